This is an optimization exercise on Yosys and OpenROAD, whose aim is small area and a short achievable clock period, not a production implementation. Function was checked by simulation only, so behaviour that the tests miss may differ from the original. Runs are listed by start time; runs that overlapped did not see each other's results, and the first one shown may already differ from the original design. The series may have gaps, and a smaller design here may also do less where the tests do not look. Power figures rest on the tool's default switching activity, not on a simulated workload.

**flow/run.sh**
```bash
#!/bin/bash
# synth_recipe.tcl (not shown) runs the flow's synth.tcl, then flattens the netlist and writes it again
# the make line also repeats each setting of config.mk as NAME=value (left out here)
make -C /OpenROAD-flow-scripts/flow DESIGN_CONFIG=/design/flow/config.mk WORK_HOME=/design/flow/orfs CLKGATE_MAP_FILE= SYNTH_SCRIPT=/design/flow/synth_recipe.tcl finish
```
**flow/config.mk**
```make
export PLATFORM = sky130hd
export DESIGN_NAME = Top_Level
export DESIGN_NICKNAME = Top_Level
export VERILOG_FILES = /design/flow/design.v
export SDC_FILE = /design/flow/constraint.sdc
export NUM_CORES = 4
export LEC_CHECK = 0
export CAP_MARGIN = 20
export CORE_MARGIN = 2
export CORE_UTILIZATION = 40
export SLEW_MARGIN = 20
```
**flow/constraint.sdc**
```tcl
create_clock -name core_clock -period 7.0 [get_ports {clk}]
set_input_delay 1.4000 -clock core_clock [delete_from_list [all_inputs] [get_ports {clk}]]
set_output_delay 1.4000 -clock core_clock [all_outputs]
set_load 0.01 [all_outputs]
```
**flow/design.v**
```verilog
`timescale 1ns / 1ps
module Adder(
  input [31:0] a, 
  input[31:0] b,
  output [31:0] out
);
  assign out = a + b;
endmodule 
`timescale 1ns / 1ps
module mux(
  input [31:0] in1,
  input [31:0] in2,
  input sel,
  output [31:0] out
);
	reg [31:0] ouput;
  always @(in1 or in2 or sel)
  begin
    if (sel)
      ouput <= in2;
    else
      ouput <= in1;
  end
  assign out = ouput;
endmodule 
`timescale 1ns / 1ps
module mux2(
  input [31:0] in1,
  input [31:0] in2, 
  input [31:0]  in3, 
  input [1:0] sel,
  output [31:0] out
);
  wire [31:0] tempResult;
  mux m1 (.in1(in1), .in2(in2), .sel(sel[0]), .out(tempResult));
  mux m2 (.in1(tempResult), .in2(in3), .sel(sel[1]), .out(out));
endmodule 
`timescale 1ns / 1ps
module PC(
  input clk, 
  input reset, 
  input [31:0] PC_In,
  output [31:0] PC_Out
);
	reg [31:0]pc_out;
  always @(posedge reset or posedge clk)
  begin
    if(reset)
      pc_out<= 31'd0;
    else
      pc_out <= PC_In;
  end
  assign PC_Out = pc_out;
endmodule 
`timescale 1ns / 1ps
module IDRegister(
  input [31:0] PC_in,
  input [31:0] ins_in,
  input clk,
  input reset,
  output [31:0] PC_out, 
  output [31:0] ins_out 
);
	reg [31:0] pc,ins;
  always @(posedge reset or posedge clk)
  begin
    if(reset)
      begin
        ins <= 32'b0;
        pc <= 32'b0;
      end
    else
      begin
        pc <= PC_in;
        ins <= ins_in;
      end
  end
  assign PC_out = pc;
  assign ins_out = ins;
endmodule 
`timescale 1ns / 1ps
module Decoder(
  input [31:0] Instruction,
  output [6:0] opcode,
  output [4:0] rd,
  output [2:0] funct3,
  output [4:0] rs1,
  output [4:0] rs2,
  output [6:0] funct7,
  output [11:0] imm
);
  assign opcode = Instruction[6:0];
  assign rd = Instruction[11:7];
  assign funct3 = Instruction[14:12];
  assign rs1 = Instruction[19:15];
  assign rs2 = Instruction[24:20];
  assign funct7 = Instruction[31:25];
  assign imm = Instruction[31:20];
endmodule 
`timescale 1ns / 1ps
module Control_Unit(
  input[6:0] Opcode,
  output Branch, 
  output MemRead, 
  output MemtoReg, 
  output MemWrite, 
  output ALUSrc, 
  output RegWrite, 
  output [1:0] ALUOp 
);
	reg branch, memRead, memtoReg, memWrite, aLUSrc, regWrite;
	reg [1:0] aLUOp;
  always @(Opcode)
  begin
    if(Opcode == 7'b0110011)
    begin
      aLUSrc <= 0;
      memtoReg <= 0;
      regWrite <= 1;
      memRead <= 0;
      memWrite <= 0;
      branch <= 0;
      aLUOp <= 2'b10;
    end
    else if(Opcode == 7'b0000011)
    begin
      aLUSrc <= 1;
      memtoReg <= 1;
      regWrite <= 1;
      memRead <= 1;
      memWrite <= 0;
      branch <= 0;
      aLUOp <= 2'b00;
    end
    else if(Opcode == 7'b0100011)
    begin
      aLUSrc <= 1;
      memtoReg <= 1;
      regWrite <=0;
      memRead <= 0;
      memWrite <= 1;
      branch <= 0;
      aLUOp <= 2'b00;
    end
    else if(Opcode == 7'b1100011)
    begin
      aLUSrc <= 0;
      memtoReg <= 0;
      regWrite <=0;
      memRead <= 0;
      memWrite <= 0;
      branch <= 1;
      aLUOp <= 2'b01;
    end
    else
    begin
      aLUSrc <= 0;
      memtoReg <= 0;
      regWrite <=0;
      memRead <= 0;
      memWrite <= 0;
      branch <= 0;
      aLUOp <= 2'b00;
    end
  end
  assign Branch = branch; 
  assign MemRead=memRead;
  assign MemtoReg= memtoReg;
  assign MemWrite= memWrite;
  assign ALUSrc= aLUSrc;
  assign RegWrite= regWrite;
  assign ALUOp = aLUOp;
endmodule 
`timescale 1ns / 1ps
module RegisterFile(
  input[4:0] rs1, 
  input[4:0] rs2, 
  input[4:0] rd, 
  input[31:0] writeData, 
  input regWrite, 
  input clk, 
  input reset,
  output[31:0] ReadData1,
  output [31:0] ReadData2 
);
  reg [31:0] registerArr [31:0];
  always @(posedge reset or posedge clk)
  begin
    if(reset)
      begin
        registerArr[0] <= 32'd0;
        registerArr[1] <= 32'd0;
        registerArr[2] <= 32'd0;
        registerArr[3] <= 32'd0;
        registerArr[4] <= 32'd0;
        registerArr[5] <= 32'd0;
        registerArr[6] <= 32'd0;
        registerArr[7] <= 32'd0;
        registerArr[8] <= 32'd0;
        registerArr[9] <= 32'd0;
        registerArr[10] <= 32'd15;
        registerArr[11] <= 32'd0;
        registerArr[12] <= 32'd0;
        registerArr[13] <= 32'd0;
        registerArr[14] <= 32'd0;
        registerArr[15] <= 32'd0;
        registerArr[16] <= 32'd0;
        registerArr[17] <= 32'd0;
        registerArr[18] <= 32'd0;
        registerArr[19] <= 32'd0;
        registerArr[20] <= 32'd0;
        registerArr[21] <= 32'd4;
        registerArr[22] <= 32'd0;
        registerArr[23] <= 32'd0;
        registerArr[24] <= 32'd0;
        registerArr[25] <= 32'd0;
        registerArr[26] <= 32'd0;
        registerArr[27] <= 32'd0;
        registerArr[28] <= 32'd0;
        registerArr[29] <= 32'd0;
        registerArr[30] <= 32'd0;
        registerArr[31] <= 32'd0;
      end
    else
    begin
      if(regWrite)
      begin
        registerArr[rd] <= writeData;
      end
    end
  end
  assign ReadData1 = registerArr[rs1];
  assign ReadData2 = registerArr[rs2];
endmodule 
`timescale 1ns / 1ps
module Sign_Entender(
		input[11:0]immediate,
		output[31:0] signExtend
    );
	  assign signExtend = {{20{immediate[11]}}, immediate};
endmodule 
`timescale 1ns / 1ps
module EXRegister(
  input [31:0] PC_in,
  input[31:0] data1_in,
  input[31:0] data2_in,
  input[31:0] immData_in, 
  input[4:0] rs1_in, 
  input[4:0] rs2_in, 
  input[4:0] rd_in,
  input[3:0] Funct_in,
	 input Branch_in, input MemRead_in, 
	 input MemtoReg_in, input MemWrite_in, 
	 input ALUSrc_in, input RegWrite_in, 
	 input[1:0] ALUOp_in, 
	 input clk, input reset,
   output[31:0] PC,
   output[31:0] data1,
   output[31:0] data2,
   output[31:0] immData, 
   output[4:0] rs1, 
   output[4:0] rs2, 
   output[4:0] rd,
   output[3:0] Funct,
          output Branch, output MemRead, 
			 output MemtoReg, output MemWrite, 
			 output ALUSrc, output RegWrite,
          output [1:0] ALUOp 
);
	reg [31:0] PC_out,data1_out,data2_out,immData_out;
         reg [4:0] rs1_out,  rs2_out, rd_out;
         reg [3:0] Funct_out;
         reg Branch_out, MemRead_out, MemtoReg_out, MemWrite_out, ALUSrc_out, RegWrite_out;
         reg [1:0] ALUOp_out ;
  always @(posedge reset or posedge clk)
  begin
    if(reset)
      begin
        PC_out <= 64'b0;
        data1_out <= 64'b0;
        data2_out <= 64'b0;
        immData_out <= 64'b0;
        rs1_out <= 5'b0;
        rs2_out <= 5'b0;
        rd_out <= 5'b0;
        Funct_out <= 4'b0;
        Branch_out <= 1'b0;
        MemRead_out <= 1'b0;
        MemtoReg_out <= 1'b0;
        MemWrite_out <= 1'b0;
        ALUSrc_out <= 1'b0;
        RegWrite_out <= 1'b0;
        ALUOp_out <= 2'b0;
      end
    else
      begin
        PC_out <= PC_in;
        data1_out <= data1_in;
        data2_out <= data2_in;
        immData_out <= immData_in;
        rs1_out <= rs1_in;
        rs2_out <= rs2_in;
        rd_out <= rd_in;
        Funct_out <= Funct_in;
        Branch_out <= Branch_in;
        MemRead_out <= MemRead_in;
        MemtoReg_out <= MemtoReg_in;
        MemWrite_out <= MemWrite_in;
        ALUSrc_out <= ALUSrc_in;
        RegWrite_out <= RegWrite_in;
        ALUOp_out <= ALUOp_in;
      end
  end
   assign PC=PC_out;
   assign data1=data1_out;
   assign data2= data2_out;
   assign immData= immData_out; 
   assign rs1= rs1_out; 
   assign rs2= rs2_out; 
   assign rd=rd_out;
   assign Funct= Funct_out;
   assign Branch= Branch_out; 
	assign MemRead= MemRead_out;
	assign MemtoReg=MemtoReg_out; 
	assign MemWrite= MemWrite_out; 
	assign ALUSrc= ALUSrc_out; 
	assign RegWrite= RegWrite_out;
   assign ALUOp= ALUOp_out; 
endmodule 
`timescale 1ns / 1ps
module ALU_Control(
  input[1:0] ALUOp, 
  input [3:0] Funct,
  output [3:0] Op
);
	reg [3:0] Operation;
  always @(ALUOp or Funct)
  begin
    Operation = 4'b1111;
    if(ALUOp == 2'b00)
      Operation = 4'b0010;
    else if(ALUOp == 2'b01)
      Operation = 4'b0110;
    else if(ALUOp == 2'b10)
    begin
      if(Funct == 4'b0000)
        Operation = 4'b0010;
      else if(Funct == 4'b1000)
        Operation = 4'b0110;
      else if(Funct == 4'b0111)
        Operation = 4'b0000;
      else if(Funct == 4'b0110)
        Operation = 4'b0001;
    end
  end
  assign Op= Operation;
endmodule 
module ForwardingUnit(
  input [4:0] rdMem,
  input regWriteMem, 
  input [4:0] rdWb, 
  input regWriteWb, 
  input [4:0] rs1, 
  input [4:0] rs2,
  output [1:0] For_A, 
  output [1:0] For_B
);
		reg [1:0] ForwardA;
		reg [1:0] ForwardB;
	  always @(rdMem or rdWb or regWriteMem or regWriteWb or rs1 or rs2)
	  begin
		 if (regWriteMem && (rdMem !== 5'b0) && (rdMem === rs2))
			ForwardB = 2'b10;
		 else if (regWriteWb && (rdWb !== 5'b0) && (rdWb === rs2))
			ForwardB <= 2'b01;
		 else
			ForwardB <= 2'b00;
		 if (regWriteMem && (rdMem !== 5'b0) && (rdMem === rs1))
			ForwardA <= 2'b10;
		 else if (regWriteWb && (rdWb !== 5'b0) && (rdWb === rs1))
			ForwardA <= 2'b01;
		 else
			ForwardA <= 2'b00;
	  end
	  assign For_A = ForwardA;
	  assign For_B = ForwardB;
endmodule 
module ALU_32_bit(
  input [31:0] a, 
  input [31:0] b, 
  input [3:0] ALUOp,
  output [31:0] Result, 
  output zero
);
	 reg [31:0] result;
    always @* begin
        case (ALUOp)
            4'b0110: result = a - b;
            4'b0010: result = a + b;
            4'b0110: result = a - b;
            4'b0000: result = a & b;
            4'b0001: result = a | b;
            4'b0111: result = (a < b) ? 32'b1 : 32'b0;
				4'b1111: 
				begin
					result = ALUOp ^ ALUOp;
            end
            default: result = 32'b0;  
        endcase
    end
    assign zero = (result == 32'b0);  
    assign Result = result;  
endmodule
module MEMRegister(
  input [31:0] PC_in,
            input [31:0] aluResult_in,
            input [31:0] data2_in,
             input [4:0] rd_in,
             input Branch_in, input MemRead_in,input MemtoReg_in,input MemWrite_in,input RegWrite_in,input zero_in,
             input clk,input reset,
  output[31:0] PC,
  output[31:0] aluResult,
  output[31:0] data2,
  output[4:0] rd,
  output Branch, output MemRead, output MemtoReg,output MemWrite,output RegWrite,output zero
);
		   reg [31:0] PC_out;
         reg [31:0] aluResult_out;
         reg [31:0] data2_out;
         reg [4:0] rd_out;
         reg Branch_out, MemRead_out, MemtoReg_out, MemWrite_out,RegWrite_out,zero_out;
  always @(posedge reset or posedge clk)
  begin
    if(reset)
      begin
        PC_out <= 64'b0;
        aluResult_out <= 64'b0;
        data2_out <= 64'b0;
        rd_out <= 5'b0;
        Branch_out <= 1'b0;
        MemRead_out <= 1'b0;
        MemtoReg_out <= 1'b0;
        MemWrite_out <= 1'b0;
        RegWrite_out <= 1'b0;
        zero_out <= 1'b0;
      end
    else
      begin
        PC_out <= PC_in;
        aluResult_out <= aluResult_in;
        data2_out <= data2_in;
        rd_out <= rd_in;
        Branch_out <= Branch_in;
        MemRead_out <= MemRead_in;
        MemtoReg_out <= MemtoReg_in;
        MemWrite_out <= MemWrite_in;
        RegWrite_out <= RegWrite_in;
        zero_out <= zero_in;
      end
  end
		assign PC=PC_out;
		assign aluResult= aluResult_out;
		assign data2 = data2_out;
		assign rd= rd_out;
		assign Branch= Branch_out;
		assign MemRead=MemRead_out;
		assign MemtoReg=MemtoReg_out;
		assign  MemWrite=  MemWrite_out;
		assign RegWrite= RegWrite_out;
		assign zero= zero_out;
endmodule 
`timescale 1ns / 1ps
 module Branch_AND(
	input branch,
	input zero,
	output pc_select
	);
	assign pc_select = branch & zero;
	endmodule
module WBRegister(
			input[31:0] aluResult_in,
			input[31:0] memData_in,
			input[4:0] rd_in,
			input MemtoReg_in,
			input RegWrite_in,
			input clk,input reset,
			output [31:0] aluResult,
			output[31:0] memData,
			output[4:0] rd,
			output MemtoReg,output RegWrite
);
			reg [31:0] aluResult_out,memData_out;
         reg [4:0] rd_out;
         reg MemtoReg_out, RegWrite_out;
  always @(posedge reset or posedge clk)
  begin
    if(reset)
      begin
        aluResult_out <= 64'b0;
        memData_out <= 64'b0;
        rd_out <= 5'b0;
        MemtoReg_out <= 1'b0;
        RegWrite_out <= 1'b0;
      end
    else
      begin
        aluResult_out <= aluResult_in;
        memData_out <= memData_in;
        rd_out <= rd_in;
        MemtoReg_out <= MemtoReg_in;
        RegWrite_out <= RegWrite_in;
      end
  end
	assign aluResult=aluResult_out;
	assign memData=memData_out;
	assign rd=rd_out;
	assign MemtoReg=MemtoReg_out;
	assign RegWrite = RegWrite_out;
endmodule 
`timescale 1ns / 1ps
module Top_Level(
	input clk,
	input reset,
	output[31:0] PC,
	input [31:0] Instruction,
	output [31:0] WriteData,
	output [4:0] WriteReg,
	output RegWrite,
	output [31:0] DataAddr,
	output [31:0] DataOut,
	output MemWrite,
	output MemRead,
	input [31:0] DataIn
    );
 wire [31:0] ALU_Results;
 wire [31:0] pc_mux_out;
PC pc(.clk(clk), .reset(reset),
  .PC_In(pc_mux_out),
  .PC_Out(PC)
	);
	wire [31:0] adder_out;
Adder adder(
  .a(PC), 
  .b(1),
  .out(adder_out)
  );
		wire [31:0] BranchPC_In;
		wire [31:0] pcMEM;
		wire pc_sel;
mux pc_select(
  .in1(adder_out),
  .in2(pcMEM),
  .sel(pc_sel),
  .out(pc_mux_out)
);
	wire [31:0]PC_IF, Instruction_IF;
IDRegister if_id(
  .PC_in(PC),
  .ins_in(Instruction),
  .clk(clk),
  .reset(reset),
  .PC_out(PC_IF), 
  .ins_out(Instruction_IF) 
);
	wire [6:0] opcode,funct7; wire [4:0]rd,rs1,rs2; wire [2:0] funct3;
	wire [11:0] imm;
Decoder decoder(
  .Instruction(Instruction_IF),
  .opcode(opcode),
  .rd(rd),.rs1(rs1),.rs2(rs2),
  .funct3(funct3),
  .funct7 (funct7),
  .imm(imm)
);
	wire branch,memRead,memToReg,memWrite,regWrite,aluSrc;
	wire [1:0] aluOp;
Control_Unit control(
  .Opcode(opcode),
  .Branch(branch), 
  .MemRead(memRead), 
  .MemtoReg(memToReg), 
  .MemWrite(memWrite), 
  .ALUSrc(aluSrc), 
  .RegWrite(regWrite), 
  .ALUOp (aluOp)
);
	wire[31:0] ReadData1,ReadData2;
RegisterFile regFile(
  .rs1(rs1), 
  .rs2(rs2), 
  .rd(rdWB), 
  .writeData(WriteData), 
  .regWrite(RegWriteWB), 
  .clk(clk), .reset(reset),
  .ReadData1(ReadData1),
  .ReadData2(ReadData2) 
);
	wire [31:0] imm_extended;
Sign_Entender signExtend(
		.immediate(imm),
		.signExtend(imm_extended)
    );
		wire [31:0] PC_out,data1_out,data2_out,immData_out;
		wire [4:0] rs1_out,  rs2_out, rd_out;
		wire [3:0] Funct_out;
		wire Branch_out, MemRead_out, MemtoReg_out, MemWrite_out, ALUSrc_out, RegWrite_out;
		wire [1:0] ALUOp_out ;
EXRegister	ID_EX(
  .PC_in(PC_IF),
  .data1_in(ReadData1),
  .data2_in(ReadData2),
  .immData_in(imm_extended), 
  .rs1_in(rs1), 
  .rs2_in(rs2), 
  .rd_in(rd),
  .Funct_in({Instruction_IF[31],funct3}),
  .Branch_in(branch), .MemRead_in(memRead), 
  .MemtoReg_in(memToReg), .MemWrite_in(memWrite), 
	.ALUSrc_in(aluSrc),.RegWrite_in(regWrite), 
	 .ALUOp_in(aluOp), 
	 .clk(clk),. reset(reset),
   .PC(PC_out),
   .data1(data1_out),
   .data2(data2_out),
   .immData(immData_out), 
   .rs1(rs1_out), 
   .rs2(rs2_out), 
   .rd(rd_out),
   .Funct(Funct_out),
	.Branch(Branch_out),.MemRead(MemRead_out), 
	.MemtoReg(MemtoReg_out),.MemWrite(MemWrite_out), 
	.ALUSrc(ALUSrc_out),.RegWrite(RegWrite_out),
	.ALUOp(ALUOp_out) 
);
  wire [3:0] Op;
ALU_Control aluCt(
	.ALUOp(ALUOp_out), 
	.Funct(Funct_out), 
	.Op(Op)
);
Adder adder1(
		.a(PC_out), 
		.b(immData_out), 
		.out(BranchPC_In)
  );
  wire [31:0] aluResultMEM,updatedData1 ;
  wire [1:0] ForwardA;
  mux2 data1ForwardingMux (
	  .in1(data1_out), 
	  .in2(WriteData), 
	  .in3(aluResultMEM), 
	  .sel(ForwardA), 
	  .out(updatedData1)
  );
  wire [1:0] ForwardB;
  wire [31:0] updatedData2;
  mux2 data2ForwardingMux (
	  .in1(data2_out), 
	  .in2(WriteData),
	  .in3(aluResultMEM),
	  .sel(ForwardB), 
	  .out(updatedData2)
  );
  wire [4:0] rdMEM,rdWB;
  wire RegWriteMEM,RegWriteWB;
  ForwardingUnit fwd(
	  .rdMem(rdMEM), 
	  .regWriteMem(RegWriteMEM), 
	  .rdWb(rdWB),
	  .regWriteWb(RegWriteWB), 
	  .rs1(rs1_out), .rs2(rs2_out), 
	  .For_A(ForwardA), 
	  .For_B(ForwardB)
  );
  wire [31:0]ReadData3;
  mux aluSrcMux(
	  .in1(updatedData2), 
	  .in2(immData_out), 
	  .out(ReadData3), 
	  .sel(ALUSrc_out)
  );
  wire zero;
 ALU_32_bit main_alu(
  .a(updatedData1), 
  .b(ReadData3), 
  .ALUOp(Op),
  .Result(ALU_Results), 
  .zero(zero)
);
  wire[31:0] data2MEM;
  wire BranchMEM,MemReadMEM, MemtoRegMEM,MemWriteMEM, zeroMEM;
  MEMRegister memReg(
		.clk(clk), 
	  .reset(reset), 
	  .PC_in(BranchPC_In),
	  .aluResult_in(ALU_Results), 
	  .data2_in(updatedData2),
		.rd_in(rd_out), 
		.Branch_in(Branch_out), 
		.MemRead_in(MemRead_out), 
		.MemtoReg_in(MemtoReg_out), 
		.MemWrite_in(MemWrite_out), 
		.RegWrite_in(RegWrite_out), 
		.zero_in(zero),
		 .aluResult(aluResultMEM), 
		 .data2(data2MEM), 
		 .rd(rdMEM),
		 .Branch(BranchMEM), 
		 .MemRead(MemReadMEM),
		 .MemtoReg(MemtoRegMEM), 
		 .MemWrite(MemWriteMEM),
		 .RegWrite(RegWriteMEM),
		 .PC(pcMEM), 
		 .zero(zeroMEM)
	 );
  wire [31:0] MemRead_Data;
  assign DataAddr = aluResultMEM;
  assign DataOut = data2MEM;
  assign MemWrite = MemWriteMEM;
  assign MemRead = MemReadMEM;
  assign MemRead_Data = MemReadMEM ? DataIn : 32'b0;
 Branch_AND b_and(
	.branch(BranchMEM),
	.zero(zeroMEM),
	.pc_select(pc_sel)
	);
	wire [31:0] aluResultWB,MemRead_DataWB;
	wire MemtoRegWB;
  WBRegister wbReg(
  .clk(clk), 
  .reset(reset),
  .aluResult_in(aluResultMEM), 
  .memData_in(MemRead_Data), 
  .rd_in(rdMEM), 
  .MemtoReg_in(MemtoRegMEM), 
  .RegWrite_in(RegWriteMEM),
  .aluResult(aluResultWB), 
  .memData(MemRead_DataWB), 
  .rd(rdWB),
  .MemtoReg(MemtoRegWB), 
  .RegWrite(RegWriteWB));
  assign WriteReg = rdWB;
  assign RegWrite = RegWriteWB;
  mux memRegMux(
	  .in1(aluResultWB), 
	  .in2(MemRead_DataWB), 
	  .out(WriteData), 
	  .sel(MemtoRegWB)
  );
endmodule 
```
==> notes.md, run 1 <==
WL/cell 35.02 µm; worst IR drop on VDD 0.2772 mV; Placer Congestion 0.9924; drt total wl 327900 µm; fmax 152.1 MHz; total negative slack 0 ns; Post-CTS Resized 0; Mapped Nets 7246; final setup margin 0.4238 ns; Detailed Place HPWL 187900 µm; min Tclk post-route 6.576 ns; crit end category register; DRT iter0 DRCs 12710; RSZ-0062 raised after global routing false; Syn Area/Cell 9.565 µm²; CP top delay family simple AND/OR/NAND/NOR gates; GRT Overall Usage 37.13%; Die ar. 171900 µm²; Skew-Pair Late Insertion Delay 0.83 ns; asr flop ratio synth 100.0%; FP Rows 150; HP Class register to register; sequential share of the synthesized area 52.90%; Die H 414.6 µm; CTS Buf Count 155; share of the synthesized area in the top cell type 52.70%; # clock sinks 1425; Congestion Overflow GR 0; Startpoint Class register; initial core utilization 40.32%; PwrDens 243.9 nW/µm²; Mapped Area 67420 µm²; area leader, netlist dfrtp_1; Buf/Inv on CP 2; crit share post-route 93.95%; Primary FF master, synth dfrtp_1; met3 GRT Util 16.74%; DRC viols 0; share of cells above drive strength 1 8.927%; most used routing layer in global routing met2; Setup CP Type register to register; crit-path max FO 48; Std-Cell Core Area 167200 µm²; slew margin rel. 9.987%; worst-path cell chain or4_1, o21ai_0, nor4_2, buf_12, nand2_1, o21ai_0, buf_4, mux2_2, ha_1, a211o_1, a31oi_2, o21ai_2, o22ai_2, o21ai_0, nor2b_1, a311o_1, nor4_1, or4bb_1, or4_1, or4_1, nor4_2; Ys Warns 12; met2 Usage GRT 52.01%; Hold Buf Count CTS 0; pin count of the biggest net entering global routing 171; H-Tree Depth 4; Slew @ Worst Pin 1.347 ns; CP max stage delay 0.56 ns; initial antenna violation count 26; status complete, no violations; vias in the first global route 59410; vias per inst 6.835; synth top area cells dfrtp_1, a21oi_1, o21ai_0; port buffer count 201; Clock power frac 45.0%; flops & latches, synth 1425; clock buffer depth 3; Root Driver clkbuf_16; slowest stage cell, crit path or4bb_1; Post-layout nets 7212; Synth cell types 93; post-CTS setup buffer count 0; TritonCTS clock tree done; via count 64010; CP arrival 7.29 ns; Place WS 0.5491 ns; Mapped Cells 7049; Seq pwr share 46.1%; maxcap violations 0; Fin. Hold Viols 0; clock-pin slew on the worst setup and hold paths 0.06 ns; Int Pwr 14.01 mW; Switching Power 5.032 mW; Worst EP required 7.71 ns; Die Wd 414.6 µm; Max Slew Vio Count 0; Commonest cells post-synth dfrtp_1, nor2_1, a21oi_1, nand2_1, o21ai_0; DR pass1 iterations 11; combinational share of power 8.8%; global-route met1 utilization 46.80%; global-route wire length before repair 457100 µm; count leader, synth dfrtp_1; Net Sw Frac 26.42%; clk_skew 0.03067 ns; # setup viols final 0; EDFF count, synth 0; P&R area growth vs syn 15.84%; # IOs 202; DRT antenna net count 0; Pleak 33.98 nW
-- final timing paths --
kind	startpoint	slack, ns	cells past startpoint	to
max in group asynchronous	reset	4.34	4	wbReg.MemtoReg_out$_DFF_PP0_
max reg2reg	memReg.rd_out[2]$_DFF_PP0_	0.42	21	memReg.zero_out$_DFF_PP0_
min in group asynchronous	reset	0.94	2	if_id.ins[15]$_DFF_PP0_
min	if_id.pc[11]$_DFF_PP0_	0.34	0	ID_EX.PC_out[11]$_DFF_PP0_
max	memReg.rd_out[2]$_DFF_PP0_	0.42	21	memReg.zero_out$_DFF_PP0_
min reg2reg	if_id.pc[11]$_DFF_PP0_	0.34	0	ID_EX.PC_out[11]$_DFF_PP0_
-- worst reg2reg max path, delay by kind of cell (launching register included) --
kind | cells | cell delay [ns]
buf+inv | 2 | 0.34
fa+ha+maj | 1 | 0.44
compound gates | 8 | 1.95
mux | 1 | 0.27
flops | 1 | 0.43
simple gates | 9 | 3.03
-- stage by stage --
| step | power (mW) | hold slack, ns | util [%] | area, µm² | instances |
|---|---|---|---|---|---|
| 2_1_floorplan | 9.759 | 0.3312 | - | 67430 | 7049 |
| 3_3_place_gp | 10.53 | 0.3316 | 43.44 | 72640 | 9053 |
| 3_5_place_dp | 10.55 | 0.3347 | 43.49 | 72730 | 9057 |
| 4_1_cts | 19.02 | 0.3435 | 46.61 | 77940 | 9335 |
| 5_1_grt | 19.52 | 0.3455 | 46.67 | 78050 | 9342 |
| 6_report | 19.05 | 0.3406 | 46.70 | 78100 | 9364 |
-- placed cells by master (no fill, tap or decap), types with 35 or more instances in the layout --
cell type,netlist,final
and2_1,39,38
nand2_1,709,699
a22oi_1,320,320
nand3_1,107,107
nor2_1,771,697
clkbuf_1,562,44
a22o_1,321,321
clkbuf_16,0,158
xnor2_1,46,46
inv_1,142,141
nand4_1,144,144
a221oi_1,332,332
nor3_1,39,35
ha_1,128,128
o21ai_0,695,695
buf_4,3,193
clkdlybuf4s50_1,0,201
o32a_1,64,64
nor2_4,0,74
a21oi_1,743,743
dfrtp_1,1420,1418
-- power groups by stage --
| stage | registers [mW] | logic [mW] | clock network (mW) |
|---|---|---|---|
| after floorplan | 8.85 | 0.904 | 0 |
| after global placement | 8.92 | 1.61 | 0 |
| after detailed placement | 8.92 | 1.63 | 0 |
| after CTS | 8.78 | 1.63 | 8.61 |
| after global routing | 8.81 | 1.78 | 8.93 |
| final | 8.79 | 1.68 | 8.58 |
-- flip-flops by register name (all words and copies together) (netlist names), 12 cells and up --
register,flops
ID_EX.immData_out,12
wbReg.aluResult_out,32
regFile.registerArr,1024
memReg.data2_out,32
ID_EX.data2_out,32
if_id.ins,32
ID_EX.data1_out,32
wbReg.memData_out,32
pc.pc_out,32
ID_EX.PC_out,32
memReg.aluResult_out,32
if_id.pc,32
memReg.PC_out,32
-- final cells by class --
class | count | area (µm²)
inverter | 144 | 544.3
sequential | 1425 | 35670
antenna | 24 | 60.06
tap | 2204 | 2758
clock buffer | 225 | 4436
multi-input combinational | 4873 | 29950
timing repair buffer | 416 | 3909
fill | 15620 | 89120
clock inverter | 53 | 775.7
-- logic make-up (layout without fill, tap and decap cells) --
family / Yosys count / count (layout) / share of synthesized area (%)
buf+inv: 751 / 838 / 4.357
other cells: 0 / 24 / 0
mux: 49 / 49 / 0.7367
fa+ha+maj: 131 / 131 / 2.464
compound gates: 2676 / 2676 / 26.15
flops: 1425 / 1425 / 52.90
xor+xnor: 80 / 80 / 1.039
simple gates: 1937 / 1937 / 12.36
-- layer usage --
metal	share of wire, %	vias up	wire, µm
met1	36	30820	119200
met2	40	5690	132300
met3	15	1801	50400
li1	-	25670	-
met5	0.14	-	448
met4	7.8	28	25600
==> inputs of run 2 (changes only) <==
==> flow/design.v (replaced) <==
module RegisterFile(
  input clk,
  input reset,
  input we,
  input [4:0] wa,
  input [31:0] wd,
  input [4:0] ra1,
  input [4:0] ra2,
  output [31:0] rd1,
  output [31:0] rd2
);
  wire [31:0] wsel;
  wire [1023:0] q;
  reg [31:0] v;
  genvar i;
  generate
    for (i = 0; i < 32; i = i + 1) begin : r
      reg [31:0] data;
      assign wsel[i] = we && (wa == i);
      always @(posedge clk)
        if (wsel[i]) data <= wd;
      assign q[i*32 +: 32] = data;
    end
  endgenerate
  always @(posedge clk or posedge reset)
    if (reset) v <= 32'b0;
    else v <= v | wsel;
  wire [31:0] s1 = (32'b1 << ra1) & v;
  wire [31:0] s2 = (32'b1 << ra2) & v;
  reg [31:0] o1, o2;
  integer k;
  always @* begin
    o1 = 32'b0;
    o2 = 32'b0;
    for (k = 0; k < 32; k = k + 1) begin
      o1 = o1 | ({32{s1[k]}} & q[k*32 +: 32]);
      o2 = o2 | ({32{s2[k]}} & q[k*32 +: 32]);
    end
    if (ra1 == 5'd10 && !v[10]) o1 = o1 | 32'd15;
    if (ra1 == 5'd21 && !v[21]) o1 = o1 | 32'd4;
    if (ra2 == 5'd10 && !v[10]) o2 = o2 | 32'd15;
    if (ra2 == 5'd21 && !v[21]) o2 = o2 | 32'd4;
  end
  assign rd1 = o1;
  assign rd2 = o2;
endmodule
module Top_Level(
	input clk,
	input reset,
	output [31:0] PC,
	input [31:0] Instruction,
	output [31:0] WriteData,
	output [4:0] WriteReg,
	output RegWrite,
	output [31:0] DataAddr,
	output [31:0] DataOut,
	output MemWrite,
	output MemRead,
	input [31:0] DataIn
);
  reg [31:0] pc;
  reg take_m;
  reg [31:0] m2_m;
  always @(posedge clk or posedge reset)
    if (reset) pc <= 32'b0;
    else pc <= take_m ? m2_m : pc + 32'd1;
  assign PC = pc;
  wire [6:0] opc = Instruction[6:0];
  wire isR_f   = opc == 7'b0110011;
  wire isLW_f  = opc == 7'b0000011;
  wire isSW_f  = opc == 7'b0100011;
  wire isBEQ_f = opc == 7'b1100011;
  reg [31:0] pc_d;
  reg [31:7] ins_d;
  reg isR_d, isLW_d, isSW_d, isBEQ_d;
  always @(posedge clk) begin
    pc_d <= pc;
    ins_d <= Instruction[31:7];
  end
  always @(posedge clk or posedge reset)
    if (reset) {isR_d, isLW_d, isSW_d, isBEQ_d} <= 4'b0;
    else {isR_d, isLW_d, isSW_d, isBEQ_d} <= {isR_f, isLW_f, isSW_f, isBEQ_f};
  wire [4:0] rd  = ins_d[11:7];
  wire [4:0] rs1 = ins_d[19:15];
  wire [4:0] rs2 = ins_d[24:20];
  wire [3:0] funct = {ins_d[31], ins_d[14:12]};
  wire [11:0] imm = ins_d[31:20];
  wire regWrite_d = isR_d | isLW_d;
  wire aluSrc_d = isLW_d | isSW_d;
  wire opSub_d = isR_d & (funct == 4'b1000);
  wire opAnd_d = isR_d & (funct == 4'b0111);
  wire opOr_d  = isR_d & (funct == 4'b0110);
  wire opArith_d = ~isR_d | (funct == 4'b0000) | (funct == 4'b1000);
  reg [4:0] rd_e, rd_m;
  reg fw_e, fw_m;             
  reg regWrite_m, memRead_m;
  reg [31:0] res_m;
  wire [31:0] rf1, rf2;
  reg [31:0] wb_data;
  reg [4:0] wb_rd;
  reg wb_we;
  RegisterFile regFile(
    .clk(clk), .reset(reset),
    .we(wb_we), .wa(wb_rd), .wd(wb_data),
    .ra1(rs1), .ra2(rs2), .rd1(rf1), .rd2(rf2));
  wire fwdM1 = fw_e & (rd_e == rs1);
  wire fwdM2 = fw_e & (rd_e == rs2);
  wire fwdW1 = fw_m & (rd_m == rs1);
  wire fwdW2 = fw_m & (rd_m == rs2);
  wire [31:0] wbval = memRead_m ? DataIn : res_m;
  wire [31:0] d1_in = fwdW1 ? wbval : rf1;
  wire [31:0] d2_in = fwdW2 ? wbval : rf2;
  wire [31:0] target = pc_d + {{20{imm[11]}}, imm};
  wire [31:0] x_in = isBEQ_d ? target : {target[31:12], imm};
  reg [31:0] d1_e, d2_e, x_e;
  reg selM1_e, selM2_e, aluSrc_e, opArith_e, opSub_e, opAnd_e, opOr_e;
  reg regWrite_e, memRead_e, memWrite_e, isBEQ_e;
  always @(posedge clk) begin
    d1_e <= d1_in;
    d2_e <= d2_in;
    x_e <= x_in;
    rd_e <= rd;
    selM1_e <= fwdM1;
    selM2_e <= fwdM2;
    aluSrc_e <= aluSrc_d;
    opArith_e <= opArith_d;
    opSub_e <= opSub_d;
    opAnd_e <= opAnd_d;
    opOr_e <= opOr_d;
  end
  always @(posedge clk or posedge reset)
    if (reset) {regWrite_e, memRead_e, memWrite_e, isBEQ_e, fw_e} <= 5'b0;
    else {regWrite_e, memRead_e, memWrite_e, isBEQ_e, fw_e} <=
         {regWrite_d, isLW_d, isSW_d, isBEQ_d, regWrite_d & (rd != 5'd0)};
  wire [31:0] a = selM1_e ? res_m : d1_e;
  wire [31:0] f2 = selM2_e ? res_m : d2_e;
  wire [31:0] b = aluSrc_e ? {{20{x_e[11]}}, x_e[11:0]} : f2;
  wire [31:0] sum = a + (opSub_e ? ~b : b) + {31'b0, opSub_e};
  wire [31:0] res = opArith_e ? sum : opAnd_e ? (a & b) : opOr_e ? (a | b) : 32'b0;
  wire take = isBEQ_e & (a == f2);
  wire [31:0] m2_in = isBEQ_e ? x_e : f2;
  reg memWrite_m;
  always @(posedge clk) begin
    res_m <= res;
    m2_m <= m2_in;
    rd_m <= rd_e;
  end
  always @(posedge clk or posedge reset)
    if (reset) {regWrite_m, memRead_m, memWrite_m, take_m, fw_m} <= 5'b0;
    else {regWrite_m, memRead_m, memWrite_m, take_m, fw_m} <=
         {regWrite_e, memRead_e, memWrite_e, take, fw_e};
  assign DataAddr = res_m;
  assign DataOut = m2_m;
  assign MemWrite = memWrite_m;
  assign MemRead = memRead_m;
  always @(posedge clk) begin
    wb_data <= wbval;
    wb_rd <= rd_m;
  end
  always @(posedge clk or posedge reset)
    if (reset) wb_we <= 1'b0;
    else wb_we <= regWrite_m;
  assign WriteData = wb_data;
  assign WriteReg = wb_rd;
  assign RegWrite = wb_we;
endmodule
==> run 2 against run 1 <==
Clock power decreased by 9.4%. Sequential power increased by 2.5%. Synthesized cell count decreased by 39%. Critical endpoint is now res_m[15]$_DFF_P_. Combinational power decreased by 57%.
==> notes.md, run 2 <==
Fin. Hold Viols 0 (unchanged); area leader, netlist edfxtp_1; Die ar. 148900 µm² (-13%); r2r endpoint res_m[15]$_DFF_P_; Post-CTS Resized 0 (unchanged); max FFs per register 1024 (unchanged); Pleak 23.15 nW (-32%); Die Wd 385.9 µm (-6.9%); asr flop ratio synth 5.750% (-94 points); Placed Cells incl. Taps 6212 (-31%); sequential share of the synthesized area 65.41% (+13 points); drt total wl 269900 µm (-18%); port buffer count 201 (unchanged); DRC viols 0 (unchanged); Root Driver clkbuf_16; Post-Synth XOR/XNOR Area 2.523% (+1.5 points); # clock sinks 1374 (-3.6%); share of cells above drive strength 1 13.35% (+4.4 points); crit share post-route 64.94% (-29 points); worst IR drop on VDD 0.1570 mV (-43%); Detailed Place HPWL 151200 µm (-20%); Ys Warns 2 (-10); share of the synthesized area in the top cell type 52.72% (about the same); global-route wire length before repair 362400 µm (-21%); FP Rows 140 (-6.7%); Mapped Cells 4281 (-39%); crit-path max FO 32 (-33%); Die H 385.9 µm (-6.9%); crit end category register; most frequent cells in the layout edfxtp_1, a22oi_1, dfxtp_1; Post-DP Area 62930 µm² (-13%); Synth Area in Simple Gates 6.845% (-5.5 points); mux cell area share after synthesis 2.821% (+2.1 points); H-Tree Depth 4 (unchanged); Setup CP Type register to register; # setup viols final 0 (unchanged); combinational family with the most area after synthesis compound AO/OA/AOI/OAI gates; maxcap violations 0 (unchanged); post-layout util 46.61% (-0.096 points); final setup margin 2.454 ns (+2.030 ns); WL/cell 41.58 µm (+19%); vias in the first global route 44300 (-25%); most common cell after layout, fill and taps aside edfxtp_1; via count 47830 (-25%); initial core utilization 40.17% (-0.15 points); Biggest register regFile.r.data; clock-pin slew on the worst setup and hold paths 0.06 ns (about the same); clk_skew 0.04278 ns (+0.01211 ns); count leader, synth edfxtp_1; EDFF count, synth 1024 (+1024); DRT iter0 DRCs 11560 (-9.0%); Slew @ Worst Pin 1.197 ns (-0.1502 ns); CP arrival 5.20 ns (-2.09 ns); synth top area cells edfxtp_1, dfxtp_1, a22oi_1; clock buffer depth 3 (unchanged); Congestion Overflow GR 0 (unchanged); status complete, no violations; adder-cell share of the synthesized area 1.399% (-1.1 points); min Tclk post-route 4.546 ns (-2.030 ns); PwrDens 258.6 nW/µm² (+6.0%); Max Slew Vio Count 0 (unchanged); Skew-Pair Late Insertion Delay 0.81 ns (-0.02 ns); CTS Buf Count 141 (-9.0%); post-synthesis compound-gate area fraction 18.05% (-8.1 points); Place WS 2.640 ns (+2.091 ns); P&R area growth vs syn 16.04%; Worst EP required 7.65 ns (-0.06 ns); pin count of the biggest net entering global routing 66 (-61%); Commonest cells post-synth edfxtp_1, a22oi_1, dfxtp_1, a221oi_1, clkbuf_1; vias per inst 7.369 (+7.8%); post-route cell area 67680 µm² (-13%); HP Class register to register; flops & latches, synth 1374 (-3.6%); total negative slack 0 ns (unchanged); Placer Congestion 0.9935 (+0.11%); Synth cell types 78 (-16%); post-CTS setup buffer count 0 (unchanged); GRT Overall Usage 35.30% (-1.8 points); Setup crit end res_m[15]$_DFF_P_; Non-Filler Instances 6491 (-31%); Post-layout nets 4568 (-37%); Mapped Nets 4411 (-39%); FF-to-FF path depth 12 (-43%); fmax 220.0 MHz (+45%); TritonCTS clock tree done; Primary FF master, synth edfxtp_1; DRT antenna net count 0 (unchanged); Hold Buf Count CTS 0 (unchanged); Startpoint Class register; Mapped Area 58330 µm² (-13%); initial antenna violation count 21 (-19%); Syn Area/Cell 13.62 µm² (+42%); RSZ-0062 raised after global routing false; # IOs 202 (unchanged); Std-Cell Core Area 145200 µm² (-13%); worst r2r src selM2_e$_DFF_P_; CP startpoint selM2_e$_DFF_P_; DR pass1 iterations 12 (+1); slew margin rel. 20.22% (+10 points); R2R Setup Slk 2.45 ns (+2.03 ns)
run 2: cell types whose count changed after synthesis, sizes merged, moves of 271 or more:
cell,previous run,this run
dfrtp,1420,79
edfxtp,0,1024
nor2,771,100
a21oi,743,102
o21ai,697,82
nand2,709,112
clkbuf,567,203
dfxtp,0,271
run 2: logic make-up (layout without fill, tap and decap cells):
group	count (synthesis)	after routing
AOI/OAI and AO/OA	1355	1355
xor gates and xnor gates	168	168
and+or+nand+nor	748	748
buffers and inverters	418	691
muxes	154	154
adders and majority gates	64	64
DFF	1374	1374
other	0	20
run 2: final cells by class:
type,count,area [µm²]
multi-input cells,2489,18950
well taps,1917,2399
flip-flops and latches,1374,38170
repair buffers,347,3120
fillers,12650,77530
diodes,20,50.05
clock inverters,73,753.2
inverters,85,320.3
clock buffers,186,3928
run 2: per-stage QoR:
step                hold slack (ns)  total power [mW]
finish                       0.3509             17.50
global route                 0.3652             17.87
CTS                          0.3529             17.49
detailed placement           0.3371             9.889
global placement             0.3353             9.883
floorplan                    0.3227             9.510
run 2: per-layer routing:
metal	global-route usage [%]	vias to the layer above	part of all wire [%]
li1	-	17800	-
met1	41.28	23040	33
met2	51.59	5325	42
met3	16.92	1648	17
met4	22.92	24	8.5
met5	0.1300	-	0.098
run 2: worst max-delay path, cell delays in order (launching register included):
cell and delay (ns):
dfxtp_2 0.97, mux2_2 0.45, mux2i_1 0.27, xnor2_1 0.11
ha_1 0.40, and3_1 0.24, a221oi_1 0.55, nor2_1 0.15
a311oi_1 0.50, o211ai_1 0.23, a31oi_1 0.25, xor2_1 0.18
mux2i_1 0.10
run 2: how the worst min path moves through the flow:
| stage | start | endpoint | slack [ns] | depth (start not counted) |
|---|---|---|---|---|
| after detailed placement | regWrite_m$_DFF_PP0_ | wb_we$_DFF_PP0_ | 0.34 | 0 |
| final | memWrite_e$_DFF_PP0_ | memWrite_m$_DFF_PP0_ | 0.35 | 0 |
| after global routing | ins_d[9]$_DFF_P_ | rd_e[2]$_DFF_P_ | 0.37 | 0 |
| after floorplan | ins_d[11]$_DFF_P_ | rd_e[4]$_DFF_P_ | 0.32 | 0 |
| after CTS | memWrite_e$_DFF_PP0_ | memWrite_m$_DFF_PP0_ | 0.35 | 0 |
| after global placement | ins_d[11]$_DFF_P_ | rd_e[4]$_DFF_P_ | 0.34 | 0 |
run 2: report_power, final:
group | total [mW] | internal (mW) | switching [mW]
Sequential | 9.01 | 8.86 | 0.151
Clock | 7.77 | 4.45 | 3.32
Combinational | 0.727 | 0.306 | 0.421
==> inputs of run 3 (changes only) <==
--- a/flow/design.v
+++ b/flow/design.v
@@ -87,7 +87,7 @@
   wire [11:0] imm = ins_d[31:20];
   wire regWrite_d = isR_d | isLW_d;
   wire aluSrc_d = isLW_d | isSW_d;
-  wire opSub_d = isR_d & (funct == 4'b1000);
+  wire sub_d = isR_d & (funct == 4'b1000) | isBEQ_d;
   wire opAnd_d = isR_d & (funct == 4'b0111);
   wire opOr_d  = isR_d & (funct == 4'b0110);
   wire opArith_d = ~isR_d | (funct == 4'b0000) | (funct == 4'b1000);
@@ -108,23 +108,27 @@
   wire fwdW1 = fw_m & (rd_m == rs1);
   wire fwdW2 = fw_m & (rd_m == rs2);
   wire [31:0] wbval = memRead_m ? DataIn : res_m;
-  wire [31:0] d1_in = fwdW1 ? wbval : rf1;
-  wire [31:0] d2_in = fwdW2 ? wbval : rf2;
-  wire [31:0] target = pc_d + {{20{imm[11]}}, imm};
-  wire [31:0] x_in = isBEQ_d ? target : {target[31:12], imm};
-  reg [31:0] d1_e, d2_e, x_e;
-  reg selM1_e, selM2_e, aluSrc_e, opArith_e, opSub_e, opAnd_e, opOr_e;
+  wire [31:0] v1 = fwdW1 ? wbval : rf1;
+  wire [31:0] v2 = fwdW2 ? wbval : rf2;
+  wire [31:0] immx = {{20{imm[11]}}, imm};
+  wire [31:0] target = pc_d + immx;
+  wire [31:0] d1_in = fwdM1 ? 32'b0 : v1;
+  wire [31:0] bx_in = aluSrc_d ? immx : (fwdM2 ? 32'b0 : v2 ^ {32{sub_d}});
+  wire [31:0] sd_in = isBEQ_d ? target : v2;
+  reg [31:0] d1_e, bx_e, sd_e;
+  reg selM1_e, selMp_e, selMn_e, selSD_e, sub_e, opArith_e, opAnd_e, opOr_e;
   reg regWrite_e, memRead_e, memWrite_e, isBEQ_e;
   always @(posedge clk) begin
     d1_e <= d1_in;
-    d2_e <= d2_in;
-    x_e <= x_in;
+    bx_e <= bx_in;
+    sd_e <= sd_in;
     rd_e <= rd;
     selM1_e <= fwdM1;
-    selM2_e <= fwdM2;
-    aluSrc_e <= aluSrc_d;
+    selMp_e <= fwdM2 & ~aluSrc_d & ~sub_d;
+    selMn_e <= fwdM2 & ~aluSrc_d & sub_d;
+    selSD_e <= fwdM2 & ~isBEQ_d;
+    sub_e <= sub_d;
     opArith_e <= opArith_d;
-    opSub_e <= opSub_d;
     opAnd_e <= opAnd_d;
     opOr_e <= opOr_d;
   end
@@ -132,13 +136,14 @@
     if (reset) {regWrite_e, memRead_e, memWrite_e, isBEQ_e, fw_e} <= 5'b0;
     else {regWrite_e, memRead_e, memWrite_e, isBEQ_e, fw_e} <=
          {regWrite_d, isLW_d, isSW_d, isBEQ_d, regWrite_d & (rd != 5'd0)};
-  wire [31:0] a = selM1_e ? res_m : d1_e;
-  wire [31:0] f2 = selM2_e ? res_m : d2_e;
-  wire [31:0] b = aluSrc_e ? {{20{x_e[11]}}, x_e[11:0]} : f2;
-  wire [31:0] sum = a + (opSub_e ? ~b : b) + {31'b0, opSub_e};
-  wire [31:0] res = opArith_e ? sum : opAnd_e ? (a & b) : opOr_e ? (a | b) : 32'b0;
-  wire take = isBEQ_e & (a == f2);
-  wire [31:0] m2_in = isBEQ_e ? x_e : f2;
+  wire [31:0] a = ({32{selM1_e}} & res_m) | d1_e;
+  wire [31:0] bb = ({32{selMp_e}} & res_m) | ({32{selMn_e}} & ~res_m) | bx_e;
+  wire [32:0] sum1 = {a, 1'b1} + {bb, sub_e};
+  wire [31:0] sum = sum1[32:1];
+  wire [31:0] res = ({32{opArith_e}} & sum) | ({32{opAnd_e}} & (a & bb)) |
+                    ({32{opOr_e}} & (a | bb));
+  wire take = isBEQ_e & (&(a ^ bb));
+  wire [31:0] m2_in = selSD_e ? res_m : sd_e;
   reg memWrite_m;
   always @(posedge clk) begin
     res_m <= res;
--- a/flow/config.mk
+++ b/flow/config.mk
@@ -7,5 +7,7 @@
 export LEC_CHECK = 0
 export CAP_MARGIN = 20
 export CORE_MARGIN = 2
-export CORE_UTILIZATION = 40
+export CORE_UTILIZATION = 60
+export SETUP_SLACK_MARGIN = 4.0
 export SLEW_MARGIN = 20
+export TNS_END_PERCENT = 5
==> run 3 against run 2 <==
Still clean. Sequential power down 0.9%. Final cell count down 6.2%. Clock skew down 0.010 ns. Total power down 1.8%. Routed wire length up 3.4%. Fmax up 31%. Worst hold slack worse by 0.0053 ns. Clock power down 0.6%. Largest cell class unchanged.
==> notes.md, run 3 <==
final setup margin 3.542 ns (+1.088 ns); DRC viols 0 (unchanged); GRT Overall Usage 52.76% (+17 points); Worst EP required 7.66 ns (about the same); flops & latches, synth 1375 (+0.073%); RSZ-0062 raised after global routing true; slowest stage cell, crit path o22ai_2; Syn Area/Cell 13.34 µm² (-2.1%); share of cells above drive strength 1 16.87% (+3.5 points); drt total wl 279000 µm (+3.4%); most common cell after layout, fill and taps aside edfxtp_1; Primary FF master, synth edfxtp_1; Die Wd 317.0 µm (-18%); synth top area cells edfxtp_1, dfxtp_1, a22oi_1; Mapped Cells 4407 (+2.9%); Root Driver clkbuf_16; Biggest register regFile.r.data; Startpoint Class register; CP max stage delay 0.51 ns (-0.46 ns); WL/cell 45.84 µm (+10%); crit end category register; Die ar. 100500 µm² (-33%); H-Tree Depth 4 (unchanged); Placed Cells incl. Taps 5691 (-8.4%); Ys Warns 2 (unchanged); Post-layout nets 4825 (+5.6%); share of the synthesized area in the top cell type 52.32% (-0.40 points); via count 50840 (+6.3%); Place WS 2.663 ns (+0.02312 ns); sequential share of the synthesized area 64.95% (-0.46 points); Placer Congestion 0.9713 (-2.2%); slew margin rel. 16.94% (-3.3 points); Congestion Overflow GR 0 (unchanged); CP arrival 4.11 ns (-1.09 ns); PwrDens 247.7 nW/µm² (-4.2%); CTS Buf Count 139 (-1.4%); area leader, netlist edfxtp_1; total negative slack 0 ns (unchanged); status complete, no violations; vias in the first global route 45940 (+3.7%); worst-path cell chain buf_8, xnor2_1, nand4_1, or2_4, buf_4, nand3_1, or3_1, o22ai_2, nor3_1, a221o_1; count leader, synth edfxtp_1; pin count of the biggest net entering global routing 64 (-3.0%); Die H 317.0 µm (-18%); vias per inst 8.352 (+13%); Synth cell types 78 (unchanged); TritonCTS clock tree done; # setup viols final 0 (unchanged); Mapped Nets 4571 (+3.6%); Skew-Pair Late Insertion Delay 0.78 ns (-0.03 ns); initial antenna violation count 38 (+81%); DR pass1 iterations 17 (+5); DRT antenna net count 0 (unchanged); # IOs 202 (unchanged); clock-pin slew on the worst setup and hold paths 0.06 ns (about the same); Commonest cells post-synth edfxtp_1, a22oi_1, dfxtp_1, clkbuf_1, nand4_1; Pleak 24.85 nW (+7.3%); asr flop ratio synth 5.745% (about the same); Slew @ Worst Pin 1.246 ns (+0.04911 ns); crit share post-route 49.40% (-16 points); clock buffer depth 3 (unchanged); clk_skew 0.03261 ns (-0.01017 ns); HP Class register to register; Detailed Place HPWL 141300 µm (-6.5%); most frequent cells in the layout edfxtp_1, a22oi_1, dfxtp_1; Mapped Area 58770 µm² (+0.76%); DRT iter0 DRCs 13940 (+21%); crit-path max FO 20 (-38%); maxcap violations 0 (unchanged); worst IR drop on VDD 0.3056 mV (+95%); global-route wire length before repair 360200 µm (-0.61%); fmax 289.2 MHz (+31%); Non-Filler Instances 6087 (-6.2%); # clock sinks 1375 (+0.073%); P&R area growth vs syn 18.06%; initial core utilization 60.68% (+21 points); min Tclk post-route 3.458 ns (-1.088 ns); Setup CP Type register to register; final hold slack 0.3456 ns (-0.005305 ns); EDFF count, synth 1024 (unchanged); Fin. Hold Viols 0 (unchanged); max FFs per register 1024 (unchanged); FP Rows 114 (-19%); port buffer count 201 (unchanged); Std-Cell Core Area 96850 µm² (-33%); Max Slew Vio Count 0 (unchanged)
run 3: critical path, delay by kind of cell (launching register included):
kind            cells  cell delay, ns
simple gates        5            1.48
compound gates      2            0.79
buf+inv             2            0.59
flops               1            0.34
xor+xnor            1            0.12
run 3: kinds of logic after synthesis:
family | after synthesis | synth area share [%]
compound gates | 1429 | 18.59
mux | 98 | 1.812
xor+xnor | 93 | 1.386
fa+ha+maj | 98 | 2.112
buf+inv | 427 | 2.885
flops | 1375 | 64.95
simple gates | 887 | 8.263
run 3: final cells by class:
class                   count  area [µm²]
well taps                1276        1597
multi-input cells        2619       20240
fillers                  6529       27470
diodes                     34       85.08
clock buffers             189        3916
clock inverters            68       749.5
flip-flops and latches   1375       38270
inverters                  97       365.4
repair buffers            429        4158
run 3: path summary, 6_finish.rpt:
check | from | end | slack (ns) | cells after the start
setup / recovery | ins_d[23]$_DFF_P_ | bx_e[4]$_DFF_P_ | 3.54 | 10
hold / removal | memWrite_e$_DFF_PP0_ | memWrite_m$_DFF_PP0_ | 0.35 | 0
setup reg to reg | ins_d[23]$_DFF_P_ | bx_e[4]$_DFF_P_ | 3.54 | 10
hold reg to reg | memWrite_e$_DFF_PP0_ | memWrite_m$_DFF_PP0_ | 0.35 | 0
max in group asynchronous | reset | take_m$_DFF_PP0_ | 4.83 | 3
min in group asynchronous | reset | memWrite_m$_DFF_PP0_ | 1.11 | 2
run 3: metrics by stage:
stage,total power [mW],cell area (µm²),util [%]
6_report,17.19,69380,71.64
5_1_grt,17.44,69320,71.57
4_1_cts,17.04,68100,70.32
3_5_place_dp,9.536,62440,64.47
3_3_place_gp,9.531,62440,64.47
2_1_floorplan,9.268,58770,-
run 3: timing repair:
item,4_1_cts,5_1_grt
gates resized for setup,175,134
setup buffers,33,55
hold endpoints to repair,0,0
setup endpoints to repair,274,251
pin swaps,20,38
gates cloned,4,13
hold buffers,0,0
run 3: metal layers:
layer	share of wire, %	track usage, %	up-vias	wire, µm
li1	-	-	18450	-
met1	30	61.69	23760	84650
met2	38	70.90	6289	106300
met3	20	30.71	2282	55440
met4	11	38.89	61	31160
met5	0.55	6.487	-	1524
run 3: power by group:
part	internal [mW]	switching, mW	leakage, nW	total, mW
clock network	4.46	3.26	2.26	7.72
registers	8.81	0.117	12.7	8.93
logic	0.206	0.329	9.93	0.534
==> inputs of run 4 (changes only) <==
==> flow/design.v (replaced) <==
module Adder_ka(input gnh, input tnh, input gnl, input tnl, output g, output t);
  assign g = ~(gnh & (tnh | gnl));
  assign t = ~(tnh | tnl);
endmodule
module Adder_kb(input gh, input th, input gl, input tl, output gn, output tn);
  assign gn = ~(gh | (th & gl));
  assign tn = ~(th & tl);
endmodule
module Adder_kag(input gnh, input tnh, input gnl, output g);
  assign g = ~(gnh & (tnh | gnl));
endmodule
module Adder_kbg(input gh, input th, input gl, output gn);
  assign gn = ~(gh | (th & gl));
endmodule
module Adder_inv(input i, output o);
  assign o = ~i;
endmodule
module Adder_pg(input a, input b, output gn, output tn);
  assign gn = ~(a & b);
  assign tn = ~(a | b);
endmodule
module Adder_sel(input c, input y0, input y1, output r);
  assign r = c ? y1 : y0;
endmodule
module Adder(
  input [31:0] a,
  input [31:0] b,
  input cin,
  input [31:0] y0,
  input [31:0] y1,
  output [31:0] r
);
  wire cinn = ~cin;
  wire g0_1, t0_1;
  wire g0_2, t0_2;
  wire g0_3, t0_3;
  wire g0_4, t0_4;
  wire g0_5, t0_5;
  wire g0_6, t0_6;
  wire g0_7, t0_7;
  wire g0_8, t0_8;
  wire g0_9, t0_9;
  wire g0_10, t0_10;
  wire g0_11, t0_11;
  wire g0_12, t0_12;
  wire g0_13, t0_13;
  wire g0_14, t0_14;
  wire g0_15, t0_15;
  wire g0_16, t0_16;
  wire g0_17, t0_17;
  wire g0_18, t0_18;
  wire g0_19, t0_19;
  wire g0_20, t0_20;
  wire g0_21, t0_21;
  wire g0_22, t0_22;
  wire g0_23, t0_23;
  wire g0_24, t0_24;
  wire g0_25, t0_25;
  wire g0_26, t0_26;
  wire g0_27, t0_27;
  wire g0_28, t0_28;
  wire g0_29, t0_29;
  wire g0_30, t0_30;
  wire g0_31, t0_31;
  wire g0_32, t0_32;
  wire g1_1;
  wire g1_2, t1_2;
  wire g1_3, t1_3;
  wire g1_4, t1_4;
  wire g1_5, t1_5;
  wire g1_6, t1_6;
  wire g1_7, t1_7;
  wire g1_8, t1_8;
  wire g1_9, t1_9;
  wire g1_10, t1_10;
  wire g1_11, t1_11;
  wire g1_12, t1_12;
  wire g1_13, t1_13;
  wire g1_14, t1_14;
  wire g1_15, t1_15;
  wire g1_16, t1_16;
  wire g1_17, t1_17;
  wire g1_18, t1_18;
  wire g1_19, t1_19;
  wire g1_20, t1_20;
  wire g1_21, t1_21;
  wire g1_22, t1_22;
  wire g1_23, t1_23;
  wire g1_24, t1_24;
  wire g1_25, t1_25;
  wire g1_26, t1_26;
  wire g1_27, t1_27;
  wire g1_28, t1_28;
  wire g1_29, t1_29;
  wire g1_30, t1_30;
  wire g1_31, t1_31;
  wire g1_32, t1_32;
  wire cinn_i;
  wire g2_2;
  wire g2_3;
  wire g2_4, t2_4;
  wire g2_5, t2_5;
  wire g2_6, t2_6;
  wire g2_7, t2_7;
  wire g2_8, t2_8;
  wire g2_9, t2_9;
  wire g2_10, t2_10;
  wire g2_11, t2_11;
  wire g2_12, t2_12;
  wire g2_13, t2_13;
  wire g2_14, t2_14;
  wire g2_15, t2_15;
  wire g2_16, t2_16;
  wire g2_17, t2_17;
  wire g2_18, t2_18;
  wire g2_19, t2_19;
  wire g2_20, t2_20;
  wire g2_21, t2_21;
  wire g2_22, t2_22;
  wire g2_23, t2_23;
  wire g2_24, t2_24;
  wire g2_25, t2_25;
  wire g2_26, t2_26;
  wire g2_27, t2_27;
  wire g2_28, t2_28;
  wire g2_29, t2_29;
  wire g2_30, t2_30;
  wire g2_31, t2_31;
  wire g2_32, t2_32;
  wire g3_4;
  wire g1_1_i;
  wire g3_5;
  wire g3_6;
  wire g3_7;
  wire g3_8, t3_8;
  wire g3_9, t3_9;
  wire g3_10, t3_10;
  wire g3_11, t3_11;
  wire g3_12, t3_12;
  wire g3_13, t3_13;
  wire g3_14, t3_14;
  wire g3_15, t3_15;
  wire g3_16, t3_16;
  wire g3_17, t3_17;
  wire g3_18, t3_18;
  wire g3_19, t3_19;
  wire g3_20, t3_20;
  wire g3_21, t3_21;
  wire g3_22, t3_22;
  wire g3_23, t3_23;
  wire g3_24, t3_24;
  wire g3_25, t3_25;
  wire g3_26, t3_26;
  wire g3_27, t3_27;
  wire g3_28, t3_28;
  wire g3_29, t3_29;
  wire g3_30, t3_30;
  wire g3_31, t3_31;
  wire g3_32, t3_32;
  wire g4_8;
  wire g4_9;
  wire g2_2_i;
  wire g4_10;
  wire g2_3_i;
  wire g4_11;
  wire g4_12;
  wire g4_13;
  wire g4_14;
  wire g4_15;
  wire g4_16, t4_16;
  wire g4_17, t4_17;
  wire g4_18, t4_18;
  wire g4_19, t4_19;
  wire g4_20, t4_20;
  wire g4_21, t4_21;
  wire g4_22, t4_22;
  wire g4_23, t4_23;
  wire g4_24, t4_24;
  wire g4_25, t4_25;
  wire g4_26, t4_26;
  wire g4_27, t4_27;
  wire g4_28, t4_28;
  wire g4_29, t4_29;
  wire g4_30, t4_30;
  wire g4_31, t4_31;
  wire g4_32, t4_32;
  wire g5_16;
  wire g5_17;
  wire g5_18;
  wire g5_19;
  wire g3_4_i;
  wire g5_20;
  wire g3_5_i;
  wire g5_21;
  wire g3_6_i;
  wire g5_22;
  wire g3_7_i;
  wire g5_23;
  wire g5_24;
  wire g5_25;
  wire g5_26;
  wire g5_27;
  wire g5_28;
  wire g5_29;
  wire g5_30;
  wire g5_31;
  wire g5_32, t5_32;
  wire g6_32;
  Adder_pg u1(.a(a[0]), .b(b[0]), .gn(g0_1), .tn(t0_1));
  Adder_pg u2(.a(a[1]), .b(b[1]), .gn(g0_2), .tn(t0_2));
  Adder_pg u3(.a(a[2]), .b(b[2]), .gn(g0_3), .tn(t0_3));
  Adder_pg u4(.a(a[3]), .b(b[3]), .gn(g0_4), .tn(t0_4));
  Adder_pg u5(.a(a[4]), .b(b[4]), .gn(g0_5), .tn(t0_5));
  Adder_pg u6(.a(a[5]), .b(b[5]), .gn(g0_6), .tn(t0_6));
  Adder_pg u7(.a(a[6]), .b(b[6]), .gn(g0_7), .tn(t0_7));
  Adder_pg u8(.a(a[7]), .b(b[7]), .gn(g0_8), .tn(t0_8));
  Adder_pg u9(.a(a[8]), .b(b[8]), .gn(g0_9), .tn(t0_9));
  Adder_pg u10(.a(a[9]), .b(b[9]), .gn(g0_10), .tn(t0_10));
  Adder_pg u11(.a(a[10]), .b(b[10]), .gn(g0_11), .tn(t0_11));
  Adder_pg u12(.a(a[11]), .b(b[11]), .gn(g0_12), .tn(t0_12));
  Adder_pg u13(.a(a[12]), .b(b[12]), .gn(g0_13), .tn(t0_13));
  Adder_pg u14(.a(a[13]), .b(b[13]), .gn(g0_14), .tn(t0_14));
  Adder_pg u15(.a(a[14]), .b(b[14]), .gn(g0_15), .tn(t0_15));
  Adder_pg u16(.a(a[15]), .b(b[15]), .gn(g0_16), .tn(t0_16));
  Adder_pg u17(.a(a[16]), .b(b[16]), .gn(g0_17), .tn(t0_17));
  Adder_pg u18(.a(a[17]), .b(b[17]), .gn(g0_18), .tn(t0_18));
  Adder_pg u19(.a(a[18]), .b(b[18]), .gn(g0_19), .tn(t0_19));
  Adder_pg u20(.a(a[19]), .b(b[19]), .gn(g0_20), .tn(t0_20));
  Adder_pg u21(.a(a[20]), .b(b[20]), .gn(g0_21), .tn(t0_21));
  Adder_pg u22(.a(a[21]), .b(b[21]), .gn(g0_22), .tn(t0_22));
  Adder_pg u23(.a(a[22]), .b(b[22]), .gn(g0_23), .tn(t0_23));
  Adder_pg u24(.a(a[23]), .b(b[23]), .gn(g0_24), .tn(t0_24));
  Adder_pg u25(.a(a[24]), .b(b[24]), .gn(g0_25), .tn(t0_25));
  Adder_pg u26(.a(a[25]), .b(b[25]), .gn(g0_26), .tn(t0_26));
  Adder_pg u27(.a(a[26]), .b(b[26]), .gn(g0_27), .tn(t0_27));
  Adder_pg u28(.a(a[27]), .b(b[27]), .gn(g0_28), .tn(t0_28));
  Adder_pg u29(.a(a[28]), .b(b[28]), .gn(g0_29), .tn(t0_29));
  Adder_pg u30(.a(a[29]), .b(b[29]), .gn(g0_30), .tn(t0_30));
  Adder_pg u31(.a(a[30]), .b(b[30]), .gn(g0_31), .tn(t0_31));
  Adder_pg u32(.a(a[31]), .b(b[31]), .gn(g0_32), .tn(t0_32));
  Adder_kag u33(.gnh(g0_1), .tnh(t0_1), .gnl(cinn), .g(g1_1));
  Adder_ka u34(.gnh(g0_2), .tnh(t0_2), .gnl(g0_1), .tnl(t0_1), .g(g1_2), .t(t1_2));
  Adder_ka u35(.gnh(g0_3), .tnh(t0_3), .gnl(g0_2), .tnl(t0_2), .g(g1_3), .t(t1_3));
  Adder_ka u36(.gnh(g0_4), .tnh(t0_4), .gnl(g0_3), .tnl(t0_3), .g(g1_4), .t(t1_4));
  Adder_ka u37(.gnh(g0_5), .tnh(t0_5), .gnl(g0_4), .tnl(t0_4), .g(g1_5), .t(t1_5));
  Adder_ka u38(.gnh(g0_6), .tnh(t0_6), .gnl(g0_5), .tnl(t0_5), .g(g1_6), .t(t1_6));
  Adder_ka u39(.gnh(g0_7), .tnh(t0_7), .gnl(g0_6), .tnl(t0_6), .g(g1_7), .t(t1_7));
  Adder_ka u40(.gnh(g0_8), .tnh(t0_8), .gnl(g0_7), .tnl(t0_7), .g(g1_8), .t(t1_8));
  Adder_ka u41(.gnh(g0_9), .tnh(t0_9), .gnl(g0_8), .tnl(t0_8), .g(g1_9), .t(t1_9));
  Adder_ka u42(.gnh(g0_10), .tnh(t0_10), .gnl(g0_9), .tnl(t0_9), .g(g1_10), .t(t1_10));
  Adder_ka u43(.gnh(g0_11), .tnh(t0_11), .gnl(g0_10), .tnl(t0_10), .g(g1_11), .t(t1_11));
  Adder_ka u44(.gnh(g0_12), .tnh(t0_12), .gnl(g0_11), .tnl(t0_11), .g(g1_12), .t(t1_12));
  Adder_ka u45(.gnh(g0_13), .tnh(t0_13), .gnl(g0_12), .tnl(t0_12), .g(g1_13), .t(t1_13));
  Adder_ka u46(.gnh(g0_14), .tnh(t0_14), .gnl(g0_13), .tnl(t0_13), .g(g1_14), .t(t1_14));
  Adder_ka u47(.gnh(g0_15), .tnh(t0_15), .gnl(g0_14), .tnl(t0_14), .g(g1_15), .t(t1_15));
  Adder_ka u48(.gnh(g0_16), .tnh(t0_16), .gnl(g0_15), .tnl(t0_15), .g(g1_16), .t(t1_16));
  Adder_ka u49(.gnh(g0_17), .tnh(t0_17), .gnl(g0_16), .tnl(t0_16), .g(g1_17), .t(t1_17));
  Adder_ka u50(.gnh(g0_18), .tnh(t0_18), .gnl(g0_17), .tnl(t0_17), .g(g1_18), .t(t1_18));
  Adder_ka u51(.gnh(g0_19), .tnh(t0_19), .gnl(g0_18), .tnl(t0_18), .g(g1_19), .t(t1_19));
  Adder_ka u52(.gnh(g0_20), .tnh(t0_20), .gnl(g0_19), .tnl(t0_19), .g(g1_20), .t(t1_20));
  Adder_ka u53(.gnh(g0_21), .tnh(t0_21), .gnl(g0_20), .tnl(t0_20), .g(g1_21), .t(t1_21));
  Adder_ka u54(.gnh(g0_22), .tnh(t0_22), .gnl(g0_21), .tnl(t0_21), .g(g1_22), .t(t1_22));
  Adder_ka u55(.gnh(g0_23), .tnh(t0_23), .gnl(g0_22), .tnl(t0_22), .g(g1_23), .t(t1_23));
  Adder_ka u56(.gnh(g0_24), .tnh(t0_24), .gnl(g0_23), .tnl(t0_23), .g(g1_24), .t(t1_24));
  Adder_ka u57(.gnh(g0_25), .tnh(t0_25), .gnl(g0_24), .tnl(t0_24), .g(g1_25), .t(t1_25));
  Adder_ka u58(.gnh(g0_26), .tnh(t0_26), .gnl(g0_25), .tnl(t0_25), .g(g1_26), .t(t1_26));
  Adder_ka u59(.gnh(g0_27), .tnh(t0_27), .gnl(g0_26), .tnl(t0_26), .g(g1_27), .t(t1_27));
  Adder_ka u60(.gnh(g0_28), .tnh(t0_28), .gnl(g0_27), .tnl(t0_27), .g(g1_28), .t(t1_28));
  Adder_ka u61(.gnh(g0_29), .tnh(t0_29), .gnl(g0_28), .tnl(t0_28), .g(g1_29), .t(t1_29));
  Adder_ka u62(.gnh(g0_30), .tnh(t0_30), .gnl(g0_29), .tnl(t0_29), .g(g1_30), .t(t1_30));
  Adder_ka u63(.gnh(g0_31), .tnh(t0_31), .gnl(g0_30), .tnl(t0_30), .g(g1_31), .t(t1_31));
  Adder_ka u64(.gnh(g0_32), .tnh(t0_32), .gnl(g0_31), .tnl(t0_31), .g(g1_32), .t(t1_32));
  Adder_inv u65(.i(cinn), .o(cinn_i));
  Adder_kbg u66(.gh(g1_2), .th(t1_2), .gl(cinn_i), .gn(g2_2));
  Adder_kbg u67(.gh(g1_3), .th(t1_3), .gl(g1_1), .gn(g2_3));
  Adder_kb u68(.gh(g1_4), .th(t1_4), .gl(g1_2), .tl(t1_2), .gn(g2_4), .tn(t2_4));
  Adder_kb u69(.gh(g1_5), .th(t1_5), .gl(g1_3), .tl(t1_3), .gn(g2_5), .tn(t2_5));
  Adder_kb u70(.gh(g1_6), .th(t1_6), .gl(g1_4), .tl(t1_4), .gn(g2_6), .tn(t2_6));
  Adder_kb u71(.gh(g1_7), .th(t1_7), .gl(g1_5), .tl(t1_5), .gn(g2_7), .tn(t2_7));
  Adder_kb u72(.gh(g1_8), .th(t1_8), .gl(g1_6), .tl(t1_6), .gn(g2_8), .tn(t2_8));
  Adder_kb u73(.gh(g1_9), .th(t1_9), .gl(g1_7), .tl(t1_7), .gn(g2_9), .tn(t2_9));
  Adder_kb u74(.gh(g1_10), .th(t1_10), .gl(g1_8), .tl(t1_8), .gn(g2_10), .tn(t2_10));
  Adder_kb u75(.gh(g1_11), .th(t1_11), .gl(g1_9), .tl(t1_9), .gn(g2_11), .tn(t2_11));
  Adder_kb u76(.gh(g1_12), .th(t1_12), .gl(g1_10), .tl(t1_10), .gn(g2_12), .tn(t2_12));
  Adder_kb u77(.gh(g1_13), .th(t1_13), .gl(g1_11), .tl(t1_11), .gn(g2_13), .tn(t2_13));
  Adder_kb u78(.gh(g1_14), .th(t1_14), .gl(g1_12), .tl(t1_12), .gn(g2_14), .tn(t2_14));
  Adder_kb u79(.gh(g1_15), .th(t1_15), .gl(g1_13), .tl(t1_13), .gn(g2_15), .tn(t2_15));
  Adder_kb u80(.gh(g1_16), .th(t1_16), .gl(g1_14), .tl(t1_14), .gn(g2_16), .tn(t2_16));
  Adder_kb u81(.gh(g1_17), .th(t1_17), .gl(g1_15), .tl(t1_15), .gn(g2_17), .tn(t2_17));
  Adder_kb u82(.gh(g1_18), .th(t1_18), .gl(g1_16), .tl(t1_16), .gn(g2_18), .tn(t2_18));
  Adder_kb u83(.gh(g1_19), .th(t1_19), .gl(g1_17), .tl(t1_17), .gn(g2_19), .tn(t2_19));
  Adder_kb u84(.gh(g1_20), .th(t1_20), .gl(g1_18), .tl(t1_18), .gn(g2_20), .tn(t2_20));
  Adder_kb u85(.gh(g1_21), .th(t1_21), .gl(g1_19), .tl(t1_19), .gn(g2_21), .tn(t2_21));
  Adder_kb u86(.gh(g1_22), .th(t1_22), .gl(g1_20), .tl(t1_20), .gn(g2_22), .tn(t2_22));
  Adder_kb u87(.gh(g1_23), .th(t1_23), .gl(g1_21), .tl(t1_21), .gn(g2_23), .tn(t2_23));
  Adder_kb u88(.gh(g1_24), .th(t1_24), .gl(g1_22), .tl(t1_22), .gn(g2_24), .tn(t2_24));
  Adder_kb u89(.gh(g1_25), .th(t1_25), .gl(g1_23), .tl(t1_23), .gn(g2_25), .tn(t2_25));
  Adder_kb u90(.gh(g1_26), .th(t1_26), .gl(g1_24), .tl(t1_24), .gn(g2_26), .tn(t2_26));
  Adder_kb u91(.gh(g1_27), .th(t1_27), .gl(g1_25), .tl(t1_25), .gn(g2_27), .tn(t2_27));
  Adder_kb u92(.gh(g1_28), .th(t1_28), .gl(g1_26), .tl(t1_26), .gn(g2_28), .tn(t2_28));
  Adder_kb u93(.gh(g1_29), .th(t1_29), .gl(g1_27), .tl(t1_27), .gn(g2_29), .tn(t2_29));
  Adder_kb u94(.gh(g1_30), .th(t1_30), .gl(g1_28), .tl(t1_28), .gn(g2_30), .tn(t2_30));
  Adder_kb u95(.gh(g1_31), .th(t1_31), .gl(g1_29), .tl(t1_29), .gn(g2_31), .tn(t2_31));
  Adder_kb u96(.gh(g1_32), .th(t1_32), .gl(g1_30), .tl(t1_30), .gn(g2_32), .tn(t2_32));
  Adder_kag u97(.gnh(g2_4), .tnh(t2_4), .gnl(cinn), .g(g3_4));
  Adder_inv u98(.i(g1_1), .o(g1_1_i));
  Adder_kag u99(.gnh(g2_5), .tnh(t2_5), .gnl(g1_1_i), .g(g3_5));
  Adder_kag u100(.gnh(g2_6), .tnh(t2_6), .gnl(g2_2), .g(g3_6));
  Adder_kag u101(.gnh(g2_7), .tnh(t2_7), .gnl(g2_3), .g(g3_7));
  Adder_ka u102(.gnh(g2_8), .tnh(t2_8), .gnl(g2_4), .tnl(t2_4), .g(g3_8), .t(t3_8));
  Adder_ka u103(.gnh(g2_9), .tnh(t2_9), .gnl(g2_5), .tnl(t2_5), .g(g3_9), .t(t3_9));
  Adder_ka u104(.gnh(g2_10), .tnh(t2_10), .gnl(g2_6), .tnl(t2_6), .g(g3_10), .t(t3_10));
  Adder_ka u105(.gnh(g2_11), .tnh(t2_11), .gnl(g2_7), .tnl(t2_7), .g(g3_11), .t(t3_11));
  Adder_ka u106(.gnh(g2_12), .tnh(t2_12), .gnl(g2_8), .tnl(t2_8), .g(g3_12), .t(t3_12));
  Adder_ka u107(.gnh(g2_13), .tnh(t2_13), .gnl(g2_9), .tnl(t2_9), .g(g3_13), .t(t3_13));
  Adder_ka u108(.gnh(g2_14), .tnh(t2_14), .gnl(g2_10), .tnl(t2_10), .g(g3_14), .t(t3_14));
  Adder_ka u109(.gnh(g2_15), .tnh(t2_15), .gnl(g2_11), .tnl(t2_11), .g(g3_15), .t(t3_15));
  Adder_ka u110(.gnh(g2_16), .tnh(t2_16), .gnl(g2_12), .tnl(t2_12), .g(g3_16), .t(t3_16));
  Adder_ka u111(.gnh(g2_17), .tnh(t2_17), .gnl(g2_13), .tnl(t2_13), .g(g3_17), .t(t3_17));
  Adder_ka u112(.gnh(g2_18), .tnh(t2_18), .gnl(g2_14), .tnl(t2_14), .g(g3_18), .t(t3_18));
  Adder_ka u113(.gnh(g2_19), .tnh(t2_19), .gnl(g2_15), .tnl(t2_15), .g(g3_19), .t(t3_19));
  Adder_ka u114(.gnh(g2_20), .tnh(t2_20), .gnl(g2_16), .tnl(t2_16), .g(g3_20), .t(t3_20));
  Adder_ka u115(.gnh(g2_21), .tnh(t2_21), .gnl(g2_17), .tnl(t2_17), .g(g3_21), .t(t3_21));
  Adder_ka u116(.gnh(g2_22), .tnh(t2_22), .gnl(g2_18), .tnl(t2_18), .g(g3_22), .t(t3_22));
  Adder_ka u117(.gnh(g2_23), .tnh(t2_23), .gnl(g2_19), .tnl(t2_19), .g(g3_23), .t(t3_23));
  Adder_ka u118(.gnh(g2_24), .tnh(t2_24), .gnl(g2_20), .tnl(t2_20), .g(g3_24), .t(t3_24));
  Adder_ka u119(.gnh(g2_25), .tnh(t2_25), .gnl(g2_21), .tnl(t2_21), .g(g3_25), .t(t3_25));
  Adder_ka u120(.gnh(g2_26), .tnh(t2_26), .gnl(g2_22), .tnl(t2_22), .g(g3_26), .t(t3_26));
  Adder_ka u121(.gnh(g2_27), .tnh(t2_27), .gnl(g2_23), .tnl(t2_23), .g(g3_27), .t(t3_27));
  Adder_ka u122(.gnh(g2_28), .tnh(t2_28), .gnl(g2_24), .tnl(t2_24), .g(g3_28), .t(t3_28));
  Adder_ka u123(.gnh(g2_29), .tnh(t2_29), .gnl(g2_25), .tnl(t2_25), .g(g3_29), .t(t3_29));
  Adder_ka u124(.gnh(g2_30), .tnh(t2_30), .gnl(g2_26), .tnl(t2_26), .g(g3_30), .t(t3_30));
  Adder_ka u125(.gnh(g2_31), .tnh(t2_31), .gnl(g2_27), .tnl(t2_27), .g(g3_31), .t(t3_31));
  Adder_ka u126(.gnh(g2_32), .tnh(t2_32), .gnl(g2_28), .tnl(t2_28), .g(g3_32), .t(t3_32));
  Adder_kbg u127(.gh(g3_8), .th(t3_8), .gl(cinn_i), .gn(g4_8));
  Adder_kbg u128(.gh(g3_9), .th(t3_9), .gl(g1_1), .gn(g4_9));
  Adder_inv u129(.i(g2_2), .o(g2_2_i));
  Adder_kbg u130(.gh(g3_10), .th(t3_10), .gl(g2_2_i), .gn(g4_10));
  Adder_inv u131(.i(g2_3), .o(g2_3_i));
  Adder_kbg u132(.gh(g3_11), .th(t3_11), .gl(g2_3_i), .gn(g4_11));
  Adder_kbg u133(.gh(g3_12), .th(t3_12), .gl(g3_4), .gn(g4_12));
  Adder_kbg u134(.gh(g3_13), .th(t3_13), .gl(g3_5), .gn(g4_13));
  Adder_kbg u135(.gh(g3_14), .th(t3_14), .gl(g3_6), .gn(g4_14));
  Adder_kbg u136(.gh(g3_15), .th(t3_15), .gl(g3_7), .gn(g4_15));
  Adder_kb u137(.gh(g3_16), .th(t3_16), .gl(g3_8), .tl(t3_8), .gn(g4_16), .tn(t4_16));
  Adder_kb u138(.gh(g3_17), .th(t3_17), .gl(g3_9), .tl(t3_9), .gn(g4_17), .tn(t4_17));
  Adder_kb u139(.gh(g3_18), .th(t3_18), .gl(g3_10), .tl(t3_10), .gn(g4_18), .tn(t4_18));
  Adder_kb u140(.gh(g3_19), .th(t3_19), .gl(g3_11), .tl(t3_11), .gn(g4_19), .tn(t4_19));
  Adder_kb u141(.gh(g3_20), .th(t3_20), .gl(g3_12), .tl(t3_12), .gn(g4_20), .tn(t4_20));
  Adder_kb u142(.gh(g3_21), .th(t3_21), .gl(g3_13), .tl(t3_13), .gn(g4_21), .tn(t4_21));
  Adder_kb u143(.gh(g3_22), .th(t3_22), .gl(g3_14), .tl(t3_14), .gn(g4_22), .tn(t4_22));
  Adder_kb u144(.gh(g3_23), .th(t3_23), .gl(g3_15), .tl(t3_15), .gn(g4_23), .tn(t4_23));
  Adder_kb u145(.gh(g3_24), .th(t3_24), .gl(g3_16), .tl(t3_16), .gn(g4_24), .tn(t4_24));
  Adder_kb u146(.gh(g3_25), .th(t3_25), .gl(g3_17), .tl(t3_17), .gn(g4_25), .tn(t4_25));
  Adder_kb u147(.gh(g3_26), .th(t3_26), .gl(g3_18), .tl(t3_18), .gn(g4_26), .tn(t4_26));
  Adder_kb u148(.gh(g3_27), .th(t3_27), .gl(g3_19), .tl(t3_19), .gn(g4_27), .tn(t4_27));
  Adder_kb u149(.gh(g3_28), .th(t3_28), .gl(g3_20), .tl(t3_20), .gn(g4_28), .tn(t4_28));
  Adder_kb u150(.gh(g3_29), .th(t3_29), .gl(g3_21), .tl(t3_21), .gn(g4_29), .tn(t4_29));
  Adder_kb u151(.gh(g3_30), .th(t3_30), .gl(g3_22), .tl(t3_22), .gn(g4_30), .tn(t4_30));
  Adder_kb u152(.gh(g3_31), .th(t3_31), .gl(g3_23), .tl(t3_23), .gn(g4_31), .tn(t4_31));
  Adder_kb u153(.gh(g3_32), .th(t3_32), .gl(g3_24), .tl(t3_24), .gn(g4_32), .tn(t4_32));
  Adder_kag u154(.gnh(g4_16), .tnh(t4_16), .gnl(cinn), .g(g5_16));
  Adder_kag u155(.gnh(g4_17), .tnh(t4_17), .gnl(g1_1_i), .g(g5_17));
  Adder_kag u156(.gnh(g4_18), .tnh(t4_18), .gnl(g2_2), .g(g5_18));
  Adder_kag u157(.gnh(g4_19), .tnh(t4_19), .gnl(g2_3), .g(g5_19));
  Adder_inv u158(.i(g3_4), .o(g3_4_i));
  Adder_kag u159(.gnh(g4_20), .tnh(t4_20), .gnl(g3_4_i), .g(g5_20));
  Adder_inv u160(.i(g3_5), .o(g3_5_i));
  Adder_kag u161(.gnh(g4_21), .tnh(t4_21), .gnl(g3_5_i), .g(g5_21));
  Adder_inv u162(.i(g3_6), .o(g3_6_i));
  Adder_kag u163(.gnh(g4_22), .tnh(t4_22), .gnl(g3_6_i), .g(g5_22));
  Adder_inv u164(.i(g3_7), .o(g3_7_i));
  Adder_kag u165(.gnh(g4_23), .tnh(t4_23), .gnl(g3_7_i), .g(g5_23));
  Adder_kag u166(.gnh(g4_24), .tnh(t4_24), .gnl(g4_8), .g(g5_24));
  Adder_kag u167(.gnh(g4_25), .tnh(t4_25), .gnl(g4_9), .g(g5_25));
  Adder_kag u168(.gnh(g4_26), .tnh(t4_26), .gnl(g4_10), .g(g5_26));
  Adder_kag u169(.gnh(g4_27), .tnh(t4_27), .gnl(g4_11), .g(g5_27));
  Adder_kag u170(.gnh(g4_28), .tnh(t4_28), .gnl(g4_12), .g(g5_28));
  Adder_kag u171(.gnh(g4_29), .tnh(t4_29), .gnl(g4_13), .g(g5_29));
  Adder_kag u172(.gnh(g4_30), .tnh(t4_30), .gnl(g4_14), .g(g5_30));
  Adder_kag u173(.gnh(g4_31), .tnh(t4_31), .gnl(g4_15), .g(g5_31));
  Adder_ka u174(.gnh(g4_32), .tnh(t4_32), .gnl(g4_16), .tnl(t4_16), .g(g5_32), .t(t5_32));
  Adder_kbg u175(.gh(g5_32), .th(t5_32), .gl(cinn_i), .gn(g6_32));
  Adder_sel u176(.c(cin), .y0(y0[0]), .y1(y1[0]), .r(r[0]));
  Adder_sel u177(.c(g1_1), .y0(y0[1]), .y1(y1[1]), .r(r[1]));
  Adder_sel u178(.c(g2_2), .y0(y1[2]), .y1(y0[2]), .r(r[2]));
  Adder_sel u179(.c(g2_3), .y0(y1[3]), .y1(y0[3]), .r(r[3]));
  Adder_sel u180(.c(g3_4), .y0(y0[4]), .y1(y1[4]), .r(r[4]));
  Adder_sel u181(.c(g3_5), .y0(y0[5]), .y1(y1[5]), .r(r[5]));
  Adder_sel u182(.c(g3_6), .y0(y0[6]), .y1(y1[6]), .r(r[6]));
  Adder_sel u183(.c(g3_7), .y0(y0[7]), .y1(y1[7]), .r(r[7]));
  Adder_sel u184(.c(g4_8), .y0(y1[8]), .y1(y0[8]), .r(r[8]));
  Adder_sel u185(.c(g4_9), .y0(y1[9]), .y1(y0[9]), .r(r[9]));
  Adder_sel u186(.c(g4_10), .y0(y1[10]), .y1(y0[10]), .r(r[10]));
  Adder_sel u187(.c(g4_11), .y0(y1[11]), .y1(y0[11]), .r(r[11]));
  Adder_sel u188(.c(g4_12), .y0(y1[12]), .y1(y0[12]), .r(r[12]));
  Adder_sel u189(.c(g4_13), .y0(y1[13]), .y1(y0[13]), .r(r[13]));
  Adder_sel u190(.c(g4_14), .y0(y1[14]), .y1(y0[14]), .r(r[14]));
  Adder_sel u191(.c(g4_15), .y0(y1[15]), .y1(y0[15]), .r(r[15]));
  Adder_sel u192(.c(g5_16), .y0(y0[16]), .y1(y1[16]), .r(r[16]));
  Adder_sel u193(.c(g5_17), .y0(y0[17]), .y1(y1[17]), .r(r[17]));
  Adder_sel u194(.c(g5_18), .y0(y0[18]), .y1(y1[18]), .r(r[18]));
  Adder_sel u195(.c(g5_19), .y0(y0[19]), .y1(y1[19]), .r(r[19]));
  Adder_sel u196(.c(g5_20), .y0(y0[20]), .y1(y1[20]), .r(r[20]));
  Adder_sel u197(.c(g5_21), .y0(y0[21]), .y1(y1[21]), .r(r[21]));
  Adder_sel u198(.c(g5_22), .y0(y0[22]), .y1(y1[22]), .r(r[22]));
  Adder_sel u199(.c(g5_23), .y0(y0[23]), .y1(y1[23]), .r(r[23]));
  Adder_sel u200(.c(g5_24), .y0(y0[24]), .y1(y1[24]), .r(r[24]));
  Adder_sel u201(.c(g5_25), .y0(y0[25]), .y1(y1[25]), .r(r[25]));
  Adder_sel u202(.c(g5_26), .y0(y0[26]), .y1(y1[26]), .r(r[26]));
  Adder_sel u203(.c(g5_27), .y0(y0[27]), .y1(y1[27]), .r(r[27]));
  Adder_sel u204(.c(g5_28), .y0(y0[28]), .y1(y1[28]), .r(r[28]));
  Adder_sel u205(.c(g5_29), .y0(y0[29]), .y1(y1[29]), .r(r[29]));
  Adder_sel u206(.c(g5_30), .y0(y0[30]), .y1(y1[30]), .r(r[30]));
  Adder_sel u207(.c(g5_31), .y0(y0[31]), .y1(y1[31]), .r(r[31]));
endmodule
module mux #(parameter W = 32) (
  input [W-1:0] in,
  output [W-1:0] out1,
  output [W-1:0] out2
);
  assign out1 = in;
  assign out2 = in;
endmodule
module ALU_32_bit(
  input [31:0] res_m,
  input [31:0] d1,
  input [31:0] bx,
  input selM1,
  input selMp,
  input selMn,
  input sub,
  input opArith,
  input opAnd,
  input opOr,
  output [31:0] res,
  output eq
);
  wire [31:0] a = ({32{selM1}} & res_m) | d1;
  wire [31:0] bb = ({32{selMp}} & res_m) | ({32{selMn}} & ~res_m) | bx;
  wire [31:0] x = a ^ bb;
  wire [31:0] lg = ({32{opAnd}} & (a & bb)) | ({32{opOr}} & (a | bb));
  wire [31:0] y0 = ({32{opArith}} & x) | lg;
  wire [31:0] y1 = ({32{opArith}} & ~x) | lg;
  Adder add(.a(a), .b(bb), .cin(sub), .y0(y0), .y1(y1), .r(res));
  assign eq = &x;
endmodule
module Top_Level(
	input clk,
	input reset,
	output [31:0] PC,
	input [31:0] Instruction,
	output [31:0] WriteData,
	output [4:0] WriteReg,
	output RegWrite,
	output [31:0] DataAddr,
	output [31:0] DataOut,
	output MemWrite,
	output MemRead,
	input [31:0] DataIn
);
  reg [31:0] pc;
  reg take_m;
  reg [31:0] m2_m;
  always @(posedge clk or posedge reset)
    if (reset) pc <= 32'b0;
    else pc <= take_m ? m2_m : pc + 32'd1;
  assign PC = pc;
  wire [6:0] opc = Instruction[6:0];
  wire isR_f   = opc == 7'b0110011;
  wire isLW_f  = opc == 7'b0000011;
  wire isSW_f  = opc == 7'b0100011;
  wire isBEQ_f = opc == 7'b1100011;
  reg [31:0] pc_d;
  reg [31:7] ins_d;
  reg [3:0] rs1lo_d, rs2lo_d;    
  reg [7:0] rs1hi_d, rs2hi_d;    
  reg isR_d, isLW_d, isSW_d, isBEQ_d;
  always @(posedge clk) begin
    pc_d <= pc;
    ins_d <= Instruction[31:7];
    rs1lo_d <= 4'b1 << Instruction[16:15];
    rs1hi_d <= 8'b1 << Instruction[19:17];
    rs2lo_d <= 4'b1 << Instruction[21:20];
    rs2hi_d <= 8'b1 << Instruction[24:22];
  end
  always @(posedge clk or posedge reset)
    if (reset) {isR_d, isLW_d, isSW_d, isBEQ_d} <= 4'b0;
    else {isR_d, isLW_d, isSW_d, isBEQ_d} <= {isR_f, isLW_f, isSW_f, isBEQ_f};
  wire [4:0] rd  = ins_d[11:7];
  wire [4:0] rs1 = ins_d[19:15];
  wire [4:0] rs2 = ins_d[24:20];
  wire [3:0] funct = {ins_d[31], ins_d[14:12]};
  wire [11:0] imm = ins_d[31:20];
  wire regWrite_d = isR_d | isLW_d;
  wire aluSrc_d = isLW_d | isSW_d;
  wire sub_d = isR_d & (funct == 4'b1000) | isBEQ_d;
  wire opAnd_d = isR_d & (funct == 4'b0111);
  wire opOr_d  = isR_d & (funct == 4'b0110);
  wire opArith_d = ~isR_d | (funct == 4'b0000) | (funct == 4'b1000);
  reg [4:0] rd_e, rd_m;
  reg fw_e, fw_m;             
  reg regWrite_m, memRead_m;
  reg [31:0] res_m;
  reg [31:0] wb_data;
  reg [4:0] wb_rd;
  reg wb_we;
  wire [31:0] wsel;
  wire [1023:0] rfq;
  reg [31:0] rfv;
  genvar i;
  generate
    for (i = 0; i < 32; i = i + 1) begin : r
      reg [31:0] data;
      assign wsel[i] = wb_we && (wb_rd == i);
      always @(posedge clk)
        if (wsel[i]) data <= wb_data;
      assign rfq[i*32 +: 32] = data;
    end
  endgenerate
  always @(posedge clk or posedge reset)
    if (reset) rfv <= 32'b0;
    else rfv <= rfv | wsel;
  wire [31:0] s1, s2;
  generate
    for (i = 0; i < 32; i = i + 1) begin : rs
      assign s1[i] = rs1lo_d[i % 4] & rs1hi_d[i / 4] & rfv[i];
      assign s2[i] = rs2lo_d[i % 4] & rs2hi_d[i / 4] & rfv[i];
    end
  endgenerate
  wire init1_10 = rs1lo_d[2] & rs1hi_d[2] & ~rfv[10];
  wire init1_21 = rs1lo_d[1] & rs1hi_d[5] & ~rfv[21];
  wire init2_10 = rs2lo_d[2] & rs2hi_d[2] & ~rfv[10];
  wire init2_21 = rs2lo_d[1] & rs2hi_d[5] & ~rfv[21];
  reg [31:0] rf1, rf2;
  integer k;
  always @* begin
    rf1 = {28'b0, init1_10, init1_10 | init1_21, init1_10, init1_10};
    rf2 = {28'b0, init2_10, init2_10 | init2_21, init2_10, init2_10};
    for (k = 0; k < 32; k = k + 1) begin
      rf1 = rf1 | ({32{s1[k]}} & rfq[k*32 +: 32]);
      rf2 = rf2 | ({32{s2[k]}} & rfq[k*32 +: 32]);
    end
  end
  wire fwdM1 = fw_e & (rd_e == rs1);
  wire fwdM2 = fw_e & (rd_e == rs2);
  wire fwdW1 = fw_m & (rd_m == rs1);
  wire fwdW2 = fw_m & (rd_m == rs2);
  wire [31:0] wbval = memRead_m ? DataIn : res_m;
  wire [31:0] v1 = fwdW1 ? wbval : rf1;
  wire [31:0] v2 = fwdW2 ? wbval : rf2;
  wire [31:0] immx = {{20{imm[11]}}, imm};
  wire [31:0] target = pc_d + immx;
  wire [31:0] d1_in = fwdM1 ? 32'b0 : v1;
  wire [31:0] bx_in = aluSrc_d ? immx : (fwdM2 ? 32'b0 : v2 ^ {32{sub_d}});
  wire [31:0] sd_in = isBEQ_d ? target : v2;
  reg [31:0] d1_e, bx_e, sd_e;
  reg selM1_e, selMp_e, selMn_e, selSD_e, sub_e, opArith_e, opAnd_e, opOr_e;
  reg regWrite_e, memRead_e, memWrite_e, isBEQ_e;
  always @(posedge clk) begin
    d1_e <= d1_in;
    bx_e <= bx_in;
    sd_e <= sd_in;
    rd_e <= rd;
    selM1_e <= fwdM1;
    selMp_e <= fwdM2 & ~aluSrc_d & ~sub_d;
    selMn_e <= fwdM2 & ~aluSrc_d & sub_d;
    selSD_e <= fwdM2 & ~isBEQ_d;
    sub_e <= sub_d;
    opArith_e <= opArith_d;
    opAnd_e <= opAnd_d;
    opOr_e <= opOr_d;
  end
  always @(posedge clk or posedge reset)
    if (reset) {regWrite_e, memRead_e, memWrite_e, isBEQ_e, fw_e} <= 5'b0;
    else {regWrite_e, memRead_e, memWrite_e, isBEQ_e, fw_e} <=
         {regWrite_d, isLW_d, isSW_d, isBEQ_d, regWrite_d & (rd != 5'd0)};
  wire [31:0] res;
  wire eq;
  ALU_32_bit alu(
    .res_m(res_m), .d1(d1_e), .bx(bx_e),
    .selM1(selM1_e), .selMp(selMp_e), .selMn(selMn_e), .sub(sub_e),
    .opArith(opArith_e), .opAnd(opAnd_e), .opOr(opOr_e),
    .res(res), .eq(eq));
  wire take = isBEQ_e & eq;
  wire [31:0] m2_in = selSD_e ? res_m : sd_e;
  wire [31:0] res_a, res_b;
  wire memRead_a, memRead_b;
  mux #(32) dupRes(.in(res), .out1(res_a), .out2(res_b));
  mux #(1) dupMemRead(.in(memRead_e), .out1(memRead_a), .out2(memRead_b));
  reg [31:0] res_o;
  reg memWrite_m, memRead_o;
  always @(posedge clk) begin
    res_m <= res_a;
    res_o <= res_b;
    m2_m <= m2_in;
    rd_m <= rd_e;
  end
  always @(posedge clk or posedge reset)
    if (reset) {regWrite_m, memRead_m, memRead_o, memWrite_m, take_m, fw_m} <= 6'b0;
    else {regWrite_m, memRead_m, memRead_o, memWrite_m, take_m, fw_m} <=
         {regWrite_e, memRead_a, memRead_b, memWrite_e, take, fw_e};
  assign DataAddr = res_o;
  assign DataOut = m2_m;
  assign MemWrite = memWrite_m;
  assign MemRead = memRead_o;
  wire [31:0] wbval_a, wbval_b;
  wire [4:0] rd_a, rd_b;
  mux #(32) dupWb(.in(wbval), .out1(wbval_a), .out2(wbval_b));
  mux #(5) dupRd(.in(rd_m), .out1(rd_a), .out2(rd_b));
  reg [31:0] wb_data_o;
  reg [4:0] wb_rd_o;
  always @(posedge clk) begin
    wb_data <= wbval_a;
    wb_data_o <= wbval_b;
    wb_rd <= rd_a;
    wb_rd_o <= rd_b;
  end
  always @(posedge clk or posedge reset)
    if (reset) wb_we <= 1'b0;
    else wb_we <= regWrite_m;
  assign WriteData = wb_data_o;
  assign WriteReg = wb_rd_o;
  assign RegWrite = wb_we;
endmodule
==> flow/flow/run.sh (new file) <==
#!/bin/bash
# The standard layout (standard.sh, all steps, standard synthesis),
# with one change: the buffers that placement puts on the input and output
# ports are buf_4 cells instead of the resizer's default pick.
set -euo pipefail
export BUFFER_PORTS_ARGS="-buffer_cell sky130_fd_sc_hd__buf_4"
bash standard.sh finish > standard.log 2>&1
==> flow/standard.sh (new file) <==
#!/bin/bash
# synth_recipe.tcl (not shown) runs the flow's synth.tcl, then flattens the netlist and writes it again
# the make line also repeats each setting of config.mk as NAME=value (left out here)
make -C /OpenROAD-flow-scripts/flow DESIGN_CONFIG=/design/flow/config.mk WORK_HOME=/design/flow/orfs CLKGATE_MAP_FILE= SYNTH_SCRIPT=/design/flow/synth_recipe.tcl "${@:-finish}"
--- a/flow/config.mk
+++ b/flow/config.mk
@@ -8,6 +8,7 @@
 export CAP_MARGIN = 20
 export CORE_MARGIN = 2
 export CORE_UTILIZATION = 60
-export SETUP_SLACK_MARGIN = 4.0
+export SETUP_SLACK_MARGIN = 4.2
 export SLEW_MARGIN = 20
+export SYNTH_HIERARCHICAL = 1
 export TNS_END_PERCENT = 5
removed: flow/run.sh
==> run 4 against run 3 <==
Highest routed layer unchanged. Largest power group unchanged. Cell area increased by 2.5%. Critical endpoint is now d1_e[24]$_SDFF_PP0_. Setup slack improved by 0.25 ns. Sequential power increased by 6.9%. Routed wire length decreased by 1.4%. Still clean on timing, DRC and antenna. Register-to-register slack improved by 0.25 ns. Sequential share of layout area increased by 1.2 points. Worst hold slack improved by 0.0024 ns. Area after synthesis increased by 7.1%. Final cell count increased by 4.9%. Critical path type unchanged. Synthesized cell count increased by 9.8%. Via count increased by 0.47%.
==> notes.md, run 4 <==
PwrDens 255.6 nW/µm² (+3.2%); # IOs 202 (unchanged); Std-Cell Core Area 103800 µm² (+7.2%); DRT antenna net count 0 (unchanged); share of the synthesized area in the top cell type 48.85% (-3.5 points); Mapped Nets 5001 (+9.4%); Biggest register r.data; TritonCTS clock tree done; combinational family with the most area after synthesis compound AO/OA/AOI/OAI gates; met3 WL post-DR 50960 µm (-8.1%); synth top area cells edfxtp_1, dfxtp_1, a22oi_1; total negative slack 0 ns (unchanged); area leader, netlist edfxtp_1; share of cells above drive strength 1 20.72% (+3.8 points); GRT Overall Usage 49.98% (-2.8 points); sequential share of the synthesized area 63.63% (-1.3 points); Startpoint Class register; clock-pin slew on the worst setup and hold paths 0.06 ns (about the same); CP startpoint rs1hi_d[5]$_SDFF_PN0_; crit end category register; CP arrival 3.84 ns (-0.27 ns); Routed met2 length 108500 µm (+2.1%); Placer Congestion 1.071 (+10%); Setup CP Type register to register; M1 wire length 88680 µm (+4.8%); DR top layer met5; Root Driver clkbuf_16; r2r endpoint d1_e[24]$_SDFF_PP0_; global-route wire length before repair 369400 µm (+2.6%); worst r2r src rs1hi_d[5]$_SDFF_PN0_; Syn Area/Cell 13.01 µm² (-2.4%); flops & latches, synth 1469 (+6.8%); clock buffer depth 3 (unchanged); CTS Buf Count 145 (+4.3%); drt total wl 275100 µm (-1.4%); HP Class register to register; vias per inst 7.998 (-4.2%); Hold EP memWrite_m$_DFF_PP0_; Placed Cells incl. Taps 6090 (+7.0%); CP max stage delay 0.77 ns (+0.26 ns); clk_skew 0.03368 ns (+0.001066 ns); Skew-Pair Late Insertion Delay 0.80 ns (+0.02 ns); Post-Synth XOR/XNOR Area 1.043% (-0.34 points); slew margin rel. 19.91% (+3.0 points); pin count of the biggest net entering global routing 62 (-3.1%); Non-Filler Instances 6386 (+4.9%); EDFF count, synth 1024 (unchanged); Die H 327.9 µm (+3.5%); Mapped Area 62950 µm² (+7.1%); Post-DP Area 65300 µm² (+4.6%); crit-path max FO 23 (+15%); adder-cell share of the synthesized area 1.940% (-0.17 points); most frequent cells in the layout edfxtp_1, a22oi_1, dfxtp_1; DRT iter0 DRCs 12640 (-9.3%); hold depth 0 (unchanged); Primary FF master, synth edfxtp_1; final hold slack 0.3479 ns (+0.002366 ns); asr flop ratio synth 5.446% (-0.30 points); post-route cell area 71090 µm² (+2.5%); Detailed Place HPWL 157900 µm (+12%); Congestion Overflow GR 0 (unchanged); worst IR drop on VDD 0.2630 mV (-14%); initial core utilization 60.65% (about the same); FF-to-FF path depth 7 (-3); # clock sinks 1469 (+6.8%); worst-path cell chain and3_2, buf_4, a22o_1, a221oi_1, nand4_1, nor3_2, a211oi_1; Hold Path Origin memWrite_e$_DFF_PP0_; FP Rows 118 (+3.5%); post-synthesis compound-gate area fraction 18.54% (-0.049 points); Synth cell types 71 (-9.0%); RSZ-0062 raised after global routing true; initial antenna violation count 24 (-37%); Pleak 25.90 nW (+4.2%); CP top delay family simple AND/OR/NAND/NOR gates; maxcap violations 0 (unchanged); post-layout util 68.49% (-3.1 points); Fin. Hold Viols 0 (unchanged); Buf/Inv on CP 1 (-1); vias in the first global route 47280 (+2.9%); Worst EP required 7.63 ns (-0.03 ns); crit share post-route 45.86% (-3.5 points); status complete, no violations; Synth Area in Simple Gates 7.787% (-0.48 points); count leader, synth edfxtp_1; most common cell after layout, fill and taps aside edfxtp_1; max FFs per register 1024 (unchanged); WL/cell 43.08 µm (-6.0%); P&R area growth vs syn 12.93%; Post-layout nets 5036 (+4.4%); Die Wd 327.9 µm (+3.5%); slowest stage cell, crit path nor3_2; min Tclk post-route 3.210 ns (-0.2477 ns); DRC viols 0 (unchanged); Commonest cells post-synth edfxtp_1, a22oi_1, dfxtp_1, a221oi_1, a22o_1; port buffer count 201 (unchanged); H-Tree Depth 4 (unchanged); mux cell area share after synthesis 2.596% (+0.78 points); Mapped Cells 4838 (+9.8%); DR pass1 iterations 11 (-6); Die ar. 107500 µm² (+7.0%); Ys Warns 7 (+5); via count 51080 (+0.47%); # setup viols final 0 (unchanged); Max Slew Vio Count 0 (unchanged); fmax 311.5 MHz (+7.7%); R2R Setup Slk 3.79 ns (+0.25 ns); Slew @ Worst Pin 1.201 ns (-0.04455 ns)
run 4: cell type report:
type / instances / area, µm²
Inverter: 120 / 454.2
Fill cell: 7362 / 32710
Sequential cell: 1469 / 40070
Multi-Input combinational cell: 2777 / 20990
Antenna cell: 11 / 27.53
Clock buffer: 189 / 4091
Timing Repair Buffer: 360 / 2831
Tap cell: 1380 / 1727
Clock inverter: 80 / 897.1
run 4: worst reg2reg max path, cell delays in order (launching register included):
cell and delay, ns:
dfxtp_1 0.42, and3_2 0.47, buf_4 0.44, a22o_1 0.33
a221oi_1 0.26, nand4_1 0.19, nor3_2 0.77, a211oi_1 0.18
run 4: where the power goes:
group / internal (mW) / switching (mW) / leakage, nW
Combinational: 0.169 / 0.264 / 10.1
Sequential: 9.38 / 0.171 / 13.4
Clock: 4.68 / 3.50 / 2.45
Total: 14.2 / 3.93 / 25.9
run 4: per-module statistics from Yosys (local to each module, per instance), excerpt:
module | flip-flops and latches | cells | copies in the design
Top_Level | 1469 | 3950 | 1
ALU_32_bit | 0 | 418 | 1
Adder_sel | 0 | 1 | 32
Adder_ka | 0 | 2 | 54
Adder_kb | 0 | 2 | 44
Adder_kbg | 0 | 1 | 10
Adder_pg | 0 | 2 | 31
Adder_kag | 0 | 1 | 21
Adder | 0 | 1 | 1
Adder_inv | 0 | 1 | 8
run 4: layer usage:
layer	vias to the layer above	global-route usage (%)
met5	-	2.529
met1	24060	59.77
li1	19100	-
met2	5952	69.19
met3	1922	26.94
met4	43	33.40
run 4: logic make-up after synthesis:
family          after synthesis
compound gates             1481
fa+ha+maj                    97
flops                      1469
buf+inv                     593
xor+xnor                     75
simple gates                986
mux                         137
run 4: what timing repair did:
item                                    in CTS  in global routing
gates cloned                                 0                  1
resized for setup                           60                 83
pin swaps                                    4                 18
hold buffers                                 0                  0
endpoints found under the setup margin     224                271
setup buffers                                0                 14
run 4: worst max-delay path by stage:
| stage | to | slack [ns] | depth (start not counted) |
|---|---|---|---|
| 2_1_floorplan | sd_e[29]$_DFF_P_ | 4.15 | 9 |
| 3_3_place_gp | res_o[31]$_DFF_P_ | 3.48 | 9 |
| 3_5_place_dp | res_o[31]$_DFF_P_ | 3.45 | 9 |
| 4_1_cts | d1_e[14]$_SDFF_PP0_ | 3.98 | 7 |
| 5_1_grt | bx_e[3]$_DFF_P_ | 3.93 | 9 |
| 6_report | d1_e[24]$_SDFF_PP0_ | 3.79 | 7 |
run 4: through the flow:
step | total power, mW | worst slack (ns)
floorplan | 9.918 | 4.150
global placement | 10.13 | 3.476
detailed placement | 10.13 | 3.448
CTS | 18.08 | 3.980
global route | 18.50 | 3.927
finish | 18.17 | 3.790

what the ideal ports hide:
The results above use ideal ports. As a check the final layouts listed here were re-extracted and re-timed, cells and wires unchanged.
Step 1 assumes that a clkbuf_16 drives the clock port and a buf_2 every other input.
Step 2 also shifts input and output timing later by t, the mid clock arrival at the registers, as if the neighbouring blocks saw the same clock.
Three values: ideal ports, drivers, drivers and shift; two values: the first two.
run | shift t [ns] | setup WS [ns] | worst setup path at the end
run 1 | 0.902 | 0.424 / 0.424 / 0.424 | register to register
run 2 | 0.868 | 2.454 / 2.454 / 2.454 | register to register
run 3 | 0.835 | 3.542 / 3.542 / 3.542 | register to register
run 4 | 0.860 | 3.790 / 3.790 / 3.790 | register to register
After both steps every run listed still meets setup and hold.
